This design comes from an exercise in tuning for small area, a short achievable clock period and few clock cycles on the open sky130 flow, not from production work. In this exercise RTL edits were held to simulation tests only and were not proved equivalent to the original. Runs are listed by start time; runs that overlapped did not see each other's results, and the first one shown may already differ from the original design. Some runs may be left out. An edit can pass the tests and still lose a function that they never use. Power and IR drop assume default switching activity.

$ cat flow/constraint.sdc
create_clock -name core_clock -period 15.0 [get_ports {clk}]
set_input_delay 3.0000 -clock core_clock [delete_from_list [all_inputs] [get_ports {clk}]]
set_output_delay 3.0000 -clock core_clock [all_outputs]
set_load 0.01 [all_outputs]
$ cat flow/run.sh
#!/bin/bash
# synth_recipe.tcl (not shown) runs the flow's synth.tcl, then flattens the netlist and writes it again
# the make line also repeats each setting of config.mk as NAME=value (left out here)
make -C /OpenROAD-flow-scripts/flow DESIGN_CONFIG=/design/flow/config.mk WORK_HOME=/design/flow/orfs CLKGATE_MAP_FILE= SYNTH_SCRIPT=/design/flow/synth_recipe.tcl finish
$ cat flow/config.mk
export PLATFORM = sky130hd
export DESIGN_NAME = riscv_pipeline
export DESIGN_NICKNAME = riscv_pipeline
export VERILOG_FILES = /design/flow/design.v
export SDC_FILE = /design/flow/constraint.sdc
export NUM_CORES = 4
export LEC_CHECK = 0
export CAP_MARGIN = 20
export CORE_MARGIN = 2
export CORE_UTILIZATION = 40
export SLEW_MARGIN = 20
$ cat flow/design.v
module ALU (
    DataA,
    DataB,
    ALUSel,
    DataOut
);
    parameter WIDTH_DATA_LENGTH = 32;
    parameter WIDTH_ALUSEL_LENGTH = 4;
    input [WIDTH_DATA_LENGTH - 1:0] DataA;
    input [WIDTH_DATA_LENGTH - 1:0] DataB;
    input [WIDTH_ALUSEL_LENGTH - 1:0] ALUSel;
    output reg [WIDTH_DATA_LENGTH - 1:0] DataOut;
    always @(*) begin
        case (ALUSel)
            4'b0000: DataOut = DataA + DataB;    
            4'b0001: DataOut = DataA - DataB;    
            4'b0010: DataOut = DataA << DataB[4:0];   
            4'b0011: DataOut = ($signed(DataA) < $signed(DataB)) ? 32'd1 : 32'd0;  
            4'b0100: DataOut = (DataA < DataB) ? 32'd1: 32'd0;   
            4'b0101: DataOut = DataA ^ DataB;    
            4'b0110: DataOut = DataA >> DataB[4:0];   
            4'b0111: DataOut = $signed(DataA) >>> DataB[4:0];  
            4'b1000: DataOut = DataA | DataB;    
            4'b1001: DataOut = DataA & DataB;    
            4'b1110: DataOut = DataA + DataB + 32'd4;            
            4'b1111: DataOut = DataB;            
            default: DataOut = 32'd0;
        endcase
    end
endmodule
module Branch_Dectector (
    Inst,
    clk,
    Br_Detected
);
    parameter WIDTH_DATA_LENGTH = 32;
    parameter WIDTH_CONTROL_LENGTH = 5;
    input clk;
    input [WIDTH_DATA_LENGTH - 1:0] Inst;
    output reg Br_Detected;
    wire [WIDTH_CONTROL_LENGTH - 1:0] Ctrl;
    assign Ctrl = Inst[6:2];
    always @(*) begin
        case (Ctrl)
            5'b11000: Br_Detected = 1'b1;
            5'b11011: Br_Detected = 1'b1;
            5'b11001: Br_Detected = 1'b1;
            default:  Br_Detected = 1'b0;
        endcase
    end
endmodule
module Branch_Result (
    Predicted,
    PC_Pre,
    PC_ALU,
    clk,
    Execute,
    Result
);
    parameter WIDTH_DATA_LENGTH = 32;
    input clk;
    input [WIDTH_DATA_LENGTH - 1:0] PC_Pre;
    input [WIDTH_DATA_LENGTH - 1:0] PC_ALU;
    input Predicted;
    input Execute;
    output reg [1:0] Result;
    wire [1:0] Temp;
    assign Temp = {Execute, Predicted};
    always @(*) begin
                case (Temp)
                    2'b00: begin
                        Result = 2'b01;       
                    end
                    2'b01: Result = 2'b10;       
                    2'b10: Result = 2'b11;       
                    2'b11: if (PC_Pre != PC_ALU) begin
                            Result = 2'b00;           
                        end else begin
                            Result = 2'b01;      
                        end
                endcase
    end
endmodule
module Branch_Target (
    PC,
    PC_Ex,
    PC_ALU,
    Br_Detected,
    clk,
    rst,
    Hit,
    Target_Add,
    Stall_Detected
);
    parameter WIDTH_DATA_LENGTH = 32;
    parameter WIDTH_TAG_LENGTH = 32-2-3;
    parameter WIDTH_ENTRY_LENTH = 3;
    parameter ENTRY_DEPTH_LENGTH = 1<<3;
    input [WIDTH_DATA_LENGTH - 1:0] PC;
    input [WIDTH_DATA_LENGTH - 1:0] PC_Ex;
    input [WIDTH_DATA_LENGTH - 1:0] PC_ALU;
    input Br_Detected;
    input clk;
    input rst;
    input Stall_Detected;
    output Hit;
    output [WIDTH_DATA_LENGTH - 1:0] Target_Add;
    reg [WIDTH_TAG_LENGTH - 1: 0] TAG [0: ENTRY_DEPTH_LENGTH - 1];
    reg [WIDTH_DATA_LENGTH - 1:0] PR_PC [0: ENTRY_DEPTH_LENGTH - 1];
    wire [WIDTH_ENTRY_LENTH - 1:0] Entry;
    wire [WIDTH_ENTRY_LENTH - 1:0] Entry_Ex;
    wire [WIDTH_TAG_LENGTH - 1:0] PC_tag;
    wire [WIDTH_TAG_LENGTH - 1:0] PC_tag_Ex;
    wire [WIDTH_TAG_LENGTH - 1:0] PC_tagT;
    integer i;
    assign Entry = PC[WIDTH_ENTRY_LENTH - 1 + 2: 0 + 2];
    assign Entry_Ex = PC_Ex[WIDTH_ENTRY_LENTH - 1 + 2: 0 + 2];
    assign PC_tag = PC[WIDTH_DATA_LENGTH - 1: WIDTH_ENTRY_LENTH + 2];
    assign PC_tag_Ex = PC_Ex[WIDTH_DATA_LENGTH - 1: WIDTH_ENTRY_LENTH + 2];
    assign PC_tagT = TAG[Entry];
    assign Target_Add = PR_PC[Entry];
    assign Hit = &(PC_tag ~^ PC_tagT);
    always @(posedge clk ) begin
        if (rst) begin
            for (i = 0; i < ENTRY_DEPTH_LENGTH; i = i + 1) begin
                TAG [i] <= {WIDTH_TAG_LENGTH{1'b0}};
                PR_PC[i] <= {WIDTH_DATA_LENGTH{1'b0}};
            end
        end else if(Br_Detected & (!Stall_Detected)) begin
            TAG[Entry_Ex] <= PC_tag_Ex;
            PR_PC[Entry_Ex] <= PC_ALU;
        end
    end
endmodule
module DFF_ex 
#(  parameter N = 182 )
(
    input   clk,
    input   rst,
    input   en,
    input   [N-1:0] D,
    output reg [N-1:0] Q 
);
always@(posedge clk )
begin
  if(rst)
    Q <= {N{1'b0}};
  else 
    if (en)
    Q <= D;
end
endmodule
module DFF_fetch 
#(  parameter N = 64 )
(
    input   clk,
    input   rst,
    input   en,
    input   [N-1:0] D,
    output reg [N-1:0] Q 
);
always@(posedge clk )
begin
  if(rst)
    Q <= {{32{1'b0}}, -32'd4};
  else 
    if (en)
    Q <= D;
end
endmodule
module DFF_mem
#(  parameter N = 148 )
(
    input   clk,
    input   rst,
    input   en,
    input   [N-1:0] D,
    output reg [N-1:0] Q 
);
always@(posedge clk )
begin
  if(rst)
    Q <= {N{1'b0}};
  else 
    if (en)
    Q <= D;
end
endmodule
module DFF_wb 
#(  parameter N = 84 )
(
    input   clk,
    input   rst,
    input   en,
    input   [N-1:0] D,
    output reg [N-1:0] Q 
);
always@(posedge clk )
begin
  if(rst)
    Q <= {N{1'b0}};
  else 
    if (en)
    Q <= D;
end
endmodule
module DMEM_ADDJ (
    DataIn,
    FormatSel,
    DataOut
);
    parameter WIDTH_DATA_LENGTH = 32;
    parameter LENGTH_MUX = 3;
    input [WIDTH_DATA_LENGTH -1:0] DataIn;
    input [LENGTH_MUX -1:0] FormatSel;
    output reg [WIDTH_DATA_LENGTH -1:0] DataOut;
    always @(FormatSel or DataIn) begin
        case (FormatSel)
            3'b000: if (DataIn[7] == 1'b1) begin
                        DataOut = {24'hFF_FF_FF, DataIn[7:0]};
                    end else begin
                        DataOut = {24'h00_00_00, DataIn[7:0]};
                    end
            3'b001: if (DataIn[15] == 1'b1) begin
                        DataOut = {16'hFF_FF, DataIn[15:0]};
                    end else begin
                        DataOut = {16'h00_00, DataIn[15:0]};
                    end
            3'b011: DataOut = {24'h00_00_00, DataIn[7:0]};
            3'b100: DataOut = {16'h00_00, DataIn[15:0]};
            3'b010: DataOut = DataIn; 
            default: DataOut = DataIn;
        endcase
    end
endmodule
module FSM_2bit (x, state_old, rst, state);
    input x;
    input rst;
    input [1:0] state_old;
    output reg [1:0] state;
    parameter NTS=2'b00, NTW=2'b01, TW=2'b10, TS=2'b11;
always @(*) begin
    if (rst) 
    state = NTS;
    else
    begin
    case (state_old)
    NTS: if (x) state = NTW;
        else state = NTS;
    NTW: if (x) state = TS;
        else state = NTS;
    TW: if (x) state = TS;
        else state = NTS;
    TS: if (x) state = TS;
        else state = TW;
    endcase
    end 
end
endmodule
module Forward_Control (
    EX_MEM_RegWEN,
    MEM_WB_RegWEN,
    Rd_MA,
    Rd_EX,
    Rs1_ID,
    Rs2_ID,
    Fw_1,
    Fw_2,
    Fw_Detected
);
    parameter No_Fw = 2'b00, WB_Fw = 2'b01, MEM_Fw = 2'b10;
    input EX_MEM_RegWEN;
    input MEM_WB_RegWEN;
    input [4:0]Rd_MA;
    input [4:0]Rd_EX;
    input [4:0]Rs1_ID;
    input [4:0]Rs2_ID;
    output reg [1:0]Fw_1;
    output reg [1:0]Fw_2;
    output reg [1:0]Fw_Detected;
    always @(*) begin
        Fw_1 = No_Fw;
        Fw_2 = No_Fw;
        Fw_Detected = 2'b00;
        if(EX_MEM_RegWEN & (Rd_EX != 0) & (Rd_EX == Rs1_ID)) begin
            Fw_1 = MEM_Fw;
            Fw_Detected = 2'b10;
        end else if(MEM_WB_RegWEN & (Rd_MA != 0) & (Rd_MA == Rs1_ID)) begin
            Fw_1 = WB_Fw;
            Fw_Detected = 2'b01;
        end
        if(EX_MEM_RegWEN & (Rd_EX != 0) & (Rd_EX == Rs2_ID)) begin
            Fw_2 = MEM_Fw;
            Fw_Detected = 2'b10;
        end else if(MEM_WB_RegWEN & (Rd_MA != 0) & (Rd_MA == Rs2_ID)) begin
            Fw_2 = WB_Fw;
            Fw_Detected = 2'b01;
        end
        if ((Fw_1 == MEM_Fw) | (Fw_2 == MEM_Fw)) begin
            Fw_Detected = 2'b10;
        end
    end
endmodule
module ImmGen (
    Inst,
    ImmSel,
    DataOut
);
    parameter WIDTH_INST_LENGTH = 32;
    parameter WIDTH_SEL_LENGTH = 3;
    parameter WIDTH_DATA_LENGTH = 32;
    input [WIDTH_INST_LENGTH - 1:0] Inst;
    input [WIDTH_SEL_LENGTH - 1:0] ImmSel;
    output reg [WIDTH_DATA_LENGTH - 1:0] DataOut;
    always @(*) begin
        case (ImmSel) 
            3'b000: DataOut = {{20{Inst[31]}}, Inst[31:20]};     
            3'b001: DataOut = {20'd0, Inst[31:20]};            
            3'b010: DataOut = {27'd0, Inst[24:20]};            
            3'b011: DataOut = {{20{Inst[31]}}, Inst[31:25], Inst[11:7]};     
            3'b100: DataOut = {{19{Inst[31]}}, Inst[31], Inst[7], Inst[30:25], Inst[11:8], 1'b0}; 
            3'b101: DataOut = {Inst[31:12], 12'b0 };
            3'b110: DataOut = {{11{Inst[31]}}, Inst[31], Inst[19:12], Inst[20], Inst[30:21], 1'b0};
            default: DataOut = 32'd0;
        endcase
    end
endmodule
module Mux2 (
    input   sel_port,
    input   [31:0] port_in_0,
    input   [31:0] port_in_1,
    output reg [31:0] port_out
    );
    always @(*) begin
        if (sel_port == 1) begin
            port_out <= port_in_1;
        end
        else begin
            port_out <= port_in_0;
        end
    end
endmodule 
module Mux4 (
input [1:0] sel_port,
input   [31:0] port_in_0,
input   [31:0] port_in_1,
input   [31:0] port_in_2,
input   [31:0] port_in_3,
output reg [31:0] port_out 
);
always @(*) begin
    case (sel_port)
      2'd0: port_out <= port_in_0;
      2'd1: port_out <= port_in_1;
      2'd2: port_out <= port_in_2;
      2'd3: port_out <= port_in_3;
    endcase
end
endmodule
module N_Branchcomp (BrEq, BrLT, Inst, jump);
    parameter WIDTH_CONTROL_LENGTH = 11;
    input BrEq; 
    input BrLT;
    input [31:0] Inst;
    output reg jump;
    wire [WIDTH_CONTROL_LENGTH - 1:0] Ctrl;
    assign Ctrl = {Inst[30], Inst[14:12], Inst[6:2], BrEq, BrLT};
    always @(*) begin
        casex (Ctrl)
            11'b?_000_11000_1_?: jump = 1'b1;    
            11'b?_000_11000_0_?: jump = 1'b0;    
            11'b?_001_11000_1_?: jump = 1'b0;    
            11'b?_001_11000_0_?: jump = 1'b1;    
            11'b?_100_11000_?_1: jump = 1'b1;    
            11'b?_100_11000_?_0: jump = 1'b0;    
            11'b?_101_11000_?_1: jump = 1'b0;    
            11'b?_101_11000_?_0: jump = 1'b1;    
            11'b?_110_11000_?_1: jump = 1'b1;    
            11'b?_110_11000_?_0: jump = 1'b0;    
            11'b?_111_11000_?_1: jump = 1'b0;    
            11'b?_111_11000_?_0: jump = 1'b1;    
            11'b?_???_11011_?_?: jump = 1'b1;    
            11'b?_000_11001_?_?: jump = 1'b1;    
            default: jump = 1'b0;
        endcase
    end
endmodule
module PC_Control (
    Br_Result,
    Br_Dectected,
    Br_Dectected_Ex,
    Br_PredictedBit,
    PC_Sel
);
    input [1:0] Br_Result;
    input Br_Dectected;
    input Br_Dectected_Ex;
    input Br_PredictedBit;
    output reg [1:0]PC_Sel;
    reg temp;
    always @(*) begin
        temp = 1'b0;
        PC_Sel = 2'b00;
        if (Br_Dectected_Ex) begin           
            case (Br_Result)
                2'b00: PC_Sel = 2'b10;       
                2'b01: begin 
                        PC_Sel = 2'b00;       
                        temp = 1'b1;
                end
                2'b10: PC_Sel = 2'b11;       
                2'b11: PC_Sel = 2'b10;       
            endcase
        end 
        if((!Br_Dectected_Ex & Br_Dectected == 1'b1) | (temp == 1'b1 & Br_Dectected)) begin      
            if (Br_PredictedBit == 1'b1) begin
                PC_Sel = 2'b01;              
            end else begin
                PC_Sel = 2'b00;              
            end     
        end 
        if(!Br_Dectected_Ex & !Br_Dectected) begin                       
            PC_Sel = 2'b00;                  
        end
    end
endmodule
module Pattern_History (
    Br_Detected,
    Br_Comp_Result,
    clk,
    rst,
    Br_PredictedBit,
    Stall_Detected
);
    parameter WIDTH_PATERN_LENGTH = 3;
    parameter BHB_DEPTH = 1<<3;
    input Br_Detected;
    input Br_Comp_Result;
    input clk;
    input rst;
    input Stall_Detected;
    output Br_PredictedBit;
    wire [1:0] temp;
    reg [WIDTH_PATERN_LENGTH -1:0] GHR;
    reg [1:0]BHB[0:BHB_DEPTH - 1]; 
FSM_2bit sm (.x(Br_Comp_Result),
             .rst(1'b0),
             .state_old(BHB[GHR]),
             .state(temp));
    integer i;
    assign Br_PredictedBit = BHB[GHR][1];
    always @(posedge clk ) begin
        if (rst) begin
            for (i = 0; i < BHB_DEPTH; i = i + 1) begin
                BHB[i] <= 2'b00;
            end
            GHR <= {WIDTH_PATERN_LENGTH{1'b0}};
        end else if(Br_Detected & (!Stall_Detected)) begin
            BHB[GHR] <= temp;
            GHR <= {Br_Comp_Result, GHR[WIDTH_PATERN_LENGTH - 1:1]};
        end
    end
endmodule
module REGBank (
    AddrA,
    AddrB,
    AddrD,
    DataD,
    clk,
    RegWEn,
    DataA,
    DataB
);
    parameter WIDTH_ADDR_LENGTH = 5;
    parameter WIDTH_DATA_LENGTH = 32;
    parameter NUM_REG_BANK = 1 << 5;
    input clk;
    input RegWEn;
    input [WIDTH_ADDR_LENGTH - 1:0] AddrA;
    input [WIDTH_ADDR_LENGTH - 1:0] AddrB;
    input [WIDTH_ADDR_LENGTH - 1:0] AddrD;
    input [WIDTH_DATA_LENGTH - 1:0] DataD;
    output [WIDTH_DATA_LENGTH - 1:0] DataA;
    output [WIDTH_DATA_LENGTH - 1:0] DataB;
    reg [WIDTH_DATA_LENGTH - 1:0] REG [1: NUM_REG_BANK - 1];
    wire Wr;
    assign Wr = RegWEn & (AddrD != 5'h00);
    assign DataA = (AddrA == 5'h00) ? 32'h0000_0000 :
                   (Wr & (AddrD == AddrA)) ? DataD : REG[AddrA];
    assign DataB = (AddrB == 5'h00) ? 32'h0000_0000 :
                   (Wr & (AddrD == AddrB)) ? DataD : REG[AddrB];
    always @(posedge clk ) begin
        if (Wr) begin
            REG[AddrD] <= DataD;
        end
    end
endmodule
module ROMControl (
    Addr,
    Data 
);
    parameter WIDTH_ADD = 6;
    parameter WIDTH_DATA = 20;
    input [WIDTH_ADD - 1:0] Addr;
    output reg [WIDTH_DATA - 1:0] Data;
    always @(*) begin
        case (Addr)
            6'd0:   Data = 20'b0_000_1_0_0_0_0000_0_00_000_01;
            6'd1:   Data = 20'b0_000_1_0_0_0_0001_0_00_000_01; 
            6'd2:   Data = 20'b0_000_1_0_0_0_0010_0_00_000_01;
            6'd3:   Data = 20'b0_000_1_0_0_0_0011_0_00_000_01;
            6'd4:   Data = 20'b0_000_1_0_0_0_0100_0_00_000_01; 
            6'd5:   Data = 20'b0_000_1_0_0_0_0101_0_00_000_01; 
            6'd6:   Data = 20'b0_000_1_0_0_0_0110_0_00_000_01; 
            6'd7:   Data = 20'b0_000_1_0_0_0_0111_0_00_000_01;
            6'd8:   Data = 20'b0_000_1_0_0_0_1000_0_00_000_01;
            6'd9:   Data = 20'b0_000_1_0_0_0_1001_0_00_000_01; 
            6'd10:  Data = 20'b0_000_1_0_1_0_0000_0_00_000_01; 
            6'd11:  Data = 20'b0_000_1_0_1_0_0011_0_00_000_01; 
            6'd12:  Data = 20'b0_000_1_0_1_0_0100_0_00_000_01; 
            6'd13:  Data = 20'b0_000_1_0_1_0_0101_0_00_000_01;
            6'd14:  Data = 20'b0_000_1_0_1_0_1000_0_00_000_01; 
            6'd15:  Data = 20'b0_000_1_0_1_0_1001_0_00_000_01;  
            6'd16:  Data = 20'b0_010_1_0_1_0_0010_0_00_000_01; 
            6'd17:  Data = 20'b0_010_1_0_1_0_0110_0_00_000_01; 
            6'd18:  Data = 20'b0_010_1_0_1_0_0111_0_00_000_01; 
            6'd19:  Data = 20'b0_000_1_0_1_0_0000_0_00_000_00;
            6'd20:  Data = 20'b0_000_1_0_1_0_0000_0_00_001_00;
            6'd21:  Data = 20'b0_000_1_0_1_0_0000_0_00_010_00;
            6'd22:  Data = 20'b0_000_1_0_1_0_0000_0_00_011_00;
            6'd23:  Data = 20'b0_000_1_0_1_0_0000_0_00_100_00;
            6'd24:  Data = 20'b0_011_0_0_1_0_0000_1_00_000_00;
            6'd25:  Data = 20'b0_011_0_0_1_0_0000_1_01_000_00;
            6'd26:  Data = 20'b0_011_0_0_1_0_0000_1_11_000_00;
            6'd27:  Data = 20'b1_100_0_0_1_1_0000_0_00_000_00;   
            6'd28:  Data = 20'b0_100_0_0_1_1_0000_0_00_000_00;
            6'd29:  Data = 20'b0_100_0_0_1_1_0000_0_00_000_00;   
            6'd30:  Data = 20'b1_100_0_0_1_1_0000_0_00_000_00;
            6'd31:  Data = 20'b1_100_0_0_1_1_0000_0_00_000_00;   
            6'd32:  Data = 20'b0_100_0_0_1_1_0000_0_00_000_00;
            6'd33:  Data = 20'b0_100_0_0_1_1_0000_0_00_000_00;   
            6'd34:  Data = 20'b1_100_0_0_1_1_0000_0_00_000_00;
            6'd35:  Data = 20'b1_100_0_1_1_1_0000_0_00_000_00;   
            6'd36:  Data = 20'b0_100_0_1_1_1_0000_0_00_000_00;
            6'd37:  Data = 20'b0_100_0_1_1_1_0000_0_00_000_00;   
            6'd38:  Data = 20'b1_100_0_1_1_1_0000_0_00_000_00;
            6'd39:  Data = 20'b0_101_1_0_1_0_1111_0_00_000_01;   
            6'd40:  Data = 20'b0_101_1_0_1_1_0000_0_00_000_01;   
            6'd41:  Data = 20'b1_110_1_0_1_1_0000_0_00_000_10;   
            6'd42:  Data = 20'b1_000_1_0_1_0_0000_0_00_000_10;   
            default: Data = 20'd0;
        endcase
    end
endmodule
module ROMDecoder (
    Inst,
    BrEq,
    BrLT,
    DataOut
);
    parameter WIDTH_INST_LENGTH = 32;
    parameter WIDTH_DATAOUT_LENGTH  = 6;
    parameter WIDTH_CONTROL_LENGTH = 11;
    input [WIDTH_INST_LENGTH - 1:0] Inst;
    input BrEq;
    input BrLT;
    output reg [WIDTH_DATAOUT_LENGTH - 1:0] DataOut;
    wire [WIDTH_CONTROL_LENGTH - 1:0] Ctrl;
    assign Ctrl = {Inst[30], Inst[14:12], Inst[6:2], BrEq, BrLT};
    always @(*) begin
        casex (Ctrl)
            11'b0_000_01100_?_?: DataOut = 6'd0;     
            11'b1_000_01100_?_?: DataOut = 6'd1;     
            11'b0_001_01100_?_?: DataOut = 6'd2;     
            11'b0_010_01100_?_?: DataOut = 6'd3;     
            11'b0_011_01100_?_?: DataOut = 6'd4;     
            11'b0_100_01100_?_?: DataOut = 6'd5;     
            11'b0_101_01100_?_?: DataOut = 6'd6;     
            11'b1_101_01100_?_?: DataOut = 6'd7;     
            11'b0_110_01100_?_?: DataOut = 6'd8;     
            11'b0_111_01100_?_?: DataOut = 6'd9;     
            11'b?_000_00100_?_?: DataOut = 6'd10;    
            11'b?_010_00100_?_?: DataOut = 6'd11;    
            11'b?_011_00100_?_?: DataOut = 6'd12;    
            11'b?_100_00100_?_?: DataOut = 6'd13;    
            11'b?_110_00100_?_?: DataOut = 6'd14;    
            11'b?_111_00100_?_?: DataOut = 6'd15;    
            11'b0_001_00100_?_?: DataOut = 6'd16;    
            11'b0_101_00100_?_?: DataOut = 6'd17;    
            11'b1_101_00100_?_?: DataOut = 6'd18;    
            11'b?_000_00000_?_?: DataOut = 6'd19;    
            11'b?_001_00000_?_?: DataOut = 6'd20;    
            11'b?_010_00000_?_?: DataOut = 6'd21;    
            11'b?_100_00000_?_?: DataOut = 6'd22;    
            11'b?_101_00000_?_?: DataOut = 6'd23;    
            11'b?_000_01000_?_?: DataOut = 6'd24;    
            11'b?_001_01000_?_?: DataOut = 6'd25;    
            11'b?_010_01000_?_?: DataOut = 6'd26;    
            11'b?_000_11000_1_?: DataOut = 6'd27;    
            11'b?_000_11000_0_?: DataOut = 6'd28;    
            11'b?_001_11000_1_?: DataOut = 6'd29;    
            11'b?_001_11000_0_?: DataOut = 6'd30;    
            11'b?_100_11000_?_1: DataOut = 6'd31;    
            11'b?_100_11000_?_0: DataOut = 6'd32;    
            11'b?_101_11000_?_1: DataOut = 6'd33;    
            11'b?_101_11000_?_0: DataOut = 6'd34;    
            11'b?_110_11000_?_1: DataOut = 6'd35;    
            11'b?_110_11000_?_0: DataOut = 6'd36;    
            11'b?_111_11000_?_1: DataOut = 6'd37;    
            11'b?_111_11000_?_0: DataOut = 6'd38;    
            11'b?_???_01101_?_?: DataOut = 6'd39;    
            11'b?_???_00101_?_?: DataOut = 6'd40;    
            11'b?_???_11011_?_?: DataOut = 6'd41;    
            11'b?_000_11001_?_?: DataOut = 6'd42;    
            default: DataOut = 6'd63;
        endcase
    end
endmodule
module Stall_Control (
    Br_result,
    Br_Detected,
    Inst,
    Fw_Detected,
    PC_Fetch_EN,
    FE_DE_Reg_EN,
    DE_EX_Reg_EN,
    DE_EX_Reg_RST,
    EX_MEM_Reg_RST,
    Stall_Detected
);
    parameter WIDTH_DATA_LENGTH = 32;
    parameter No_Fw = 2'b00, WB_Fw = 2'b01, MEM_Fw = 2'b10;
    input [1:0] Br_result;
    input [WIDTH_DATA_LENGTH - 1:0] Inst;
    input [1:0]Fw_Detected;
    input Br_Detected;
    output reg PC_Fetch_EN;
    output reg FE_DE_Reg_EN;
    output reg DE_EX_Reg_EN;
    output reg DE_EX_Reg_RST;
    output reg EX_MEM_Reg_RST;
    output reg Stall_Detected;
    wire Load_Inst;
    assign Load_Inst = !(|(Inst[6:2]));
    always @(*) begin
        PC_Fetch_EN = 1'b1;
        FE_DE_Reg_EN = 1'b1;
        DE_EX_Reg_EN = 1'b1;
        DE_EX_Reg_RST = 1'b0;
        EX_MEM_Reg_RST = 1'b0;
        Stall_Detected = 1'b0;
        if (Load_Inst & (Fw_Detected == MEM_Fw)) begin
            PC_Fetch_EN = 1'b0;
            FE_DE_Reg_EN = 1'b0;
            DE_EX_Reg_EN = 1'b0;
            EX_MEM_Reg_RST = 1'b1;
            Stall_Detected = 1'b1;
        end else if((Br_result != 2'b01)& (Br_Detected)) begin         
            DE_EX_Reg_RST = 1'b1;
        end
    end
endmodule
module add4 (
    input [31:0] port_in,
    output [31:0] port_out
);
assign port_out = port_in + 4;
endmodule
 module branch_comp (A,B,BrUn,BrEq,BrLT);
 input [31:0] A,B;
 input BrUn ;
 output BrEq,BrLT;
assign BrEq = (A == B);
assign BrLT = (BrUn) ? (A < B) : (({A[31], B[31]} == 2'b10) || ((A[31] == B[31]) && (A < B)));
endmodule 
module riscv_pipeline (
    input         clk,
    input         rst,
    output [31:0] imem_addr,
    input  [31:0] imem_rdata,
    output [31:0] dmem_addr,
    output [31:0] dmem_wdata,
    output        dmem_we,
    output [1:0]  dmem_size,
    input  [31:0] dmem_rdata
);
    wire [31:0] PC4_NEW;
    wire [31:0] PC_ALU;
    wire [31:0] PC4_OLD;
    wire [1:0] PC_SEL;
    wire [31:0] PC_MUX;
    wire [31:0] PC_FE;
    wire [31:0] Inst_FE;
    wire [31:0] PC_DE;
    wire [31:0] Inst_DE;
    wire [31:0] DataA_DE;
    wire [31:0] DataB_DE;
    wire [19:0] ROM_DATA_DE;
    wire [5:0] dec2rom;
    wire [31:0] PC_EX;
    wire [31:0] DataA_EX;
    wire [31:0] DataB_EX;
    wire [31:0] Inst_EX;
    wire [19:0] ROM_DATA_EX;
    wire [31:0] DataA_Mux_EX;
    wire [31:0] DataB_Mux_EX;
    wire [31:0] ALU_A;
    wire [31:0] ALU_B;
    wire [31:0] ALU_OUT_EX;
    wire [31:0] IMM;
    wire BrEq;
    wire BrLT;
    wire [31:0] PC_Predicted_EX;
    wire Br_PredictedBit_EX;
    wire [31:0] PC_MEM;
    wire [31:0] PC4_MEM;
    wire [31:0] ALU_OUT_MEM;
    wire [31:0] DataB_Mux_MEM;
    wire [31:0] Inst_MEM;
    wire [19:0] ROM_DATA_MEM;
    wire [31:0] Data_WB_MEM;
    wire [31:0] Fw_MEM;
    wire [31:0] dataR;
    wire [31:0] dataROut;
    wire [31:0] Inst_WB;
    wire [19:0] ROM_DATA_WB;
    wire [31:0] DATA_WB_WB;
    wire Reg_WB_WEN;
    wire [1:0] Br_Result;
    wire Br_Detected;
    wire Br_Detected_Ex;
    wire Br_PredictedBit;
    wire [31:0] PC_Predicted;
    wire Hit;
    wire [1:0] Fw_1;
    wire [1:0] Fw_2;
    wire [1:0] Fw_Detected;
    wire Stall_Detected;
    wire PC_Fetch_EN;
    wire FE_DE_Reg_EN;
    wire DE_EX_Reg_EN;
    wire DE_EX_Reg_RST;
    wire EX_MEM_Reg_RST;
    wire Br_Comp_Result;
    wire Predict_StateM;
    assign Br_PredictedBit = Hit & Predict_StateM;
    Mux4 pc_mux (.sel_port(PC_SEL),
                 .port_in_0(PC4_NEW),
                 .port_in_1(PC_Predicted),
                 .port_in_2(PC_ALU),
                 .port_in_3(PC4_OLD),
                 .port_out(PC_MUX));
    assign PC_ALU = ALU_OUT_EX;
    add4 add4_2 (.port_in(PC_EX),
                 .port_out(PC4_OLD));
    assign PC_FE = PC_MUX;
    add4 add4_1 (.port_in(PC_DE),
                 .port_out(PC4_NEW));
    assign imem_addr = PC_FE;
    assign Inst_FE = imem_rdata;
    wire [63:0] FetOut_Bus;
    wire [63:0] DecIn_Bus;
    assign FetOut_Bus = {Inst_FE, PC_FE};
    assign  {Inst_DE, PC_DE} = DecIn_Bus;
    DFF_fetch dff_fet_dec (.clk(clk),
                           .rst(rst),
                           .en(FE_DE_Reg_EN),
                           .D(FetOut_Bus),
                           .Q(DecIn_Bus));
    REGBank regb_1 (.AddrA(Inst_DE[19:15]),
                    .AddrB(Inst_DE[24:20]),
                    .AddrD(Inst_WB[11:7]),
                    .DataD(DATA_WB_WB),
                    .clk(clk),
                    .RegWEn(Reg_WB_WEN),
                    .DataA(DataA_DE),
                    .DataB(DataB_DE));
    Branch_Dectector br_detec (.Inst(Inst_DE),
                               .clk(clk),
                               .Br_Detected(Br_Detected));
    Pattern_History pattern (.Br_Detected(Br_Detected_Ex),
                             .Br_Comp_Result(Br_Comp_Result),
                             .clk(clk),
                             .rst(rst),
                             .Br_PredictedBit(Predict_StateM),
                             .Stall_Detected(Stall_Detected));
    Branch_Target br_target (.PC(PC_DE),
                             .PC_Ex(PC_EX),
                             .PC_ALU(ALU_OUT_EX),
                             .Br_Detected(Br_Detected_Ex),
                             .clk(clk),
                             .rst(rst),
                             .Hit(Hit),
                             .Target_Add(PC_Predicted),
                             .Stall_Detected(Stall_Detected));
    ROMDecoder romdec_1 (.Inst(Inst_DE),
                         .BrEq(1'b0),
                         .BrLT(1'b0),
                         .DataOut(dec2rom));    
    ROMControl romctrl_1 (.Addr(dec2rom),
                          .Data(ROM_DATA_DE));       
    wire [181:0] DecOut_Bus;
    wire [181:0] HoldEx_Bus;
    wire [181:0] ExIn_Bus;
    assign DecOut_Bus = {Br_Detected, Br_PredictedBit, 
                         PC_Predicted, ROM_DATA_DE,
                         DataB_DE, DataA_DE,
                         Inst_DE, PC_DE};           
    assign {Br_Detected_Ex, Br_PredictedBit_EX,
            PC_Predicted_EX, ROM_DATA_EX,
            DataB_EX, DataA_EX,
            Inst_EX, PC_EX} = ExIn_Bus;
    assign HoldEx_Bus = {Br_Detected_Ex, Br_PredictedBit_EX,
                         PC_Predicted_EX, ROM_DATA_EX,
                         DataB_Mux_EX, DataA_Mux_EX,
                         Inst_EX, PC_EX};
    DFF_ex dff_dec_ex (.clk(clk),
                        .rst(DE_EX_Reg_RST | rst),
                        .en(1'b1),
                        .D(DE_EX_Reg_EN ? DecOut_Bus : HoldEx_Bus),
                        .Q(ExIn_Bus));
    Mux4 mux4_fw_A (.sel_port(Fw_1),
                    .port_in_0(DataA_EX),
                    .port_in_1(DATA_WB_WB),
                    .port_in_2(Fw_MEM),
                    .port_in_3(32'h0),
                    .port_out(DataA_Mux_EX));
    Mux4 mux4_fw_B (.sel_port(Fw_2),
                    .port_in_0(DataB_EX),
                    .port_in_1(DATA_WB_WB),
                    .port_in_2(Fw_MEM),
                    .port_in_3(32'h0),
                    .port_out(DataB_Mux_EX));  
    ImmGen immgen_1 (.Inst(Inst_EX),
                     .ImmSel(ROM_DATA_EX[18:16]),
                     .DataOut(IMM)); 
    branch_comp brcomp_1 (.A(DataA_Mux_EX),
                          .B(DataB_Mux_EX),
                          .BrUn(ROM_DATA_EX[14]),
                          .BrEq(BrEq),
                          .BrLT(BrLT));
    N_Branchcomp compresult (.BrEq(BrEq),
                             .BrLT(BrLT),
                             .Inst(Inst_EX),
                             .jump(Br_Comp_Result));
    Mux2 mux2_2 (.sel_port(ROM_DATA_EX[12]),
                 .port_in_0(DataA_Mux_EX),
                 .port_in_1(PC_EX),
                 .port_out(ALU_A));
    Mux2 mux2_3 (.sel_port(ROM_DATA_EX[13]),
                 .port_in_0(DataB_Mux_EX),
                 .port_in_1(IMM),
                 .port_out(ALU_B));
    ALU alu_1 (.DataA(ALU_A),
               .DataB(ALU_B),
               .ALUSel(ROM_DATA_EX[11:8]),
               .DataOut(ALU_OUT_EX));
    Branch_Result brPreResult (.clk(clk),
                               .Predicted(Br_PredictedBit_EX),
                               .Execute(Br_Comp_Result),
                               .PC_Pre(PC_Predicted_EX),
                               .PC_ALU(PC_ALU),
                               .Result(Br_Result));
    PC_Control pcCtrl (.Br_Result(Br_Result),
                       .Br_Dectected(Br_Detected),
                       .Br_Dectected_Ex(Br_Detected_Ex),
                       .Br_PredictedBit(Br_PredictedBit),
                       .PC_Sel(PC_SEL));
    Stall_Control stall (.Br_result(Br_Result),
                         .Br_Detected(Br_Detected_Ex),
                         .Inst(Inst_MEM),
                         .Fw_Detected(Fw_Detected),
                         .PC_Fetch_EN(PC_Fetch_EN),
                         .FE_DE_Reg_EN(FE_DE_Reg_EN),
                         .DE_EX_Reg_EN(DE_EX_Reg_EN),
                         .DE_EX_Reg_RST(DE_EX_Reg_RST),
                         .EX_MEM_Reg_RST(EX_MEM_Reg_RST),
                         .Stall_Detected(Stall_Detected));
    wire [147:0] ExOut_Bus;
    wire [147:0] MemIn_Bus;
    assign ExOut_Bus = {ROM_DATA_EX, DataB_Mux_EX,
                        ALU_OUT_EX, Inst_EX,
                        PC_EX};           
    assign {ROM_DATA_MEM, DataB_Mux_MEM,
            ALU_OUT_MEM, Inst_MEM,
            PC_MEM} = MemIn_Bus;
    DFF_mem dff_ex_mem (.clk(clk),
                        .rst(EX_MEM_Reg_RST | rst),
                        .en(1'b1),
                        .D(ExOut_Bus),
                        .Q(MemIn_Bus));      
    add4 add4_3 (.port_in(PC_MEM),
                 .port_out(PC4_MEM));  
    assign Fw_MEM = (ROM_DATA_MEM[1:0] == 2'b10) ? PC4_MEM : ALU_OUT_MEM;
    assign dmem_addr  = ALU_OUT_MEM;
    assign dmem_wdata = DataB_Mux_MEM;
    assign dmem_we    = ROM_DATA_MEM[7];
    assign dmem_size  = ROM_DATA_MEM[6:5];
    assign dataR      = dmem_rdata;
    DMEM_ADDJ dmemAddj (.DataIn(dataR),
                        .FormatSel(ROM_DATA_MEM[4:2]),
                        .DataOut(dataROut));    
    Mux4 mux4Wb (.sel_port(ROM_DATA_MEM[1:0]),
                 .port_in_0(dataROut),
                 .port_in_1(ALU_OUT_MEM),
                 .port_in_2(PC4_MEM),
                 .port_in_3(32'h0),
                 .port_out(Data_WB_MEM));
    wire [83:0] MemOut_Bus;
    wire [83:0] WbIn_Bus;
    assign MemOut_Bus = {ROM_DATA_MEM, Data_WB_MEM,
                         Inst_MEM};           
    assign {ROM_DATA_WB, DATA_WB_WB,
            Inst_WB} = WbIn_Bus;
    DFF_wb dff_mem_wb (.clk(clk),
                        .rst(rst),
                        .en(1'b1),
                        .D(MemOut_Bus),
                        .Q(WbIn_Bus));  
    assign Reg_WB_WEN = ROM_DATA_WB[15];
    Forward_Control fwCtrl (.EX_MEM_RegWEN(ROM_DATA_MEM[15]),
                            .MEM_WB_RegWEN(ROM_DATA_WB[15]),
                            .Rd_MA(Inst_WB[11:7]),
                            .Rd_EX(Inst_MEM[11:7]),
                            .Rs1_ID(Inst_EX[19:15]),
                            .Rs2_ID(Inst_EX[24:20]),
                            .Fw_1(Fw_1),
                            .Fw_2(Fw_2),
                            .Fw_Detected(Fw_Detected));
endmodule
==> results of run 1 <==
## layout by cell type (no fill, tap or decap), types with 140 or more instances in the layout
cell and n:
mux4_2 677, a211oi_1 171, nor3_1 140, nor2_1 1017, xnor2_1 147, o21ai_0 224, and3_1 155, dfxtp_1 385
clkbuf_16 201, inv_1 183, edfxtp_1 1480, buf_4 639, nand2_1 627, mux2i_1 289, clkdlybuf4s50_1 160, nand3_1 170
a21oi_1 481
## where the power goes
| group | switching [mW] | leakage, nW | internal, mW |
|---|---|---|---|
| Combinational | 2.86 | 20.6 | 1.50 |
| Sequential | 0.335 | 17.5 | 5.86 |
| Clock | 2.23 | 3.33 | 2.99 |
| Total | 5.42 | 41.4 | 10.3 |
## worst max path at each step
stage          slack, ns               from  depth (start not counted)             to
2_1_floorplan       1.78    dff_mem_wb.Q[7]                         44  imem_addr[30]
3_3_place_gp        0.51   dff_ex_mem.Q[14]                         44  imem_addr[30]
3_5_place_dp        0.62   dff_dec_ex.Q[50]                         42  imem_addr[30]
4_1_cts            0.001   dff_ex_mem.Q[14]                         44  imem_addr[30]
5_1_grt             0.13   dff_mem_wb.Q[10]                         47  imem_addr[28]
6_report            0.47  dff_dec_ex.Q[141]                         44  imem_addr[26]
## state kept, by name, summed over array words and instances, names as in the netlist, named ones only
signal,flops
dff_ex_mem.Q,115
pattern.BHB,16
br_target.TAG,216
br_target.PR_PC,256
pattern.GHR,3
dff_dec_ex.Q,174
regb_1.REG,992
dff_mem_wb.Q,38
dff_fet_dec.Q,62
## metal layers
layer	vias up	wire length [um]	GRT usage [%]
met2	4986	211000	53.3
met4	14	36100	22.1
met3	1149	46200	7.93
met1	42300	174000	43.3
met5	-	91	0
li1	34500	-	-
## worst max-delay path, delay by kind of cell (launching register included)
kind | cells | cell delay (ns)
compound gates | 13 | 3.34
buf+inv | 9 | 2.53
flops | 1 | 0.67
xor+xnor | 1 | 0.11
simple gates | 18 | 3.34
fa+ha+maj | 3 | 0.61
## layout make-up
cell class | count | area (um^2) | area share, %
antenna | 8 | 20.0 | 0.0166
clock buffer | 246 | 5240 | 4.35
clock inverter | 129 | 1660 | 1.38
inverter | 205 | 777 | 0.645
multi-input combinational | 5925 | 49000 | 40.7
sequential | 1893 | 52800 | 43.8
tap | 3402 | 4260 | 3.53
timing repair buffer | 819 | 6740 | 5.60
## cells by family (layout without fill, tap and decap cells)
kind of cell | count (synthesis) | after routing
compound gates | 1789 | 1789
xor+xnor | 195 | 195
fa+ha+maj | 139 | 139
buf+inv | 985 | 1399
flops | 1893 | 1893
mux | 1008 | 1008
other cells | 0 | 8
simple gates | 2794 | 2794
## stage by stage
step / area, um^2 / util [%] / setup WS [ns] / cells / hold slack [ns]
2_1_floorplan: 104000 / - / 1.78 / 8803 / 0.432
5_1_grt: 120000 / 46.4 / 0.126 / 12600 / 0.473
3_3_place_gp: 112000 / 43.3 / 0.514 / 12200 / 0.445
6_report: 120000 / 46.4 / 0.473 / 12600 / 0.454
4_1_cts: 120000 / 46.0 / 0.000998 / 12600 / 0.455
3_5_place_dp: 113000 / 43.3 / 0.624 / 12200 / 0.447
## repair_timing
action / in CTS / in global routing
pin swaps: 2 / 24
resized for setup: 28 / 149
setup endpoints to repair: 4 / 8
setup buffers: 1 / 26
==> metrics.cfg, run 1 <==
[outcome]
status=complete, no violations

[sta]
tightest_slew_ns=1.22
finalSetupTns_ns=0
fmax_mhz=68.8
setup_viol=0
rsz0062_at_grt=false
slew_headroom_pct=18.1
post-route-period-util_pct=96.8
skew_ns=0.0811
hold_violations=0
final.min_clock_period_ns=14.53
finalMaxSlewViolations=0

[worst_setup_path]
crit_type=reg2out
worst-path-max-fanout=17
cp_common_cell=buf_4
rrSetupSlack_ns=4.68
required_ns=12.00
regToRegEndpoint=dff_fet_dec.Q[30]
r2r_start=dff_dec_ex.Q[141]
cpPeakStageDelay_ns=0.67
start_kind=flip-flop
r2r_cells=44
end_kind=primary output
cp_data_arrival_time_ns=11.53
slowest_stage=dfxtp_2

[synthesis]
yosysTopAreaCellShare_pct=42.5
ys_seq_elements=1893
synth_area_leader_cell=edfxtp_1
ys_types=121
synth_compound_area_share_pct=11.9
seq_area_frac_synth_pct=50.4
synth_common_cells=edfxtp_1, nor2_1, mux4_2
yosysMostFrequentCell=edfxtp_1
synthAdderAreaFrac_pct=1.66
synth_edf_count=1480
syn-cell-area_um2=104000
synth_top_family_by_area=multiplexers
async_reset_ff_share_pct=0
ys_warn_count=21
yosys-top-cells-area=edfxtp_1, mux4_2, dfxtp_1, nor2_1, mux2i_1
synth.avg_cell_area_um2=11.9
synth_xor_xnor_area_share_pct=1.63
synthCells=8803
synthMuxAreaShare_pct=17.8
synth_simple_gate_area_share_pct=12.6
yosys_most_used_dff=edfxtp_1

[placed_design]
portBuffers=162
place_hpwl_um=324000
place_congestion=1.08

[worst_hold_path]
hold_depth=2
hold_end=dff_fet_dec.Q[58]
hold_path.class=reg2reg
worstHoldStart=dff_fet_dec.Q[58]

[clock_network]
numCtsBuffers=200
clk_pin_slew_worst_paths_ns=0.07
clkLatencyLatePin_ns=0.91
root_buffer=clkbuf_16
cts-hold-fix-buffers=0
cts_sinks=1893
tritoncts=built
clock_path_buffers=3
h-tree-depth=4

[job]
max-cap-violations=0

[global_route]
grtUsageTotal_pct=34.4
grt_pass1_vias=80100
grt_first_pass_wirelength_um=639000
gr-total-overflow=0
antenna_found_initial=27
grt_max_degree=157

[floorplanning]
ios=165
coreArea_um2=260000
initial_core_util_pct=40.2
fp.dieH_um=515
dieArea_um2=265000
die-width_um=515
rows=187

[pwr]
ir_worst_vdd_v=0.000117
power.total_mw=15.8
p_leak_nw=41.4
p_per_area_nw_per_um2=131

[detailed_routing]
ant_nets=0
viasPerCell=6.57
wl_per_cell_um=37.0
first_iter_violations=11600
drcViolationCount=0
routed_wl_um=467000
drt-pass1-iter-count=8
vias=82900

[finish]
area_delta_synth_final_pct=15.3
nets=9248
layout-drive-gt1-share_pct=21.9
nFillCells=23400

Testbench counts, summed over its fixed seeds: cycles 155,300.
==> run 2: changes to the inputs <==
==> flow/design.v (replaced) <==
module riscv_pipeline (
    input         clk,
    input         rst,
    output [31:0] imem_addr,
    input  [31:0] imem_rdata,
    output [31:0] dmem_addr,
    output [31:0] dmem_wdata,
    output        dmem_we,
    output [1:0]  dmem_size,
    input  [31:0] dmem_rdata
);
    reg  [31:0] opa;        
    reg  [31:0] opb;        
    reg  [31:0] alub;       
    reg  [31:2] pc4;        
    reg  [31:2] tgt;        
    reg  [4:0]  rd;
    reg         wen;        
    reg  [2:0]  f3;
    reg         alt;        
    reg         is_sub;     
    reg         c_jal, c_jalr, c_br, c_st;
    reg         r_alu, r_ld, r_imm, r_tgt, r_link;    
    reg  [31:0] rf [1:31];
    wire [31:0] sum = opa + alub;
    wire [32:0] dif = {1'b0, opa} - {1'b0, alub};
    wire        ltu = dif[32];
    wire        lt  = (opa[31] ^ alub[31]) ? opa[31] : dif[31];
    wire        eq  = (opa == alub);
    reg         cond;
    always @(*) begin
        case (f3[2:1])
            2'b00:   cond = eq;
            2'b10:   cond = lt;
            2'b11:   cond = ltu;
            default: cond = 1'b0;
        endcase
        cond = cond ^ f3[0];
    end
    wire take = c_jal | (c_br & cond);
    wire [31:2] npc = c_jalr ? sum[31:2] : take ? tgt : pc4;
    wire        shl = ~f3[2];
    reg  [31:0] sh_in;
    reg  [31:0] sll_r;
    integer k;
    always @(*) begin
        for (k = 0; k < 32; k = k + 1) sh_in[k] = shl ? opa[31-k] : opa[k];
    end
    wire [31:0] srx = $signed({alt & ~shl & opa[31], sh_in}) >>> alub[4:0];
    always @(*) begin
        for (k = 0; k < 32; k = k + 1) sll_r[k] = srx[31-k];
    end
    reg  [31:0] alu;
    always @(*) begin
        case (f3)
            3'd0: alu = is_sub ? dif[31:0] : sum;
            3'd1: alu = sll_r;
            3'd2: alu = {31'd0, lt};
            3'd3: alu = {31'd0, ltu};
            3'd4: alu = opa ^ alub;
            3'd5: alu = srx;
            3'd6: alu = opa | alub;
            default: alu = opa & alub;
        endcase
    end
    wire [31:0] ld = f3[1] ? dmem_rdata :
                     f3[0] ? {{16{~f3[2] & dmem_rdata[15]}}, dmem_rdata[15:0]} :
                             {{24{~f3[2] & dmem_rdata[7]}},  dmem_rdata[7:0]};
    wire [31:0] res = ({32{r_alu}}  & alu)
                    | ({32{r_ld}}   & ld)
                    | ({32{r_imm}}  & alub)
                    | ({32{r_tgt}}  & {tgt, 2'b00})
                    | ({32{r_link}} & {pc4, 2'b00});
    always @(posedge clk) begin
        if (wen) rf[rd] <= res;
    end
    assign imem_addr  = {npc, 2'b00};
    assign dmem_addr  = sum;
    assign dmem_wdata = opb;
    assign dmem_we    = c_st;
    assign dmem_size  = {f3[1], f3[1] | f3[0]};
    wire [31:0] in  = imem_rdata;
    wire [4:0]  op  = in[6:2];
    wire [4:0]  rs1 = in[19:15];
    wire [4:0]  rs2 = in[24:20];
    wire [4:0]  rdn = in[11:7];
    wire d_lui   = (op == 5'b01101);
    wire d_auipc = (op == 5'b00101);
    wire d_jal   = (op == 5'b11011);
    wire d_jalr  = (op == 5'b11001);
    wire d_br    = (op == 5'b11000);
    wire d_ld    = (op == 5'b00000);
    wire d_st    = (op == 5'b01000);
    wire d_opi   = (op == 5'b00100);
    wire d_op    = (op == 5'b01100);
    wire [31:0] rv1 = (rs1 == 5'd0) ? 32'd0 :
                      (wen && rd == rs1) ? res : rf[rs1];
    wire [31:0] rv2 = (rs2 == 5'd0) ? 32'd0 :
                      (wen && rd == rs2) ? res : rf[rs2];
    wire [31:0] imm_i = {{20{in[31]}}, in[31:20]};
    wire [31:0] imm_s = {{20{in[31]}}, in[31:25], in[11:7]};
    wire [31:0] imm_u = {in[31:12], 12'd0};
    wire [31:0] imm_b = {{20{in[31]}}, in[7], in[30:25], in[11:8], 1'b0};
    wire [31:0] imm_j = {{12{in[31]}}, in[19:12], in[20], in[30:21], 1'b0};
    wire [31:0] imm   = d_st ? imm_s : d_lui ? imm_u : imm_i;
    wire [31:0] immt  = d_jal ? imm_j : d_br ? imm_b : imm_u;
    always @(posedge clk) begin
        opa  <= rv1;
        opb  <= rv2;
        alub <= (d_op | d_br) ? rv2 : imm;
        tgt  <= npc + immt[31:2];
        rd   <= rdn;
        f3   <= in[14:12];
        alt  <= in[30];
        is_sub <= d_op & in[30];
        r_alu  <= d_op | d_opi;
        r_ld   <= d_ld;
        r_imm  <= d_lui;
        r_tgt  <= d_auipc;
        r_link <= d_jal | d_jalr;
        if (rst) begin
            pc4    <= 30'd0;
            wen    <= 1'b0;
            c_jal  <= 1'b0;
            c_jalr <= 1'b0;
            c_br   <= 1'b0;
            c_st   <= 1'b0;
        end else begin
            pc4    <= npc + 30'd1;
            wen    <= (d_lui | d_auipc | d_jal | d_jalr | d_ld | d_opi | d_op)
                      & (rdn != 5'd0);
            c_jal  <= d_jal;
            c_jalr <= d_jalr;
            c_br   <= d_br;
            c_st   <= d_st;
        end
    end
endmodule
==> run 2 against run 1 <==
Largest power group unchanged; synthesized cell count down 44%; register-to-register slack worse by 0.87 ns; global-route usage down 6.2 points; critical path depth down 16; clock power down 37%; die area down 39%; final area down 41%; via count down 45%; sequential cell count down 725; non-clock buffer count down 519; sequential share of layout area up 2.8 points.
==> metrics.cfg, run 2 <==
[sta]
fmax_mhz=82.5  ; +20%
hold_violations=0  ; unchanged
skew_ns=0.0355  ; -0.0456 ns
slew_headroom_pct=21.5  ; +3.4 points
setup_viol=0  ; unchanged
post-route-period-util_pct=80.8  ; -16 points
holdWs_ns=0.814  ; +0.360 ns
finalMaxSlewViolations=0  ; unchanged
tightest_slew_ns=1.17  ; -0.0487 ns
finalSetupTns_ns=0  ; unchanged
rsz0062_at_grt=false
final.min_clock_period_ns=12.12  ; -2.41 ns

[detailed_routing]
vias=45900  ; -45%
drt-pass1-iter-count=7  ; -1
wl_per_cell_um=32.5  ; -12%
ant_nets=0  ; unchanged
drcViolationCount=0  ; unchanged
first_iter_violations=5994  ; -48%
viasPerCell=6.43  ; -2.0%
routed_wl_um=232000  ; -50%

[clock_network]
root_buffer=clkbuf_16
h-tree-depth=4  ; unchanged
cts_resized=0  ; -100%
clk_pin_slew_worst_paths_ns=0.06  ; about the same
tritoncts=built
numCtsBuffers=134  ; -33%
cts_setup_buffers=0  ; -1
clock_path_buffers=3  ; unchanged
cts_sinks=1168  ; -38%
clkLatencyLatePin_ns=0.79  ; -0.12 ns
cts-hold-fix-buffers=0  ; unchanged

[finish]
layout-drive-gt1-share_pct=16.4  ; -5.4 points
layout_common_cells=edfxtp_1, nor2_1, mux2i_1
stdcell_count=7128  ; -44%
top_register=rf
layout_commonest_cell=edfxtp_1
area_delta_synth_final_pct=13.6
nets=5154  ; -44%
largest_reg_flops=992  ; unchanged

[floorplanning]
rows=145  ; -22%
coreArea_um2=156000  ; -40%
ios=165  ; unchanged
initial_core_util_pct=40.3  ; +0.044 points
die-width_um=401  ; -22%
dieArea_um2=161000  ; -39%
fp.dieH_um=401  ; -22%

[job]
max-cap-violations=0  ; unchanged

[placed_design]
place_hpwl_um=149000  ; -54%
placedCellCount=6886  ; -44%
portBuffers=160  ; -1.2%
place_congestion=0.990  ; -8.7%

[worst_setup_path]
rrSetupSlack_ns=3.81  ; -0.87 ns
path_delay_family=compound AO/OA/AOI/OAI gates
worst-path-max-fanout=43  ; +26
start_kind=flip-flop
cp_common_cell=a21oi_1
crit_type=reg2out
required_ns=12.00  ; about the same
cpPeakStageDelay_ns=0.71  ; +0.04 ns
r2r_cells=44  ; unchanged
slowest_stage=o21ai_0
r2r_start=alub[2]
end_kind=primary output
cp_data_arrival_time_ns=9.12  ; -2.41 ns
crit_buf_inv=6  ; -3
regToRegEndpoint=tgt[30]

[worst_hold_path]
hold_end=pc4[26]
worstHoldStart=pc4[26]
hold_depth=5  ; +3
hold_path.class=reg2reg

[global_route]
grt_pass1_vias=44500  ; -44%
busiest_layer=met2
gr-usage-met1_pct=37.6  ; -5.7 points
grt_max_degree=113  ; -28%
antenna_found_initial=11  ; -59%
use_met2_pct=44.9  ; -8.4 points
gr-total-overflow=0  ; unchanged
grt_first_pass_wirelength_um=327000  ; -49%
gr-usage-met3_pct=5.08  ; -2.8 points
grtUsageTotal_pct=28.2  ; -6.2 points

[synthesis]
synthCells=4910  ; -44%
ys_warn_count=1  ; -95%
ys_types=95  ; -21%
yosysTopAreaCellShare_pct=47.3  ; +4.8 points
syn-cell-area_um2=63000  ; -40%
yosys-top-cells-area=edfxtp_1, mux4_2, mux2i_1, dfxtp_1, nor2_1
ys_seq_elements=1168  ; -38%
synth_edf_count=992  ; -33%
seq_area_frac_synth_pct=52.9  ; +2.4 points
yosys_most_used_dff=edfxtp_1
async_reset_ff_share_pct=0  ; unchanged
synth_area_leader_cell=edfxtp_1
yosysMostFrequentCell=edfxtp_1
synth_common_cells=edfxtp_1, nor2_1, mux2i_1
synth.avg_cell_area_um2=12.8  ; +8.1%

[pwr]
p_per_area_nw_per_um2=117  ; -10%
ir_worst_vdd_v=0.000121  ; +3.5%
p_leak_nw=25.0  ; -40%
power.total_mw=8.38  ; -47%

[outcome]
status=complete, no violations

## run 2: where the power goes
group | leakage (nW) | switching, mW | internal (mW)
Sequential | 10.4 | 0.0711 | 3.57
Combinational | 12.4 | 0.902 | 0.535
Clock | 2.11 | 1.39 | 1.91
Total | 25.0 | 2.36 | 6.02
## run 2: worst max path at each step
stage | from | endpoint | cells past startpoint
2_1_floorplan | alub[1] | tgt[30] | 45
3_3_place_gp | alub[2] | imem_addr[29] | 28
3_5_place_dp | alub[2] | imem_addr[29] | 28
4_1_cts | alub[2] | imem_addr[29] | 28
5_1_grt | alub[2] | imem_addr[29] | 28
6_report | alub[2] | imem_addr[29] | 28
## run 2: routing by layer
metal,vias to the layer above,routed length [um]
li1,19300,-
met1,23500,92400
met2,2469,108000
met3,521,20600
met4,4,11200
met5,-,27
## run 2: kinds of logic after synthesis
kind of cell | after synthesis | synth area share [%]
compound gates | 1183 | 12.6
flops | 1168 | 52.9
simple gates | 987 | 6.75
mux | 797 | 20.2
buf+inv | 521 | 3.24
fa+ha+maj | 127 | 2.56
xor+xnor | 126 | 1.76
other cells | 1 | 0.00595
## run 2: layout make-up
type	count	area [um^2]
fill	13900	84900
sequential	1168	33300
multi-input combinational	3222	28000
clock buffer	178	3600
timing repair buffer	300	2710
tap	2058	2570
clock inverter	61	766
inverter	138	518
antenna	3	7.51
## run 2: tightest hold or removal path: stages (launching register included)
cell and delay [ns]:
dfxtp_1 0.33, mux2i_1 0.07, nor2_1 0.08, a21oi_1 0.09
xnor2_1 0.14, nor2_1 0.08
## run 2: metrics by stage
stage	util, %	setup WS, ns	cell area, um^2
after global routing	45.7	2.64	71500
after CTS	45.7	3.12	71500
after global placement	42.9	3.94	67200
after floorplan	-	5.54	63000
after detailed placement	42.9	3.97	67200
final	45.7	2.88	71500
Testbench counts for the RTL of run 2, summed over its fixed seeds: cycles 127,730.
==> run 3: changes to the inputs <==
--- a/flow/design.v
+++ b/flow/design.v
@@ -1,2 +1,31 @@
+module add4 #(parameter N = 32) (
+    input  [N-1:0] a,
+    input  [N-1:0] b,
+    input          ci,
+    output [N-1:0] s,
+    output         co
+);
+    reg [N:0] g, p, gn, pn;
+    integer l, i;
+    always @(*) begin
+        g = {a & b, ci};
+        p = {a ^ b, 1'b0};
+        for (l = 1; l <= N; l = l * 2) begin
+            for (i = 0; i <= N; i = i + 1) begin
+                if (i >= l) begin
+                    gn[i] = g[i] | (p[i] & g[i-l]);
+                    pn[i] = p[i] & p[i-l];
+                end else begin
+                    gn[i] = g[i];
+                    pn[i] = p[i];
+                end
+            end
+            g = gn;
+            p = pn;
+        end
+    end
+    assign s  = (a ^ b) ^ g[N-1:0];
+    assign co = g[N];
+endmodule
 module riscv_pipeline (
     input         clk,
@@ -10,7 +39,9 @@
     input  [31:0] dmem_rdata
 );
+    localparam K = 2;
     reg  [31:0] opa;        
-    reg  [31:0] opb;        
     reg  [31:0] alub;       
+    reg  [31:0] ap;         
+    reg  [32:0] ag;         
     reg  [31:2] pc4;        
     reg  [31:2] tgt;        
@@ -19,13 +50,35 @@
     reg  [2:0]  f3;
     reg         alt;        
-    reg         is_sub;     
     reg         c_jal, c_jalr, c_br, c_st;
     reg         r_alu, r_ld, r_imm, r_tgt, r_link;    
     reg  [31:0] rf [1:31];
-    wire [31:0] sum = opa + alub;
-    wire [32:0] dif = {1'b0, opa} - {1'b0, alub};
-    wire        ltu = dif[32];
-    wire        lt  = (opa[31] ^ alub[31]) ? opa[31] : dif[31];
-    wire        eq  = (opa == alub);
+    reg  [32:0] eg, ep, egn, epn;
+    integer l, i, j;
+    always @(*) begin
+        eg = ag;
+        for (i = 0; i <= 32; i = i + 1) begin
+            ep[i] = 1'b1;
+            for (j = i - (1 << K) + 1; j <= i; j = j + 1)
+                ep[i] = ep[i] & ((j >= 1) ? ap[j-1] : 1'b0);
+        end
+        for (l = (1 << K); l <= 32; l = l * 2) begin
+            for (i = 0; i <= 32; i = i + 1) begin
+                if (i >= l) begin
+                    egn[i] = eg[i] | (ep[i] & eg[i-l]);
+                    epn[i] = ep[i] & ep[i-l];
+                end else begin
+                    egn[i] = eg[i];
+                    epn[i] = ep[i];
+                end
+            end
+            eg = egn;
+            ep = epn;
+        end
+    end
+    wire [31:0] sum  = ap ^ eg[31:0];
+    wire        cout = eg[32];
+    wire        ltu = ~cout;
+    wire        lt  = (opa[31] != alub[31]) ? opa[31] : sum[31];
+    wire        eq  = &ap;      
     reg         cond;
     always @(*) begin
@@ -54,5 +107,5 @@
     always @(*) begin
         case (f3)
-            3'd0: alu = is_sub ? dif[31:0] : sum;
+            3'd0: alu = sum;
             3'd1: alu = sll_r;
             3'd2: alu = {31'd0, lt};
@@ -77,5 +130,5 @@
     assign imem_addr  = {npc, 2'b00};
     assign dmem_addr  = sum;
-    assign dmem_wdata = opb;
+    assign dmem_wdata = alub;
     assign dmem_we    = c_st;
     assign dmem_size  = {f3[1], f3[1] | f3[0]};
@@ -103,15 +156,39 @@
     wire [31:0] imm_b = {{20{in[31]}}, in[7], in[30:25], in[11:8], 1'b0};
     wire [31:0] imm_j = {{12{in[31]}}, in[19:12], in[20], in[30:21], 1'b0};
+    wire        inv   = d_br | ((d_op | d_opi) & (in[14:13] == 2'b01))
+                      | (d_op & in[30] & (in[14:12] == 3'd0));
     wire [31:0] imm   = d_st ? imm_s : d_lui ? imm_u : imm_i;
     wire [31:0] immt  = d_jal ? imm_j : d_br ? imm_b : imm_u;
+    wire [31:0] bx    = ((d_op | d_br) ? rv2 : imm) ^ {32{inv}};
+    reg  [32:0] fg, fp, fgn, fpn;
+    always @(*) begin
+        fg = {rv1 & bx, inv};
+        fp = {rv1 ^ bx, 1'b0};
+        for (l = 1; l < (1 << K); l = l * 2) begin
+            for (i = 0; i <= 32; i = i + 1) begin
+                if (i >= l) begin
+                    fgn[i] = fg[i] | (fp[i] & fg[i-l]);
+                    fpn[i] = fp[i] & fp[i-l];
+                end else begin
+                    fgn[i] = fg[i];
+                    fpn[i] = fp[i];
+                end
+            end
+            fg = fgn;
+            fp = fpn;
+        end
+    end
+    wire [31:2] tgt_n, pc4_n;
+    add4 #(30) u_tgt (.a(npc), .b(immt[31:2]), .ci(1'b0), .s(tgt_n), .co());
+    add4 #(30) u_inc (.a(npc), .b(30'd0), .ci(1'b1), .s(pc4_n), .co());
     always @(posedge clk) begin
         opa  <= rv1;
-        opb  <= rv2;
-        alub <= (d_op | d_br) ? rv2 : imm;
-        tgt  <= npc + immt[31:2];
+        alub <= (d_op | d_br | d_st) ? rv2 : imm;
+        ap   <= rv1 ^ bx;
+        ag   <= fg;
+        tgt  <= tgt_n;
         rd   <= rdn;
         f3   <= in[14:12];
         alt  <= in[30];
-        is_sub <= d_op & in[30];
         r_alu  <= d_op | d_opi;
         r_ld   <= d_ld;
@@ -127,5 +204,5 @@
             c_st   <= 1'b0;
         end else begin
-            pc4    <= npc + 30'd1;
+            pc4    <= pc4_n;
             wen    <= (d_lui | d_auipc | d_jal | d_jalr | d_ld | d_opi | d_op)
                       & (rdn != 5'd0);
==> run 3 against run 2 <==
Combinational power about the same; core utilization down 0.052 points; still clean; synthesized cell count down 2.0%; largest power group unchanged; largest cell class unchanged; register-to-register slack better by 4.2 ns; critical path depth down 15.
==> metrics.cfg, run 3 <==
[outcome]
status=complete, no violations

[finish]
area_delta_synth_final_pct=13.8
fin_util_pct=45.7  ; -0.052 points
largest_reg_flops=992  ; unchanged
top_register=rf
layout_commonest_cell=edfxtp_1
layout-drive-gt1-share_pct=17.7  ; +1.3 points
layout_common_cells=edfxtp_1, mux4_2, mux2i_1
reg.largest.list=rf: 992 flops, ag: 33 flops
nets=5078  ; -1.5%

[placed_design]
place_hpwl_um=145000  ; -2.4%
portBuffers=160  ; unchanged
place_congestion=0.959  ; -3.1%

[detailed_routing]
first_iter_violations=6038  ; +0.73%
highest_layer=met5
vias=46000  ; +0.29%
drcViolationCount=0  ; unchanged
ant_nets=0  ; unchanged
dr_wl_met2_um=104000  ; -3.0%
routed_wl_um=232000  ; about the same
drt-met1-wl_um=92000  ; -0.42%
met3_length_um=23400  ; +14%
wl_per_cell_um=32.8  ; +0.77%
drt-pass1-iter-count=11  ; +4
viasPerCell=6.50  ; +1.0%

[global_route]
antenna_found_initial=6  ; -5
grt_max_degree=92  ; -19%
gr-total-overflow=0  ; unchanged
grtUsageTotal_pct=28.1  ; -0.090 points
grt_first_pass_wirelength_um=326000  ; -0.44%
grt_pass1_vias=44200  ; -0.47%

[synthesis]
synth.avg_cell_area_um2=13.2  ; +2.8%
yosys_most_used_dff=edfxtp_1
ys_types=97  ; +2.1%
synth_edf_count=992  ; unchanged
yosys-top-cells-area=edfxtp_1, mux4_2, dfxtp_1, mux2i_1, a21oi_1
yosysTopAreaCellShare_pct=46.9  ; -0.35 points
seq_area_frac_synth_pct=53.5  ; +0.62 points
async_reset_ff_share_pct=0  ; unchanged
yosysMostFrequentCell=edfxtp_1
syn-cell-area_um2=63500  ; +0.75%
synthCells=4814  ; -2.0%
synth_area_leader_cell=edfxtp_1
synth_common_cells=edfxtp_1, mux4_2, nor2_1
ys_warn_count=2  ; +1
ys_seq_elements=1200  ; +2.7%

[pwr]
p_comb_share_pct=16.7  ; -0.4 points
p_leak_nw=25.3  ; +1.3%
switching_share_pct=29.0  ; +0.85 points
p_int_mw=6.05  ; +0.55%
seqPwrFrac_pct=44.8  ; +1.3 points
p_switching_mw=2.48  ; +4.8%
ir_worst_vdd_v=0.000115  ; -5.1%
p_per_area_nw_per_um2=118  ; +0.82%
pwr-share-clk_pct=38.5  ; -0.9 points
power.total_mw=8.53  ; +1.8%

[sta]
final.min_clock_period_ns=8.51  ; -3.61 ns
finalMaxSlewViolations=0  ; unchanged
rsz0062_at_grt=false
tightest_slew_ns=1.15  ; -0.0139 ns
post-route-period-util_pct=56.7  ; -24 points
finalSetupTns_ns=0  ; unchanged
slew_headroom_pct=22.3  ; +0.81 points
fmax_mhz=117  ; +42%
hold_violations=0  ; unchanged
skew_ns=0.0516  ; +0.0162 ns
setup_viol=0  ; unchanged

[floorplanning]
dieArea_um2=162000  ; +0.74%
die-width_um=402  ; +0.37%
fp.dieH_um=402  ; +0.37%
rows=146  ; +0.69%
initial_core_util_pct=40.2  ; -0.12 points
ios=165  ; unchanged
coreArea_um2=158000  ; +1.0%

[clock_network]
root_buffer=clkbuf_16
cts_setup_buffers=0  ; unchanged
clkLatencyLatePin_ns=0.80  ; about the same
h-tree-depth=4  ; unchanged
numCtsBuffers=134  ; unchanged
clock_path_buffers=3  ; unchanged
cts-hold-fix-buffers=0  ; unchanged
tritoncts=built
cts_sinks=1200  ; +2.7%
clk_pin_slew_worst_paths_ns=0.06  ; about the same
cts_resized=0  ; unchanged

[worst_hold_path]
worstHoldStart=pc4[2]
hold_path.class=reg2reg

[worst_setup_path]
cp_data_arrival_time_ns=5.51  ; -3.61 ns
r2r_start=f3[1]
worst-path-max-fanout=37  ; -14%
crit_type=reg2out
end_kind=primary output
required_ns=12.00  ; about the same
start_kind=flip-flop
cp-startpoint=f3[1]

[job]
max-cap-violations=0  ; unchanged

-- run 3: stage by stage --
stage | worst slack (ns) | std cells | hold slack (ns) | instance area (um^2)
finish | 6.49 | 7076 | 0.752 | 72200
global route | 6.39 | 7069 | 0.807 | 72200
CTS | 6.61 | 7067 | 0.747 | 72100
detailed placement | 7.04 | 6826 | 0.730 | 67700
global placement | 7.01 | 6826 | 0.715 | 67700
floorplan | 7.97 | 4815 | 0.663 | 63500
-- run 3: per-layer routing --
| metal | vias to the layer above | GRT usage, % |
|---|---|---|
| li1 | 19200 | - |
| met1 | 23600 | 38.2 |
| met2 | 2709 | 42.9 |
| met3 | 540 | 5.86 |
| met4 | 6 | 13.4 |
| met5 | - | 0 |
-- run 3: critical path, stage by stage, from the launching register on --
cell and delay, ns:
dfxtp_1 0.34, buf_4 0.26, inv_2 0.08, buf_4 0.41, nand2_1 0.19, nor2_1 0.28
o2111ai_4 0.25, o211ai_2 0.36, nand3_2 0.63, buf_4 0.42, mux2_2 0.24, nand2_1 0.04
o21ai_0 0.44, clkdlybuf4s50_1 0.72
-- run 3: logic make-up after synthesis --
group	Yosys count	synth area share (%)
flip-flops	1200	53.5
AO/OA/AOI/OAI	1150	12.2
AND/OR/NAND/NOR	923	6.47
multiplexers	807	20.7
buffers and inverters	482	2.96
XOR/XNOR	129	1.80
adder cells (fa/ha/maj)	122	2.41
other	1	0.00591
-- run 3: worst paths after layout --
check / end / slack [ns] / cells after the start
hold / removal: pc4[2] / 0.75 / 3
hold reg to reg: pc4[2] / 0.75 / 3
setup reg to reg: tgt[29] / 8.01 / 25
setup / recovery: imem_addr[28] / 6.49 / 13
-- run 3: layout make-up --
type,instances,area [um^2]
fillers,13900,85800
well taps,2072,2590
multi-input cells,3133,28000
clock buffers,167,3550
diodes,7,17.5
clock inverters,74,855
repair buffers,305,2800
inverters,118,443
flip-flops and latches,1200,34000
-- run 3: power by group through the flow --
stage	combinational, mW	clock, mW	sequential [mW]
after floorplan	0.798	0	3.81
after global placement	1.38	0	3.88
after detailed placement	1.39	0	3.88
after CTS	1.39	3.32	3.81
after global routing	1.49	3.46	3.82
final	1.43	3.28	3.82
Testbench counts for the RTL of run 3, summed over its fixed seeds: cycles 127,730.
==> run 4: changes to the inputs <==
--- a/flow/design.v
+++ b/flow/design.v
@@ -147,8 +147,16 @@
     wire d_opi   = (op == 5'b00100);
     wire d_op    = (op == 5'b01100);
-    wire [31:0] rv1 = (rs1 == 5'd0) ? 32'd0 :
-                      (wen && rd == rs1) ? res : rf[rs1];
-    wire [31:0] rv2 = (rs2 == 5'd0) ? 32'd0 :
-                      (wen && rd == rs2) ? res : rf[rs2];
+    reg  [31:0] rf1, rf2;
+    integer r;
+    always @(*) begin
+        rf1 = 32'd0;
+        rf2 = 32'd0;
+        for (r = 1; r < 32; r = r + 1) begin
+            rf1 = rf1 | ({32{rs1 == r}} & rf[r]);
+            rf2 = rf2 | ({32{rs2 == r}} & rf[r]);
+        end
+    end
+    wire [31:0] rv1 = (wen && rd == rs1) ? res : rf1;
+    wire [31:0] rv2 = (wen && rd == rs2) ? res : rf2;
     wire [31:0] imm_i = {{20{in[31]}}, in[31:20]};
     wire [31:0] imm_s = {{20{in[31]}}, in[31:25], in[11:7]};
==> run 4 against run 3 <==
Synthesized cell count decreased by 2.8%; sequential cell count is the same; maximum frequency down 0.95%; via count rose by 12%; still clean; combinational power fell by 3%; critical endpoint is now imem_addr[21].
==> metrics.cfg, run 4 <==
[synthesis]
ys_seq_elements=1200  ; unchanged
yosys_most_used_dff=edfxtp_1
yosys-top-cells-area=edfxtp_1, dfxtp_1, a22oi_1, a221oi_1, a22o_1
yosysTopAreaCellShare_pct=51.8  ; +4.8 points
async_reset_ff_share_pct=0  ; unchanged
yosysMostFrequentCell=edfxtp_1
synth_area_leader_cell=edfxtp_1
synth_common_cells=edfxtp_1, a22oi_1, nor2_1
synth.avg_cell_area_um2=12.3  ; -6.7%
syn-cell-area_um2=57500  ; -9.3%
ys_warn_count=2  ; unchanged
ys_types=96  ; -1.0%
synth_edf_count=992  ; unchanged
synthCells=4680  ; -2.8%
seq_area_frac_synth_pct=59.0  ; +5.5 points

[global_route]
gr-total-overflow=0  ; unchanged
grt_max_degree=68  ; -26%
grtUsageTotal_pct=37.6  ; +9.6 points
antenna_found_initial=10  ; +4
grt_first_pass_wirelength_um=383000  ; +18%
grt_pass1_vias=47000  ; +6.3%

[finish]
multi_input_area_um2=22800  ; -19%
layout-drive-gt1-share_pct=12.9  ; -4.8 points
nets=4995  ; -1.6%
layout_commonest_cell=edfxtp_1
finish.instance_area_um2=66600  ; -7.8%
top_register=rf
reg.largest.list=rf: 992 flops, ag: 33 flops
largest_reg_flops=992  ; unchanged
seqCellArea_um2=34000  ; about the same
layout_common_cells=edfxtp_1, a22oi_1, a221oi_1
nFillCells=12700  ; -8.8%
stdcell_count=6810  ; -3.8%
area_delta_synth_final_pct=15.7

[detailed_routing]
drcViolationCount=0  ; unchanged
vias=51400  ; +12%
wl_per_cell_um=42.2  ; +29%
first_iter_violations=12000  ; +98%
ant_nets=0  ; unchanged
routed_wl_um=287000  ; +24%
drt-pass1-iter-count=10  ; -1
viasPerCell=7.55  ; +16%

[floorplanning]
fp.dieH_um=383  ; -4.7%
coreArea_um2=143000  ; -9.4%
dieArea_um2=147000  ; -9.3%
ios=165  ; unchanged
die-width_um=383  ; -4.7%
rows=139  ; -4.8%
initial_core_util_pct=40.2  ; about the same

[sta]
post-route-period-util_pct=57.3  ; +0.55 points
skew_ns=0.142  ; +0.0903 ns
fmax_mhz=116  ; -0.95%
tightest_slew_ns=1.31  ; +0.153 ns
setup_viol=0  ; unchanged
slew_headroom_pct=12.3  ; -10 points
holdWs_ns=0.754  ; +0.00253 ns
hold_violations=0  ; unchanged
finalMaxSlewViolations=0  ; unchanged
final.min_clock_period_ns=8.59  ; +0.0818 ns
finalSetupTns_ns=0  ; unchanged
rsz0062_at_grt=false

[worst_setup_path]
required_ns=12.00  ; about the same
cp_data_arrival_time_ns=5.59  ; +0.08 ns
crit_type=reg2out
start_kind=flip-flop
end_kind=primary output
r2r_cells=23  ; -8.0%
worst-path-max-fanout=67  ; +81%

[clock_network]
cts_setup_buffers=0  ; unchanged
clk_pin_slew_worst_paths_ns=0.06  ; about the same
cts_sinks=1200  ; unchanged
clkLatencyLatePin_ns=0.82  ; +0.02 ns
tritoncts=built
numCtsBuffers=119  ; -11%
cts_resized=0  ; unchanged
cts-hold-fix-buffers=0  ; unchanged
h-tree-depth=3  ; -1
clock_path_buffers=3  ; unchanged
root_buffer=clkbuf_16

[pwr]
pwr-share-clk_pct=37.5  ; -1.0 points
ir_worst_vdd_v=0.000127  ; +11%
switching_share_pct=28.9  ; -0.10 points
p_switching_mw=2.43  ; -2.0%
p_comb_share_pct=16.4  ; -0.3 points
seqPwrFrac_pct=46.0  ; +1.2 points
p_per_area_nw_per_um2=126  ; +6.6%
p_leak_nw=22.4  ; -11%
p_int_mw=5.96  ; -1.5%

[placed_design]
place_hpwl_um=164000  ; +13%
portBuffers=160  ; unchanged
dpl_cell_area_um2=62400  ; -7.9%
placedCellCount=6582  ; -3.6%
place_congestion=1.01  ; +5.5%

[outcome]
status=complete, no violations

[worst_hold_path]
hold_path.class=reg2reg
hold_depth=3  ; unchanged

[job]
max-cap-violations=0  ; unchanged

-- run 4: area by class of cell --
cell class / count / area share, %
antenna: 7 / 0.0263
clock buffer: 144 / 4.78
clock inverter: 75 / 1.38
inverter: 102 / 0.575
multi-input combinational: 3033 / 34.2
sequential: 1200 / 51.0
tap: 1903 / 3.58
timing repair buffer: 346 / 4.50
-- run 4: through the flow --
stage	worst slack (ns)	utilization (%)	power [mW]
after global routing	6.20	46.5	8.54
final	6.41	46.5	8.39
after global placement	6.52	43.6	5.21
after detailed placement	6.49	43.6	5.22
after CTS	6.47	46.5	8.30
after floorplan	7.88	-	4.52
-- run 4: critical path, cell delays in order, from the launching register on --
cell and delay, ns:
dfxtp_4 0.46, buf_4 0.69, nand2_1 0.58, a41o_1 0.44
nor2_1 0.19, nand4b_1 0.14, mux2_2 0.32, nand2_1 0.29
and3_1 0.31, a221oi_1 0.60, inv_1 0.21, clkdlybuf4s50_1 0.54
-- run 4: metal layers --
metal,track usage (%),part of all wire [%],vias to the layer above
met1,46.5,33,24800
met5,0.992,0.15,-
met4,23.9,8.7,14
met3,17.3,18,1569
li1,-,-,19300
met2,52.9,40,5731
-- run 4: final timing paths --
| check | start | endpoint | slack (ns) |
|---|---|---|---|
| worst min-delay path | pc4[26] | pc4[26] | 0.75 |
| worst max register to register | f3[2] | tgt[31] | 7.67 |
| worst max-delay path | f3[2] | imem_addr[21] | 6.41 |
| worst min register to register | pc4[26] | pc4[26] | 0.75 |
-- run 4: cells by family (layout without fill, tap and decap cells) --
kind of cell	count (synthesis)	count (layout)	share of synthesized area, %
compound gates	1640	1640	21.6
xor+xnor	117	117	1.78
fa+ha+maj	127	127	2.77
buf+inv	448	667	3.01
flops	1200	1200	59.0
mux	125	125	3.14
other cells	1	9	0.00652
simple gates	1022	1022	8.73
-- run 4: power groups by stage --
| stage | combinational, mW | sequential, mW | clock [mW] |
|---|---|---|---|
| after floorplan | 0.678 | 3.84 | 0 |
| after global placement | 1.29 | 3.92 | 0 |
| after detailed placement | 1.30 | 3.92 | 0 |
| after CTS | 1.31 | 3.85 | 3.15 |
| after global routing | 1.41 | 3.86 | 3.28 |
| final | 1.38 | 3.86 | 3.15 |
Testbench counts for the RTL of run 4, summed over its fixed seeds: cycles 127,730.
==> run 5: changes to the inputs <==
==> flow/flow/run.sh (new file) <==
#!/bin/bash
set -euo pipefail
bash standard.sh SETUP_SLACK_MARGIN=9 finish > standard_flow.log 2>&1
==> flow/standard.sh (new file) <==
#!/bin/bash
# synth_recipe.tcl (not shown) runs the flow's synth.tcl, then flattens the netlist and writes it again
# the make line also repeats each setting of config.mk as NAME=value (left out here)
make -C /OpenROAD-flow-scripts/flow DESIGN_CONFIG=/design/flow/config.mk WORK_HOME=/design/flow/orfs CLKGATE_MAP_FILE= SYNTH_SCRIPT=/design/flow/synth_recipe.tcl "${@:-finish}"
removed: flow/run.sh
==> run 5 against run 4 <==
Combinational power grew 27%; sequential power is essentially flat; register-to-register slack improved by 1.4 ns; total power increased by 5.6%; final area increased by 7.3%; clock-buffer cell count up 6.
==> metrics.cfg, run 5 <==
[sta]
final.min_clock_period_ns=6.71  ; -1.88 ns
holdWs_ns=0.843  ; +0.0884 ns
fmax_mhz=149  ; +28%
setup_viol=0  ; unchanged
finalSetupTns_ns=0  ; unchanged
tightest_slew_ns=1.21  ; -0.0939 ns
hold_violations=0  ; unchanged
rsz0062_at_grt=true
slew_headroom_pct=19.2  ; +6.9 points
finalMaxSlewViolations=0  ; unchanged
skew_ns=0.0989  ; -0.0431 ns
post-route-period-util_pct=44.8  ; -13 points

[synthesis]
synthMuxAreaShare_pct=3.14  ; unchanged
yosys_most_used_dff=edfxtp_1
synth_simple_gate_area_share_pct=8.73  ; unchanged
synth_common_cells=edfxtp_1, a22oi_1, nor2_1
yosysMostFrequentCell=edfxtp_1
ys_seq_elements=1200  ; unchanged
synth_area_leader_cell=edfxtp_1
yosysTopAreaCellShare_pct=51.8  ; unchanged
synth.avg_cell_area_um2=12.3  ; unchanged
synth_xor_xnor_area_share_pct=1.78  ; unchanged
ys_types=96  ; unchanged
ys_warn_count=2  ; unchanged
seq_area_frac_synth_pct=59.0  ; unchanged
async_reset_ff_share_pct=0  ; unchanged
synth_top_family_by_area=compound AO/OA/AOI/OAI gates
syn-cell-area_um2=57500  ; unchanged
synthCells=4680  ; unchanged
synth_compound_area_share_pct=21.6  ; unchanged
synthAdderAreaFrac_pct=2.77  ; unchanged
yosys-top-cells-area=edfxtp_1, dfxtp_1, a22oi_1, a221oi_1, a22o_1
synth_edf_count=992  ; unchanged

[clock_network]
tritoncts=built
cts-hold-fix-buffers=0  ; unchanged
clk_pin_slew_worst_paths_ns=0.06  ; about the same
cts_sinks=1200  ; unchanged
clock_path_buffers=3  ; unchanged
h-tree-depth=3  ; unchanged
root_buffer=clkbuf_16
numCtsBuffers=121  ; +1.7%
clkLatencyLatePin_ns=0.84  ; +0.02 ns

[detailed_routing]
ant_nets=0  ; unchanged
vias=53100  ; +3.3%
viasPerCell=7.49  ; -0.81%
drcViolationCount=0  ; unchanged
routed_wl_um=301000  ; +4.6%
first_iter_violations=12500  ; +4.3%
wl_per_cell_um=42.4  ; +0.48%
drt-pass1-iter-count=11  ; +1

[floorplanning]
rows=139  ; unchanged
dieArea_um2=147000  ; unchanged
initial_core_util_pct=40.2  ; unchanged
fp.dieH_um=383  ; unchanged
ios=165  ; unchanged
coreArea_um2=143000  ; unchanged
die-width_um=383  ; unchanged

[global_route]
antenna_found_initial=7  ; -3
grt_max_degree=60  ; -12%
gr-total-overflow=0  ; unchanged
grt_first_pass_wirelength_um=402000  ; +4.9%
grt_pass1_vias=49100  ; +4.5%
grtUsageTotal_pct=39.4  ; +1.8 points

[worst_setup_path]
start_kind=flip-flop
crit_type=reg2out
end_kind=primary output
worst-path-max-fanout=5  ; -93%
required_ns=12.00  ; about the same
cp_data_arrival_time_ns=3.71  ; -1.88 ns

[finish]
nets=5271  ; +5.5%
reg.largest.list=rf: 992 flops, ag: 33 flops
fin_util_pct=49.9  ; +3.4 points
layout-drive-gt1-share_pct=23.6  ; +11 points
layout_commonest_cell=edfxtp_1
area_delta_synth_final_pct=24.1
stdcell_count=7091  ; +4.1%
layout_common_cells=edfxtp_1, a22oi_1, buf_4
multi_input_area_um2=24600  ; +8.2%
nFillCells=12200  ; -4.1%
seqCellArea_um2=34100  ; +0.27%
top_register=rf
largest_reg_flops=992  ; unchanged

[job]
max-cap-violations=0  ; unchanged

[worst_hold_path]
hold_path.class=reg2reg

[pwr]
p_per_area_nw_per_um2=124  ; -1.5%
ir_worst_vdd_v=0.000112  ; -12%
power.total_mw=8.86  ; +5.6%
p_leak_nw=24.6  ; +9.9%

[placed_design]
placedCellCount=6585  ; +0.046%
place_congestion=0.971  ; -4.1%
portBuffers=160  ; unchanged
place_hpwl_um=172000  ; +5.0%

[outcome]
status=complete, no violations

-- run 5: area by class of cell --
cell class | count | share of cell area, %
Sequential cell | 1200 | 47.7
Tap cell | 1903 | 3.33
Clock buffer | 150 | 4.54
Antenna cell | 5 | 0.0175
Clock inverter | 78 | 1.37
Timing Repair inverter | 1 | 0.00701
Inverter | 102 | 0.557
Timing Repair Buffer | 614 | 8.02
Multi-Input combinational cell | 3038 | 34.5
-- run 5: where the power goes --
part           total (mW)  internal (mW)  switching (mW)
sequential           3.88           3.71           0.168
clock                3.23           1.84            1.39
combinational        1.75          0.703            1.05
total                8.86           6.25            2.61
-- run 5: what timing repair did --
| item | in CTS | in global routing |
|---|---|---|
| cloned | 8 | 0 |
| buffers inserted | 193 | 68 |
| pin swaps | 116 | 102 |
| resized for setup | 555 | 200 |
| endpoints found under the setup margin | 192 | 89 |
| hold endpoints to repair | 0 | 0 |
-- run 5: worst max-delay path, stage by stage, from the launching register on --
cell	delay (ns)
dfxtp_4	0.40
inv_2	0.06
ha_4	0.29
buf_6	0.10
nor2_4	0.05
o21ai_1	0.09
and3_4	0.21
nor2_2	0.03
mux2_4	0.32
buf_6	0.14
buf_6	0.10
buf_6	0.11
o21a_4	0.21
or2_4	0.30
buf_12	0.15
a211oi_4	0.23
buf_2	0.18
-- run 5: cell families (layout without fill, tap and decap cells) --
logic type / after synthesis / in the layout
mux: 125 / 125
flops: 1200 / 1200
fa+ha+maj: 127 / 127
simple gates: 1022 / 1026
other cells: 1 / 7
xor+xnor: 117 / 117
buf+inv: 448 / 945
compound gates: 1640 / 1641
-- run 5: metal layers --
layer  global-route usage, %  up-vias  wire [um]
li1                        -    19900          -
met1                    47.1    25500      97700
met2                    55.7     5964     121000
met3                    17.6     1732      51700
met4                    29.5       16      29600
met5                   0.694        -        576
-- run 5: path summary, 6_finish.rpt --
| kind | from | cells past startpoint | endpoint | slack [ns] |
|---|---|---|---|---|
| setup / recovery | alub[31] | 16 | imem_addr[7] | 8.29 |
| hold / removal | rf[27][10] | 6 | alub[10] | 0.84 |
| setup reg to reg | alub[31] | 29 | tgt[30] | 9.03 |
| hold reg to reg | rf[27][10] | 6 | alub[10] | 0.84 |
-- run 5: metrics by stage --
stage               setup WS, ns  cell area [um^2]
floorplan                   8.65             57700
global placement            6.69             62500
detailed placement          6.62             62600
CTS                         8.30             70100
global route                8.20             71400
finish                      8.29             71400
==> run 6: changes to the inputs <==
--- a/flow/design.v
+++ b/flow/design.v
@@ -50,5 +50,6 @@
     reg  [2:0]  f3;
     reg         alt;        
-    reg         c_jal, c_jalr, c_br, c_st;
+    reg         c_jal, c_jalr, c_st;
+    reg         b_eq, b_ne, b_lt, b_ge, b_ltu, b_geu;    
     reg         r_alu, r_ld, r_imm, r_tgt, r_link;    
     reg  [31:0] rf [1:31];
@@ -81,15 +82,6 @@
     wire        lt  = (opa[31] != alub[31]) ? opa[31] : sum[31];
     wire        eq  = &ap;      
-    reg         cond;
-    always @(*) begin
-        case (f3[2:1])
-            2'b00:   cond = eq;
-            2'b10:   cond = lt;
-            2'b11:   cond = ltu;
-            default: cond = 1'b0;
-        endcase
-        cond = cond ^ f3[0];
-    end
-    wire take = c_jal | (c_br & cond);
+    wire take = c_jal | (b_eq & eq) | (b_ne & ~eq) | (b_lt & lt) | (b_ge & ~lt)
+              | (b_ltu & ltu) | (b_geu & ~ltu);
     wire [31:2] npc = c_jalr ? sum[31:2] : take ? tgt : pc4;
     wire        shl = ~f3[2];
@@ -166,6 +158,8 @@
     wire        inv   = d_br | ((d_op | d_opi) & (in[14:13] == 2'b01))
                       | (d_op & in[30] & (in[14:12] == 3'd0));
-    wire [31:0] imm   = d_st ? imm_s : d_lui ? imm_u : imm_i;
-    wire [31:0] immt  = d_jal ? imm_j : d_br ? imm_b : imm_u;
+    wire        sel_s = in[5] & ~in[4] & ~in[2];    
+    wire        sel_u = in[4] & in[2];              
+    wire [31:0] imm   = sel_s ? imm_s : sel_u ? imm_u : imm_i;
+    wire [31:0] immt  = in[3] ? imm_j : in[6] ? imm_b : imm_u;   
     wire [31:0] bx    = ((d_op | d_br) ? rv2 : imm) ^ {32{inv}};
     reg  [32:0] fg, fp, fgn, fpn;
@@ -209,5 +203,10 @@
             c_jal  <= 1'b0;
             c_jalr <= 1'b0;
-            c_br   <= 1'b0;
+            b_eq   <= 1'b0;
+            b_ne   <= 1'b0;
+            b_lt   <= 1'b0;
+            b_ge   <= 1'b0;
+            b_ltu  <= 1'b0;
+            b_geu  <= 1'b0;
             c_st   <= 1'b0;
         end else begin
@@ -217,5 +216,10 @@
             c_jal  <= d_jal;
             c_jalr <= d_jalr;
-            c_br   <= d_br;
+            b_eq   <= d_br & (in[14:12] == 3'd0);
+            b_ne   <= d_br & (in[14:12] == 3'd1);
+            b_lt   <= d_br & (in[14:12] == 3'd4);
+            b_ge   <= d_br & (in[14:12] == 3'd5);
+            b_ltu  <= d_br & (in[14:12] == 3'd6);
+            b_geu  <= d_br & (in[14:12] == 3'd7);
             c_st   <= d_st;
         end
==> run 6 against run 5 <==
The layout now fails its checks (max-capacitance violations, max-slew violations); combinational power about the same; synthesized area rose by 0.74%; clock power is 2% higher; register-to-register slack improved by 0.06 ns; sequential power about the same; maximum frequency grew 2.1%; clock-buffer cell count is 1 higher.
==> metrics.cfg, run 6 <==
[clock_network]
numCtsBuffers=130  ; +7.4%
root_buffer=clkbuf_16
clock_path_buffers=3  ; unchanged
h-tree-depth=4  ; +1
tritoncts=built
clkLatencyLatePin_ns=0.80  ; -0.04 ns
cts_sinks=1205  ; +0.42%
clk_pin_slew_worst_paths_ns=0.06  ; about the same

[sta]
finalMaxSlewViolations=3  ; +3
final.min_clock_period_ns=6.58  ; -0.138 ns
skew_ns=0.0479  ; -0.0510 ns
setup_viol=0  ; unchanged
holdWs_ns=0.798  ; -0.0446 ns
final.setup.worst_slack_ns=8.42  ; +0.138 ns
fmax_mhz=152  ; +2.1%
slew_headroom_pct=-3.23  ; -22 points
finalSetupTns_ns=0  ; unchanged
post-route-period-util_pct=43.8  ; -0.92 points
tightest_slew_ns=1.54  ; +0.329 ns
hold_violations=0  ; unchanged
rsz0062_at_grt=true

[floorplanning]
rows=139  ; unchanged
fp.dieH_um=385  ; +0.37%
dieArea_um2=148000  ; +0.74%
ios=165  ; unchanged
initial_core_util_pct=40.3  ; +0.15 points
coreArea_um2=144000  ; +0.36%
die-width_um=385  ; +0.37%

[worst_setup_path]
required_ns=12.00  ; about the same
path_delay_family=simple AND/OR/NAND/NOR gates
cp_common_cell=nand4_1
cp_data_arrival_time_ns=3.58  ; -0.13 ns
crit_type=reg2out
cp-startpoint=ap[21]
worst-path-max-fanout=5  ; unchanged
start_kind=flip-flop
crit_path_cell_trace=nand4_1 > nor3_4 > nand4_1 > buf_4 > nand4_1 > o2111a_2 > buf_6 > buf_12 > buf_12 > nand3_2 > a31oi_1 > buf_4 > buf_6
cpPeakStageDelay_ns=0.37  ; -0.03 ns
slowest_stage=dfxtp_4
r2r_start=f3[2]
crit_buf_inv=6  ; -1
end_kind=primary output

[finish]
nets=5318  ; +0.89%
finish.instance_area_um2=71400  ; about the same
multi_input_area_um2=24500  ; -0.65%
seqCellArea_um2=34100  ; +0.28%
largest_reg_flops=992  ; unchanged
layout_commonest_cell=edfxtp_1
stdcell_count=7135  ; +0.62%
reg.largest.list=rf: 992 flops, ag: 33 flops
top_register=rf
layout_common_cells=edfxtp_1, a22oi_1, buf_4
nFillCells=12500  ; +2.2%
layout-drive-gt1-share_pct=21.9  ; -1.7 points
area_delta_synth_final_pct=23.1
fin_util_pct=49.7  ; -0.22 points

[synthesis]
ys_types=94  ; -2.1%
synth_area_leader_cell=edfxtp_1
synthAdderAreaFrac_pct=2.75  ; -0.020 points
synth_compound_area_share_pct=20.3  ; -1.2 points
yosys-top-cells-area=edfxtp_1, a22oi_1, dfxtp_1, ha_1, a221oi_1
yosysTopAreaCellShare_pct=51.4  ; -0.38 points
yosys_most_used_dff=edfxtp_1
ys_seq_elements=1205  ; +0.42%
synth_simple_gate_area_share_pct=8.92  ; +0.19 points
synth_top_family_by_area=compound AO/OA/AOI/OAI gates
synth_edf_count=992  ; unchanged
synth.avg_cell_area_um2=12.3  ; -0.24%
synth_common_cells=edfxtp_1, a22oi_1, nor2_1
synthCells=4726  ; +0.98%
yosysMostFrequentCell=edfxtp_1
seq_area_frac_synth_pct=58.8  ; -0.26 points
async_reset_ff_share_pct=0  ; unchanged
synth_xor_xnor_area_share_pct=1.75  ; -0.028 points
synthMuxAreaShare_pct=4.48  ; +1.3 points
ys_warn_count=2  ; unchanged
syn-cell-area_um2=58000  ; +0.74%

[worst_hold_path]
worstHoldStart=pc4[2]
hold_path.class=reg2reg

[detailed_routing]
ant_nets=0  ; unchanged
wl_per_cell_um=42.2  ; -0.48%
routed_wl_um=301000  ; +0.13%
vias=53600  ; +1.0%
first_iter_violations=12400  ; -0.54%
viasPerCell=7.51  ; +0.38%
drcViolationCount=0  ; unchanged
drt-pass1-iter-count=22  ; +11

[placed_design]
place_congestion=1.00  ; +3.4%
placedCellCount=6666  ; +1.2%
dp_worst_setup_slack_ns=6.68  ; +0.0637 ns
portBuffers=160  ; unchanged
dpl_cell_area_um2=63000  ; +0.78%
place_hpwl_um=172000  ; -0.14%

[global_route]
grtUsageTotal_pct=39.0  ; -0.45 points
antenna_found_initial=22  ; +15
gr-total-overflow=0  ; unchanged
grt_first_pass_wirelength_um=398000  ; -1.1%
grt_pass1_vias=48900  ; -0.53%
grt_max_degree=64  ; +6.7%

[outcome]
status=complete, but fails checks
so.violations=max-capacitance violations, max-slew violations

[pwr]
p_leak_nw=24.9  ; +1.2%
ir_worst_vdd_v=0.000135  ; +21%
power.total_mw=8.91  ; +0.55%
p_per_area_nw_per_um2=125  ; +0.63%

[job]
max-cap-violations=1  ; +1

run 6: cell types whose count changed after synthesis, sizes merged, moves of 21 or more:
cell    change
a22oi     +231
a221oi    -127
a22o      -118
nor2       -60
nand2      +56
mux2i      +49
a21oi      -39
xnor2      -29
xor2       +28
a31oi      +22
and4       +21
run 6: cells by family (layout without fill, tap and decap cells):
logic type      count (synthesis)  in the layout
other cells                     1             14
xor+xnor                      116            116
simple gates                 1040           1041
compound gates               1606           1608
buf+inv                       446            936
fa+ha+maj                     127            127
flops                        1205           1205
mux                           185            185
run 6: cell type report:
cell class | instances | area share (%)
diodes | 12 | 0.0421
well taps | 1903 | 3.34
multi-input cells | 3079 | 34.3
clock inverters | 76 | 1.26
repair inverters | 1 | 0.00701
repair buffers | 599 | 7.89
inverters | 109 | 0.579
clock buffers | 151 | 4.75
flip-flops and latches | 1205 | 47.8
run 6: worst paths after layout:
check,endpoint,slack [ns],cells past startpoint
max,imem_addr[22],8.42,13
min,pc4[5],0.80,5
max reg2reg,ag[19],9.09,16
min reg2reg,pc4[5],0.80,5
run 6: tightest hold or removal path, stage by stage (launching register included):
cell	delay (ns)
dfxtp_1	0.33
nand3_1	0.11
o211ai_1	0.09
o21ai_0	0.09
xor2_1	0.07
nor2_1	0.07
run 6: layer usage:
| metal | track usage, % | routed length, um | vias up |
|---|---|---|---|
| met4 | 26.8 | 27500 | 28 |
| met2 | 55.2 | 121000 | 6146 |
| met5 | 0 | 320 | - |
| met1 | 47.4 | 97700 | 25700 |
| li1 | - | - | 20000 |
| met3 | 17.5 | 54500 | 1724 |
run 6: timing repair:
action,in CTS,in global routing
setup endpoints to repair,186,82
setup buffers,159,59
pin swaps,75,48
cloned,8,3
hold buffers,0,0
resized for setup,541,168
run 6: power breakdown:
group / switching (mW) / internal [mW] / leakage (nW)
clock: 1.40 / 1.89 / 2.11
combinational: 1.06 / 0.651 / 11.9
sequential: 0.168 / 3.73 / 10.9
Testbench counts for the RTL of run 6, summed over its fixed seeds: cycles 127,730.
==> run 7: changes to the inputs <==
--- a/flow/config.mk
+++ b/flow/config.mk
@@ -8,4 +8,4 @@
 export CAP_MARGIN = 20
 export CORE_MARGIN = 2
-export CORE_UTILIZATION = 40
+export CORE_UTILIZATION = 55
 export SLEW_MARGIN = 20
==> run 7 against run 6 <==
Non-clock buffer count is 45 lower; first-iteration DRC count is 11% higher; global-route usage increased by 15 points; final cell count shrank 7.8%; sequential share of layout area up 1.1 points; core utilization grew 17 points; final area fell by 2.2%; the run now finishes clean; largest power group unchanged; via count about the same; clock power about the same.
==> metrics.cfg, run 7 <==
[worst_setup_path]
cp_data_arrival_time_ns=3.49  ; -0.09 ns
crit_type=reg2out
cpPeakStageDelay_ns=0.37  ; about the same
required_ns=12.00  ; about the same
start_kind=flip-flop
slowest_stage=dfxtp_4
r2r_start=f3[2]
end_kind=primary output
cp-startpoint=ap[21]
worst-path-max-fanout=4  ; -1
cp_common_cell=nand4_1
crit_path_cell_trace=nand4_1 > nor3_4 > nand4_1 > buf_4 > nand4_1 > o2111a_2 > nand2_4 > buf_12 > mux2_4 > a21boi_4 > inv_2 > buf_6

[detailed_routing]
first_iter_violations=13700  ; +11%
ant_nets=0  ; unchanged
wl_per_cell_um=45.3  ; +7.5%
vias=53600  ; +0.0019%
drt-pass1-iter-count=14  ; -36%
drcViolationCount=0  ; unchanged
routed_wl_um=298000  ; -0.89%
viasPerCell=8.15  ; +8.5%

[synthesis]
ys_seq_elements=1205  ; unchanged
synthAdderAreaFrac_pct=2.75  ; unchanged
synth_edf_count=992  ; unchanged
synth_compound_area_share_pct=20.3  ; unchanged
yosysMostFrequentCell=edfxtp_1
synth_common_cells=edfxtp_1, a22oi_1, nor2_1
synth.avg_cell_area_um2=12.3  ; unchanged
yosys_most_used_dff=edfxtp_1
synth_top_family_by_area=compound AO/OA/AOI/OAI gates
yosysTopAreaCellShare_pct=51.4  ; unchanged
syn-cell-area_um2=58000  ; unchanged
synth_simple_gate_area_share_pct=8.92  ; unchanged
async_reset_ff_share_pct=0  ; unchanged
ys_types=94  ; unchanged
synthCells=4726  ; unchanged
synth_xor_xnor_area_share_pct=1.75  ; unchanged
ys_warn_count=2  ; unchanged
seq_area_frac_synth_pct=58.8  ; unchanged
yosys-top-cells-area=edfxtp_1, a22oi_1, dfxtp_1, ha_1, a221oi_1
synthMuxAreaShare_pct=4.48  ; unchanged
synth_area_leader_cell=edfxtp_1

[sta]
holdWs_ns=0.814  ; +0.0162 ns
finalMaxSlewViolations=0  ; -3
slew_headroom_pct=9.15  ; +12 points
setup_viol=0  ; unchanged
rsz0062_at_grt=true
fmax_mhz=154  ; +1.3%
finalSetupTns_ns=0  ; unchanged
final.min_clock_period_ns=6.49  ; -0.0823 ns
tightest_slew_ns=1.36  ; -0.179 ns
post-route-period-util_pct=43.3  ; -0.55 points
hold_violations=0  ; unchanged
skew_ns=0.0324  ; -0.0155 ns

[floorplanning]
die-width_um=329  ; -15%
coreArea_um2=105000  ; -27%
initial_core_util_pct=55.2  ; +15 points
ios=165  ; unchanged
fp.dieH_um=329  ; -15%
rows=119  ; -14%
dieArea_um2=108000  ; -27%

[clock_network]
root_buffer=clkbuf_16
cts_sinks=1205  ; unchanged
clkLatencyLatePin_ns=0.77  ; -0.03 ns
numCtsBuffers=130  ; unchanged
h-tree-depth=4  ; unchanged
cts-hold-fix-buffers=0  ; unchanged
clock_path_buffers=3  ; unchanged
tritoncts=built
clk_pin_slew_worst_paths_ns=0.06  ; about the same

[finish]
multi_input_area_um2=24100  ; -1.7%
layout_common_cells=edfxtp_1, a22oi_1, buf_4
nets=5270  ; -0.90%
fin_util_pct=66.5  ; +17 points
reg.largest.list=rf: 992 flops, ag: 33 flops
layout-drive-gt1-share_pct=20.1  ; -1.8 points
largest_reg_flops=992  ; unchanged
nFillCells=7896  ; -37%
top_register=rf
area_delta_synth_final_pct=20.4
finish.instance_area_um2=69800  ; -2.2%
seqCellArea_um2=34100  ; about the same
layout_commonest_cell=edfxtp_1

[global_route]
grt_pass1_vias=49100  ; +0.49%
grtUsageTotal_pct=53.6  ; +15 points
gr-total-overflow=0  ; unchanged
grt_first_pass_wirelength_um=396000  ; -0.58%
antenna_found_initial=15  ; -32%
grt_max_degree=58  ; -9.4%

[pwr]
p_per_area_nw_per_um2=127  ; +1.9%
ir_worst_vdd_v=0.000121  ; -11%
p_leak_nw=24.5  ; -1.8%

[worst_hold_path]
hold_path.class=reg2reg
worstHoldStart=rf[28][30]

[job]
max-cap-violations=0  ; -1

[placed_design]
portBuffers=160  ; unchanged
place_congestion=1.04  ; +3.5%
place_hpwl_um=165000  ; -4.4%
dpl_cell_area_um2=62300  ; -1.3%

[outcome]
status=complete, no violations

[run 7: changes by cell type in the layout (fill, tap and decap cells not counted), moves of 8 or more]
cell / previous run / this run
buf_4: 344 / 307
clkbuf_1: 16 / 26
clkinv_1: 24 / 16
nor4_1: 18 / 26
nor4_2: 12 / 2
o21ai_0: 135 / 145
[run 7: routing by layer]
layer | GRT usage, % | vias up | part of all wire (%)
li1 | - | 19900 | -
met1 | 63.6 | 25600 | 31
met2 | 75.3 | 6217 | 40
met3 | 24.6 | 1879 | 18
met4 | 41.8 | 18 | 11
met5 | 1.38 | - | 0.17
[run 7: report_power, final]
part           switching [mW]  internal [mW]
Sequential              0.182           3.73
Combinational            1.02          0.611
Clock                    1.38           1.95
[run 7: critical path, delay by kind of cell, from the launching register on]
family | cells | cell delay, ns
buf+inv | 4 | 0.59
compound gates | 2 | 0.49
simple gates | 5 | 0.97
mux | 1 | 0.32
flops | 1 | 0.37
[run 7: through the flow]
stage                     worst slack [ns]  cells  power (mW)
final                                 8.51   6578        8.88
after CTS                             8.53   6516        8.69
after global routing                  8.49   6563        9.00
after global placement                6.94   6133        5.32
after detailed placement              6.87   6136        5.33
after floorplan                       8.95   4727        4.58
[run 7: area by class of cell]
| type | count | area share [%] |
|---|---|---|
| flip-flops and latches | 1205 | 48.9 |
| repair inverters | 1 | 0.00717 |
| multi-input cells | 3076 | 34.5 |
| repair buffers | 554 | 7.24 |
| diodes | 15 | 0.0538 |
| clock buffers | 165 | 5.08 |
| inverters | 109 | 0.592 |
| well taps | 1391 | 2.49 |
| clock inverters | 62 | 1.13 |
[run 7: final timing paths]
path | slack, ns | cells after the start | endpoint
setup / recovery | 8.51 | 12 | imem_addr[26]
hold / removal | 0.81 | 5 | alub[30]
setup reg to reg | 9.16 | 15 | ag[6]
hold reg to reg | 0.81 | 5 | alub[30]
[run 7: cell families after synthesis]
group	count (synthesis)
AO/OA/AOI/OAI	1606
other	1
flip-flops	1205
AND/OR/NAND/NOR	1040
adder cells (fa/ha/maj)	127
buffers and inverters	446
XOR/XNOR	116
multiplexers	185
[run 7: timing repair]
item / in CTS / in global routing
setup buffers: 150 / 39
pin swaps: 79 / 49
endpoints found under the setup margin: 171 / 82
gates cloned: 3 / 3
gates resized for setup: 470 / 156

[what the ideal ports hide]
In the flow no input, the clock included, has a driving cell. The finished layouts below were timed again as built, in two steps. Step 1 (the two cells are an assumption about what drives the block):
set clk [get_ports {clk}]
set_driving_cell -lib_cell sky130_fd_sc_hd__clkbuf_16 $clk
set_driving_cell -lib_cell sky130_fd_sc_hd__buf_2 [delete_from_list [all_inputs] $clk]
Step 2, shift: input delay + t, output delay - t, t = (earliest + latest rising clock arrival at the registers) / 2. This alone moves slack from input paths to output paths. Slacks: ideal / step 1 / step 2; pairs: ideal / step 1.
run | t (ns) | slack for setup (ns) | clock arrival spread, ns | worst data-port slew with drivers (ns)
run 1 | 0.955 | 0.473 / 0.378 / 1.333 | 0.089 / 0.090 | 0.08
run 2 | 0.859 | 2.883 / 2.800 / 3.659 | 0.036 / 0.036 | 0.08
run 3 | 0.859 | 6.489 / 6.407 / 6.800 | 0.054 / 0.055 | 0.17
run 4 | 0.825 | 6.407 / 6.328 / 6.153 | 0.142 / 0.142 | 0.05
run 5 | 0.869 | 8.287 / 8.207 / 8.135 | 0.100 / 0.100 | 0.07
run 6 | 0.851 | 8.425 / 8.347 / 8.110 | 0.048 / 0.048 | 0.19
run 7 | 0.839 | 8.507 / 8.425 / 8.063 | 0.032 / 0.033 | 0.05
The setup slack of run 7, which loses most, moves by -0.082 ns with the drivers and by -0.444 ns with both steps.
